Background: an optimization exercise with open tools, aiming at small area. Do not read the settings as production practice.
The RTL was checked by simulation tests, not by an equivalence proof against the original design.
Order is by start time. A run may have started before the one above it ended, and the first run may already hold edits.
Some runs may be left out. An edit can pass the tests and still lose a function that they never use.
Power is estimated from default activity; no workload was simulated.

==> design/flow/constraint.sdc <==
create_clock -name core_clock -period 20.0 [get_ports {clk}]
set_input_delay 4.0000 -clock core_clock [delete_from_list [all_inputs] [get_ports {clk}]]
set_output_delay 4.0000 -clock core_clock [all_outputs]
set_load 0.01 [all_outputs]
==> design/flow/design.v <==
module riscv_pipeline (
    input clk,
    input rst,
    output [31:0] inst_adr,
    input [31:0] inst,
    output mem_read,
    output mem_write,     
    output [3:0] data_out_mask,   
    input  [31:0] data_in,
    output [31:0] data_adr,
    output [31:0] data_out
);
    wire b,h,w;
    wire pc_en; 
    wire NOP;
    wire [4:0] ID_EX_rd_hu;
    wire mem_read_hu;
    wire [4:0] ID_Src1_hu;
    wire [4:0] ID_Src2_hu;
    wire IF_ID_en;
    wire ID_EX_en;
    wire EX_MEM_en;
    wire MEM_WB_en;
    wire[4:0] ID_EX_rd_fu;
    wire[4:0] EX_MEM_rd_fu;
    wire[4:0] MEM_WB_rd_fu;
    wire ID_EX_reg_write_fu; 
    wire EX_MEM_reg_write_fu; 
    wire MEM_WB_reg_write_fu; 
    wire[1:0] forwardSrc1; 
    wire[1:0] forwardSrc2;
    wire[6:0] opcode; 
    wire[2:0] func3;
    wire[6:0] func7; 
    wire PC_src;
    wire jal_jalr;
    wire alu_src1;
    wire [1:0] alu_src2;
    wire ensh2;
    wire set0;
    wire gt;
    wire lt;
    wire eq;
    wire sgn_unsgn;
    wire [2:0] imm_typ;
    wire [3:0] alu_operation;
    wire wb_src;
    wire reg_write;
    wire mem_read_i; 
    wire mem_write_i;
    wire bhu;
    wire IF_flush;
  datapath DP(
    .clk(clk),
    .rst(rst),
    .pc_en(pc_en), 
    .NOP(NOP),
    .ID_EX_rd_hu(ID_EX_rd_hu),
    .mem_read_hu(mem_read_hu), 
    .ID_Src1_hu(ID_Src1_hu),
    .ID_Src2_hu(ID_Src2_hu),
    .IF_ID_en(IF_ID_en),
    .ID_EX_en(ID_EX_en),
    .EX_MEM_en(ID_EX_en),
    .MEM_WB_en(ID_EX_en), 
    .ID_EX_rd_fu(ID_EX_rd_fu),
    .EX_MEM_rd_fu(EX_MEM_rd_fu),
    .MEM_WB_rd_fu(MEM_WB_rd_fu),
    .ID_EX_reg_write_fu(ID_EX_reg_write_fu), 
    .EX_MEM_reg_write_fu(EX_MEM_reg_write_fu), 
    .MEM_WB_reg_write_fu(MEM_WB_reg_write_fu), 
    .forwardSrc1(forwardSrc1), 
    .forwardSrc2(forwardSrc2),
    .inst_adr(inst_adr),
    .inst(inst),
    .opcode(opcode), 
    .func3(func3),
    .func7(func7), 
    .PC_src(PC_src),
    .jal_jalr(jal_jalr),
    .alu_src1(alu_src1),
    .alu_src2(alu_src2),
    .ensh2(ensh2),
    .set0(set0),
    .gt(gt),
    .lt(lt),
    .eq(eq),
    .sgn_unsgn(sgn_unsgn),
    .imm_typ(imm_typ),
    .alu_operation(alu_operation),
    .wb_src(wb_src),
    .reg_write(reg_write),
    .mem_read_i(mem_read_i), 
    .mem_write_i(mem_write_i),
    .b(b),
    .h(h),
    .w(w),
    .bhu(bhu),
    .IF_flush(IF_flush),
    .mem_read_o(mem_read), 
    .mem_write_o(mem_write),
    .data_out_mask(data_out_mask), 
    .data_adr(data_adr), 
    .data_out(data_out),
    .data_in(data_in)
);
  controller CU( 
    .opcode(opcode), 
    .func3(func3),
    .func7(func7),
    .gt(gt),
    .lt(lt),
    .eq(eq), 
    .PC_src(PC_src),
    .jal_jalr(jal_jalr),
    .alu_src1(alu_src1),
    .alu_src2(alu_src2),
    .ensh2(ensh2),
    .set0(set0),
    .sgn_unsgn(sgn_unsgn),
    .imm_typ(imm_typ),
    .alu_operation(alu_operation),
    .wb_src(wb_src),
    .reg_write(reg_write),
    .mem_read_i(mem_read_i), 
    .mem_write_i(mem_write_i),
    .b(b),
    .h(h),
    .w(w),
    .bhu(bhu),
    .IF_flush(IF_flush)
);
  hazard_unit HU (
    .ID_EX_memread(mem_read_hu),
    .ID_EX_rd(ID_EX_rd_hu), 
    .IF_ID_rs1(ID_Src1_hu), 
    .IF_ID_rs2(ID_Src2_hu),
    .pc_en(pc_en), 
    .IF_ID_en(IF_ID_en), 
    .ID_EX_en(ID_EX_en),
    .EX_MEM_en(ID_EX_en),
    .MEM_WB_en(ID_EX_en), 
    .c_or_nop(NOP)
);
  forwarding_unit FU(
    .ID_EX_reg_write(ID_EX_reg_write_fu), 
    .EX_MEM_reg_write(EX_MEM_reg_write_fu), 
    .MEM_WB_reg_write(MEM_WB_reg_write_fu),
    .IF_ID_rs1(ID_Src1_hu), 
    .IF_ID_rs2(ID_Src2_hu), 
    .ID_EX_rd(ID_EX_rd_fu), 
    .EX_MEM_rd(EX_MEM_rd_fu), 
    .MEM_WB_rd(MEM_WB_rd_fu),
    .forwardSrc1(forwardSrc1),
    .forwardSrc2(forwardSrc2)
);
endmodule
module datapath(
    input clk,
    input rst,
    input pc_en, 
    input NOP,
    output [4:0] ID_EX_rd_hu,
    output mem_read_hu, 
    output [4:0] ID_Src1_hu,
    output [4:0] ID_Src2_hu,
    input IF_ID_en,
    input ID_EX_en,
    input EX_MEM_en,
    input MEM_WB_en, 
    output[4:0] ID_EX_rd_fu,
    output[4:0] EX_MEM_rd_fu,
    output[4:0] MEM_WB_rd_fu,
    output ID_EX_reg_write_fu, 
    output EX_MEM_reg_write_fu, 
    output MEM_WB_reg_write_fu, 
    input[1:0] forwardSrc1, 
    input[1:0] forwardSrc2,
    output[31:0] inst_adr,
    input[31:0] inst,
    output[6:0] opcode, 
    output[2:0] func3,
    output[6:0] func7, 
    input PC_src,
    input jal_jalr,
    input alu_src1,
    input [1:0] alu_src2,
    input ensh2,
    input set0,
    output gt,
    output lt,
    output eq,
    input sgn_unsgn,
    input [2:0] imm_typ,
    input [3:0] alu_operation,
    input wb_src,
    input reg_write,
    input mem_read_i, 
    input mem_write_i,
    input b,
    input h,
    input w,
    input bhu,
    input IF_flush,
    output mem_read_o, 
    output mem_write_o,
    output [3:0] data_out_mask, 
    output[31:0] data_adr, 
    output[31:0] data_out,
    input[31:0] data_in
);
    wire [31:0] IF_PC_Out;  
    wire [31:0] IF_PC_Out_reg;  
    wire [31:0] inst_reg;  
    wire [31:0] jump_address;  
    wire bhu_reg;  
    wire b_reg;  
    wire h_reg;  
    wire w_reg;  
    wire [7:0] control_signals_nop_reg;  
    wire [31:0] ID_PC_reg;   
    wire [31:0] ID_ALU_Src2_L1_reg;  
    wire [4:0] ID_rf_rd_reg;  
    wire [31:0] ID_ALU_Src2_reg;  
    wire [31:0] ID_ALU_Src1_reg;  
    wire [4:0] ID_EX_rd;  
    wire ID_EX_reg_write;  
    wire [31:0] alu_out;  
    wire ID_EX_bhu_reg;  
    wire ID_EX_b_reg;  
    wire ID_EX_h_reg;  
    wire ID_EX_w_reg;  
    wire ID_EX_wb_src_reg;  
    wire ID_EX_reg_write_reg;  
    wire ID_EX_mem_read_i_reg;  
    wire ID_EX_mem_write_i_reg;  
    wire [31:0] EX_PC_reg;  
    wire [31:0] ID_EX_ALU_Src2_L1_reg;  
    wire [31:0] alu_out_reg;  
    wire [4:0] ID_EX_rd_reg;  
    wire[4:0] EX_MEM_rd;  
    wire EX_MEM_reg_write;  
    wire [31:0] EX_MEM_alu_out;  
    wire EX_MEM_mem_read_i;  
    wire EX_MEM_mem_write_i;  
    wire [31:0] data_out_pr;  
    wire [31:0] EX_RF_WR_Data;  
    wire EX_MEM_reg_write_reg;  
    wire [31:0] MEM_PC_reg;  
    wire [31:0] EX_RF_WR_Data_reg;  
    wire [4:0] EX_MEM_rd_reg;  
    wire[4:0] MEM_WB_rd;  
    wire MEM_WB_reg_write;  
    wire [31:0] RF_WR_Data;  
    assign ID_EX_rd_fu = ID_EX_rd;
    assign ID_EX_reg_write_fu = ID_EX_reg_write;
    assign EX_MEM_rd_fu = EX_MEM_rd;
    assign EX_MEM_reg_write_fu = EX_MEM_reg_write;
    assign MEM_WB_rd_fu = MEM_WB_rd;
    assign MEM_WB_reg_write_fu = MEM_WB_reg_write;
    assign mem_read_o = EX_MEM_mem_read_i; 
    assign mem_write_o = EX_MEM_mem_write_i; 
    assign data_out = data_out_pr;
    assign data_adr = {EX_MEM_alu_out[31:2], 2'b00};
    assign inst_adr = IF_PC_Out;
    fetch_stage IF (
        .clk(clk),
        .rst(rst),
        .pc_en(pc_en),  
        .PC_src(PC_src),  
        .IF_flush(IF_flush),  
        .IF_ID_en(IF_ID_en),  
        .inst(inst),  
        .jump_address(jump_address),  
        .IF_PC_Out(IF_PC_Out),  
        .IF_PC_Out_reg(IF_PC_Out_reg),  
        .inst_reg(inst_reg)  
    );
    decode_stage ID (
        .clk(clk),
        .rst(rst),
        .imm_typ(imm_typ),  
        .jal_jalr(jal_jalr),  
        .ensh2(ensh2),  
        .set0(set0),  
        .mem_write_i(mem_write_i),  
        .mem_read_i(mem_read_i),  
        .reg_write(reg_write),  
        .wb_src(wb_src),  
        .alu_operation(alu_operation),  
        .NOP(NOP),  
        .forwardSrc1(forwardSrc1),  
        .forwardSrc2(forwardSrc2),  
        .alu_src1(alu_src1),  
        .alu_src2(alu_src2),  
        .sgn_unsgn(sgn_unsgn),  
        .ID_EX_en(ID_EX_en),  
        .bhu(bhu),  
        .b(b),  
        .h(h),  
        .w(w),  
        .inst_reg(inst_reg),  
        .IF_PC_Out_reg(IF_PC_Out_reg),  
        .EX_RF_WR_Data(EX_RF_WR_Data),  
        .alu_out(alu_out),  
        .MEM_WB_reg_write(MEM_WB_reg_write),  
        .MEM_WB_rd(MEM_WB_rd),  
        .RF_WR_Data(RF_WR_Data),  
        .func3(func3),  
        .func7(func7),  
        .opcode(opcode),  
        .ID_Src1_hu(ID_Src1_hu),  
        .ID_Src2_hu(ID_Src2_hu),  
        .gt(gt),  
        .lt(lt),  
        .eq(eq),  
        .jump_address(jump_address),  
        .bhu_reg(bhu_reg),  
        .b_reg(b_reg),  
        .h_reg(h_reg),  
        .w_reg(w_reg),  
        .control_signals_nop_reg(control_signals_nop_reg),  
        .ID_PC_reg(ID_PC_reg),  
        .ID_ALU_Src2_L1_reg(ID_ALU_Src2_L1_reg),  
        .ID_rf_rd_reg(ID_rf_rd_reg),  
        .ID_ALU_Src2_reg(ID_ALU_Src2_reg),  
        .ID_ALU_Src1_reg(ID_ALU_Src1_reg)  
    );
    execute_stage EX(
        .clk(clk),
        .rst(rst),
        .EX_MEM_en(EX_MEM_en),  
        .bhu_reg(bhu_reg),  
        .b_reg(b_reg),  
        .h_reg(h_reg),  
        .w_reg(w_reg),  
        .control_signals_nop_reg(control_signals_nop_reg),  
        .ID_PC_reg(ID_PC_reg),  
        .ID_ALU_Src2_L1_reg(ID_ALU_Src2_L1_reg),  
        .ID_rf_rd_reg(ID_rf_rd_reg),  
        .ID_ALU_Src2_reg(ID_ALU_Src2_reg),  
        .ID_ALU_Src1_reg(ID_ALU_Src1_reg),  
        .ID_EX_rd_hu(ID_EX_rd_hu),  
        .mem_read_hu(mem_read_hu),  
        .ID_EX_rd(ID_EX_rd),  
        .ID_EX_reg_write(ID_EX_reg_write),  
        .alu_out(alu_out),  
        .ID_EX_bhu_reg(ID_EX_bhu_reg),  
        .ID_EX_b_reg(ID_EX_b_reg),  
        .ID_EX_h_reg(ID_EX_h_reg),  
        .ID_EX_w_reg(ID_EX_w_reg),  
        .ID_EX_wb_src_reg(ID_EX_wb_src_reg),  
        .ID_EX_reg_write_reg(ID_EX_reg_write_reg),  
        .ID_EX_mem_read_i_reg(ID_EX_mem_read_i_reg),  
        .ID_EX_mem_write_i_reg(ID_EX_mem_write_i_reg),  
        .EX_PC_reg(EX_PC_reg),  
        .ID_EX_ALU_Src2_L1_reg(ID_EX_ALU_Src2_L1_reg),  
        .alu_out_reg(alu_out_reg),  
        .ID_EX_rd_reg(ID_EX_rd_reg)  
    );
    mem_stage MEM(
        .clk(clk),
        .rst(rst),
        .data_in(data_in),  
        .data_out_mask(data_out_mask),  
        .MEM_WB_en(MEM_WB_en),  
        .ID_EX_bhu_reg(ID_EX_bhu_reg),  
        .ID_EX_b_reg(ID_EX_b_reg),  
        .ID_EX_h_reg(ID_EX_h_reg),  
        .ID_EX_w_reg(ID_EX_w_reg),  
        .ID_EX_wb_src_reg(ID_EX_wb_src_reg),  
        .ID_EX_reg_write_reg(ID_EX_reg_write_reg),  
        .ID_EX_mem_read_i_reg(ID_EX_mem_read_i_reg),  
        .ID_EX_mem_write_i_reg(ID_EX_mem_write_i_reg),  
        .EX_PC_reg(EX_PC_reg),  
        .ID_EX_ALU_Src2_L1_reg(ID_EX_ALU_Src2_L1_reg),  
        .alu_out_reg(alu_out_reg),  
        .ID_EX_rd_reg(ID_EX_rd_reg),  
        .EX_MEM_rd(EX_MEM_rd),  
        .EX_MEM_reg_write(EX_MEM_reg_write),  
        .EX_MEM_alu_out(EX_MEM_alu_out),  
        .EX_MEM_mem_read_i(EX_MEM_mem_read_i),  
        .EX_MEM_mem_write_i(EX_MEM_mem_write_i),  
        .data_out_pr(data_out_pr),  
        .EX_RF_WR_Data(EX_RF_WR_Data),  
        .EX_MEM_reg_write_reg(EX_MEM_reg_write_reg),  
        .MEM_PC_reg(MEM_PC_reg),  
        .EX_RF_WR_Data_reg(EX_RF_WR_Data_reg),  
        .EX_MEM_rd_reg(EX_MEM_rd_reg)  
    );
    writeback_stage WB(
        .EX_MEM_reg_write_reg(EX_MEM_reg_write_reg),  
        .MEM_PC_reg(MEM_PC_reg),  
        .EX_RF_WR_Data_reg(EX_RF_WR_Data_reg),  
        .EX_MEM_rd_reg(EX_MEM_rd_reg),  
        .MEM_WB_rd(MEM_WB_rd),  
        .MEM_WB_reg_write(MEM_WB_reg_write),  
        .RF_WR_Data(RF_WR_Data)  
    );
endmodule
module fetch_stage (
    input clk,
    input rst,
    input pc_en,  
    input PC_src,  
    input IF_flush,  
    input IF_ID_en,  
    input [31:0] inst,  
    input [31:0] jump_address,  
    output [31:0] IF_PC_Out,  
    output [31:0] IF_PC_Out_reg,  
    output [31:0] inst_reg  
);
    wire [31:0] IF_PC_In;  
    wire [31:0] PCplus4;  
    register #(
        .size(32)
    ) PC (
        .clk(clk),
        .rst(rst),
        .clr(1'b0),
        .ld(pc_en),
        .d_in(IF_PC_In),
        .d_out(IF_PC_Out)
    );
    adder #(
        .size(32)
    ) PCC_ADDER (
        .a(IF_PC_Out),
        .b(32'd4),
        .cin(1'b0),
        .cout(),
        .sum(PCplus4)
    );
    mux2to1 #(
        .size(32)
    ) PC_Input_Src_MUX (
        .i0(PCplus4), 
        .i1(jump_address),
        .sel(PC_src),
        .y(IF_PC_In)
    );
    register #(
        .size(64)
    ) IF_ID_reg (
        .clk(clk),
        .rst(rst),
        .clr(IF_flush & IF_ID_en),
        .ld(IF_ID_en),
        .d_in({IF_PC_Out, inst}),
        .d_out({IF_PC_Out_reg, inst_reg})
    );
endmodule
module decode_stage (
    input clk,
    input rst,
    input [2:0] imm_typ,  
    input jal_jalr,  
    input ensh2,  
    input set0,  
    input mem_write_i,  
    input mem_read_i,  
    input reg_write,  
    input wb_src,  
    input [3:0] alu_operation,  
    input NOP,  
    input [1:0] forwardSrc1,  
    input [1:0] forwardSrc2,  
    input alu_src1,  
    input [1:0] alu_src2,  
    input sgn_unsgn,  
    input ID_EX_en,  
    input bhu,  
    input b,  
    input h,  
    input w,  
    input [31:0] inst_reg,  
    input [31:0] IF_PC_Out_reg,  
    input [31:0] EX_RF_WR_Data,  
    input [31:0] alu_out,  
    input MEM_WB_reg_write,  
    input [4:0] MEM_WB_rd,  
    input [31:0] RF_WR_Data,  
    output [2:0] func3,  
    output [6:0] func7,  
    output [6:0] opcode,  
    output [4:0] ID_Src1_hu,  
    output [4:0] ID_Src2_hu,  
    output gt,  
    output lt,  
    output eq,  
    output [31:0] jump_address,  
    output bhu_reg, 
    output b_reg, 
    output h_reg, 
    output w_reg, 
    output [7:0] control_signals_nop_reg, 
    output [31:0] ID_PC_reg,  
    output [31:0] ID_ALU_Src2_L1_reg, 
    output [4:0] ID_rf_rd_reg, 
    output [31:0] ID_ALU_Src2_reg, 
    output [31:0] ID_ALU_Src1_reg
);
    wire [31:0] ID_PC;  
    wire [4:0] shamt;  
    wire [11:0] imm_itype;  
    wire [19:0] imm_jtype;  
    wire [11:0] imm_stype;  
    wire [11:0] imm_btype;  
    wire [19:0] imm_utype;  
    wire [4:0] ID_rf_src2;  
    wire [4:0] ID_rf_src1;  
    wire [4:0] ID_rf_rd;  
    wire [31:0] RF_src1_data;  
    wire [31:0] RF_src2_data;  
    wire [31:0] sgn_ext_imm;  
    wire [31:0] base_address;  
    wire [31:0] offset_address;  
    wire [31:0] j_address;  
    wire [7:0] control_signals_nop;  
    wire [31:0] ID_ALU_Src1_L1;  
    wire [31:0] ID_ALU_Src1;  
    wire [31:0] ID_ALU_Src2_L1;  
    wire [31:0] ID_ALU_Src2;  
    wire [32:0] diff_sgn, diff_usg;  
    wire gt_sgn, lt_sgn, gt_usg, lt_usg;  
    assign func3 = inst_reg[14:12];
    assign func7 = inst_reg[31:25];
    assign ID_rf_src2 = inst_reg[24:20];
    assign ID_rf_src1 = inst_reg[19:15];
    assign ID_rf_rd = inst_reg[11:7];
    assign opcode = inst_reg[6:0];
    assign imm_itype = inst_reg[31:20];
    assign imm_jtype = {inst_reg[31], inst_reg[20:13], inst_reg[21], inst_reg[30:21]};
    assign imm_stype = {inst_reg[31:25], inst_reg[11:7]};
    assign imm_utype = inst_reg[31:12];
    assign imm_btype = {inst_reg[31], inst_reg[7], inst_reg[30:25], inst_reg[11:8]};
    assign shamt = inst_reg[24:20];
    assign ID_PC = IF_PC_Out_reg;
    assign ID_Src1_hu = ID_rf_src1;
    assign ID_Src2_hu = ID_rf_src2;
    reg_file RF (
        .clk(clk),
        .rst(rst),
        .reg_write(MEM_WB_reg_write),  
        .rd_reg1(ID_rf_src1), 
        .rd_reg2(ID_rf_src2), 
        .wr_reg(MEM_WB_rd),
        .wr_data(RF_WR_Data),
        .rd_data1(RF_src1_data), 
        .rd_data2(RF_src2_data)
    );
    imm_gen IMM_GEN (
        .imm_itype(imm_itype),
        .imm_jtype(imm_jtype),
        .imm_stype(imm_stype),
        .imm_btype(imm_btype),
        .imm_utype(imm_utype),
        .shamt(shamt),
        .typ(imm_typ),
        .d_out(sgn_ext_imm)
    );
    mux2to1 #(
        .size(32)
    ) BASE_JMP_MUX (
        .i0(ID_PC), 
        .i1(RF_src1_data), 
        .sel(jal_jalr),
        .y(base_address)
    );
    assign offset_address = (ensh2) ? {sgn_ext_imm[29:0], 2'b00} : sgn_ext_imm;
    adder #(
        .size(32)
    ) ADDRESS_ADDER (
        .a(base_address),
        .b(offset_address),
        .cin(1'b0),
        .cout(),
        .sum(j_address)
    );
    assign jump_address = (set0) ? {j_address[31:1], 1'b0} : j_address;
    mux2to1 #(
        .size(8)
    ) STALL_MUX (
        .i0({alu_operation, wb_src, reg_write, mem_read_i, mem_write_i}), 
        .i1(8'b0),
        .sel(NOP),
        .y(control_signals_nop)
    );
    mux4to1 #(
        .size(32)
    ) MUX_ALU_Src1_L1 (
        .i0(RF_src1_data), 
        .i1(alu_out),
        .i2(EX_RF_WR_Data),
        .i3(RF_WR_Data),
        .sel(forwardSrc1),
        .y(ID_ALU_Src1_L1)
    );
    mux2to1 #(
        .size(32)
    ) MUX_ALU_Src1 (
        .i0(ID_ALU_Src1_L1), 
        .i1(ID_PC),
        .sel(alu_src1),
        .y(ID_ALU_Src1)
    );
    mux4to1 #(
        .size(32)
    ) MUX_ALU_Src2_L1 (
        .i0(RF_src2_data), 
        .i1(alu_out),
        .i2(EX_RF_WR_Data),
        .i3(RF_WR_Data),
        .sel(forwardSrc2),
        .y(ID_ALU_Src2_L1)
    );
    mux4to1 #(
        .size(32)
    ) MUX_ALU_Src2 (
        .i0(ID_ALU_Src2_L1), 
        .i1(sgn_ext_imm),
        .i2(32'd4),
        .i3(),
        .sel(alu_src2),
        .y(ID_ALU_Src2)
    );
    assign diff_sgn = {ID_ALU_Src1_L1[31], ID_ALU_Src1_L1} - {ID_ALU_Src2_L1[31], ID_ALU_Src2_L1};
    assign gt_sgn = (diff_sgn[32] == 1'b1) ? 1'b0 : 1'b1;
    assign lt_sgn = (diff_sgn[32] == 1'b1) ? 1'b1 : 1'b0;
    assign diff_usg = {1'b0, ID_ALU_Src1_L1} - {1'b0, ID_ALU_Src2_L1};
    assign gt_usg = (diff_usg[32] == 1'b1) ? 1'b0 : 1'b1;
    assign lt_usg = (diff_usg[32] == 1'b1) ? 1'b1 : 1'b0;
    assign gt = (sgn_unsgn == 1'b0) ? gt_sgn :
                gt_usg;
    assign lt = (sgn_unsgn == 1'b0) ? lt_sgn :
                lt_usg;
    assign eq = (ID_ALU_Src1_L1 == ID_ALU_Src2_L1) ? 1'b1 : 1'b0;
    register #(
        .size(145)
    ) ID_EX_reg (
        .clk(clk),
        .rst(rst),
        .clr(1'b0), 
        .ld(ID_EX_en),
        .d_in({bhu, b, h, w, control_signals_nop, ID_PC,  ID_ALU_Src2_L1, ID_rf_rd, ID_ALU_Src2, ID_ALU_Src1}),
        .d_out({bhu_reg, b_reg, h_reg, w_reg, control_signals_nop_reg, ID_PC_reg, ID_ALU_Src2_L1_reg, ID_rf_rd_reg, ID_ALU_Src2_reg, ID_ALU_Src1_reg})
    );
endmodule
module execute_stage (
    input clk,
    input rst,
    input EX_MEM_en,  
    input bhu_reg,  
    input b_reg,  
    input h_reg,  
    input w_reg,  
    input [7:0] control_signals_nop_reg,  
    input [31:0] ID_PC_reg,  
    input [31:0] ID_ALU_Src2_L1_reg,  
    input [4:0] ID_rf_rd_reg,  
    input [31:0] ID_ALU_Src2_reg,  
    input [31:0] ID_ALU_Src1_reg,  
    output [4:0] ID_EX_rd_hu,  
    output mem_read_hu,  
    output [4:0] ID_EX_rd,  
    output ID_EX_reg_write,  
    output [31:0] alu_out,  
    output ID_EX_bhu_reg,  
    output ID_EX_b_reg,  
    output ID_EX_h_reg,  
    output ID_EX_w_reg,  
    output ID_EX_wb_src_reg,  
    output ID_EX_reg_write_reg,  
    output ID_EX_mem_read_i_reg,  
    output ID_EX_mem_write_i_reg,  
    output [31:0] EX_PC_reg,  
    output [31:0] ID_EX_ALU_Src2_L1_reg,  
    output [31:0] alu_out_reg,  
    output [4:0] ID_EX_rd_reg  
);
    wire [31:0] EX_PC;  
    wire [31:0] ALU_OP1;  
    wire [31:0] ALU_OP2;  
    wire [3:0] ID_EX_alu_operation;  
    wire ID_EX_wb_src;  
    wire ID_EX_mem_read_i;  
    wire ID_EX_mem_write_i;  
    wire zero;  
    wire [31:0] ID_EX_ALU_Src2_L1;  
    wire ID_EX_b;  
    wire ID_EX_h;  
    wire ID_EX_w;  
    wire ID_EX_bhu;  
    assign EX_PC = ID_PC_reg;
    assign ID_EX_ALU_Src2_L1 = ID_ALU_Src2_L1_reg;
    assign ID_EX_rd = ID_rf_rd_reg;
    assign ALU_OP1 = ID_ALU_Src1_reg;
    assign ALU_OP2 = ID_ALU_Src2_reg;
    assign {ID_EX_alu_operation, ID_EX_wb_src, ID_EX_reg_write, ID_EX_mem_read_i, ID_EX_mem_write_i} = control_signals_nop_reg;
    assign ID_EX_w = w_reg;
    assign ID_EX_h = h_reg;
    assign ID_EX_b = b_reg;
    assign ID_EX_bhu = bhu_reg;
    assign ID_EX_rd_hu = ID_EX_rd;
    assign mem_read_hu = ID_EX_mem_read_i;
    alu #(
        .size(32)
    ) ALU (
        .a(ALU_OP1), 
        .b(ALU_OP2),
        .ctrl(ID_EX_alu_operation),
        .y(alu_out),
        .zero(zero)
    ); 
    register #(
        .size(109)
    ) EX_MEM_reg (
        .clk(clk),
        .rst(rst),
        .clr(1'b0),
        .ld(EX_MEM_en),
        .d_in({ID_EX_bhu, ID_EX_b, ID_EX_h, ID_EX_w, ID_EX_wb_src, ID_EX_reg_write, ID_EX_mem_read_i, ID_EX_mem_write_i, EX_PC, ID_EX_ALU_Src2_L1, alu_out, ID_EX_rd}),
        .d_out({ID_EX_bhu_reg, ID_EX_b_reg, ID_EX_h_reg, ID_EX_w_reg, ID_EX_wb_src_reg, ID_EX_reg_write_reg, ID_EX_mem_read_i_reg, ID_EX_mem_write_i_reg, EX_PC_reg, ID_EX_ALU_Src2_L1_reg, alu_out_reg, ID_EX_rd_reg})
    );
endmodule
module mem_stage(
    input clk,
    input rst,
    input [31:0] data_in,  
    output [3:0] data_out_mask,  
    input MEM_WB_en,  
    input ID_EX_bhu_reg,  
    input ID_EX_b_reg,  
    input ID_EX_h_reg,  
    input ID_EX_w_reg,  
    input ID_EX_wb_src_reg,  
    input ID_EX_reg_write_reg,  
    input ID_EX_mem_read_i_reg,  
    input ID_EX_mem_write_i_reg,  
    input [31:0] EX_PC_reg,  
    input [31:0] ID_EX_ALU_Src2_L1_reg,  
    input [31:0] alu_out_reg,  
    input [4:0] ID_EX_rd_reg,  
    output [4:0] EX_MEM_rd,  
    output EX_MEM_reg_write,  
    output [31:0] EX_MEM_alu_out,  
    output EX_MEM_mem_read_i,  
    output EX_MEM_mem_write_i,  
    output [31:0] data_out_pr,  
    output [31:0] EX_RF_WR_Data,  
    output EX_MEM_reg_write_reg,  
    output [31:0] MEM_PC_reg,  
    output [31:0] EX_RF_WR_Data_reg,  
    output [4:0] EX_MEM_rd_reg  
);
    wire [31:0] EX_MEM_ALU_Src2_L1;  
    wire [31:0] MEM_PC;  
    wire EX_MEM_wb_src;  
    wire [31:0] data_in_pr;
    wire EX_MEM_b;  
    wire EX_MEM_h;  
    wire EX_MEM_w;  
    wire EX_MEM_bhu;  
    assign EX_MEM_rd = ID_EX_rd_reg;
    assign EX_MEM_alu_out = alu_out_reg;
    assign EX_MEM_ALU_Src2_L1 = ID_EX_ALU_Src2_L1_reg;
    assign MEM_PC = EX_PC_reg;
    assign {EX_MEM_wb_src, EX_MEM_reg_write, EX_MEM_mem_read_i, EX_MEM_mem_write_i} = {ID_EX_wb_src_reg, ID_EX_reg_write_reg, ID_EX_mem_read_i_reg, ID_EX_mem_write_i_reg};
    assign EX_MEM_w = ID_EX_w_reg;
    assign EX_MEM_h = ID_EX_h_reg;
    assign EX_MEM_b = ID_EX_b_reg;
    assign EX_MEM_bhu = ID_EX_bhu_reg;
    assign data_in_pr = (EX_MEM_b && ~EX_MEM_bhu && EX_MEM_alu_out[1:0]==2'b00) ? {{24{data_in[7]}}, data_in[7:0]} :
                        (EX_MEM_b && ~EX_MEM_bhu && EX_MEM_alu_out[1:0]==2'b01) ? {{24{data_in[15]}}, data_in[15:8]} :
                        (EX_MEM_b && ~EX_MEM_bhu && EX_MEM_alu_out[1:0]==2'b10) ? {{24{data_in[23]}}, data_in[23:16]} :
                        (EX_MEM_b && ~EX_MEM_bhu && EX_MEM_alu_out[1:0]==2'b11) ? {{24{data_in[31]}}, data_in[31:24]} :
                        (EX_MEM_h && ~EX_MEM_bhu && EX_MEM_alu_out[1:0]==2'b00) ? {{16{data_in[15]}}, data_in[15:0]} :
                        (EX_MEM_h && ~EX_MEM_bhu && EX_MEM_alu_out[1:0]==2'b10) ? {{16{data_in[31]}}, data_in[31:16]} :
                        (EX_MEM_b && EX_MEM_bhu && EX_MEM_alu_out[1:0]==2'b00) ? {24'd0, data_in[7:0]} :
                        (EX_MEM_b && EX_MEM_bhu && EX_MEM_alu_out[1:0]==2'b01) ? {24'd0, data_in[15:8]} :
                        (EX_MEM_b && EX_MEM_bhu && EX_MEM_alu_out[1:0]==2'b10) ? {24'd0, data_in[23:16]} :
                        (EX_MEM_b && EX_MEM_bhu && EX_MEM_alu_out[1:0]==2'b11) ? {24'd0, data_in[31:24]} :
                        (EX_MEM_h && EX_MEM_bhu && EX_MEM_alu_out[1:0]==2'b00) ? {16'd0, data_in[15:0]} :
                        (EX_MEM_h && EX_MEM_bhu && EX_MEM_alu_out[1:0]==2'b10) ? {16'd0, data_in[31:16]} :
                        (EX_MEM_w) ? data_in :
                        data_in;
    assign data_out_pr = (EX_MEM_b && EX_MEM_alu_out[1:0]==2'b00) ? {24'd0, EX_MEM_ALU_Src2_L1[7:0]} :
                         (EX_MEM_b && EX_MEM_alu_out[1:0]==2'b01) ? {16'd0, EX_MEM_ALU_Src2_L1[7:0], 8'd0} :
                         (EX_MEM_b && EX_MEM_alu_out[1:0]==2'b10) ? {8'd0, EX_MEM_ALU_Src2_L1[7:0], 16'd0} :
                         (EX_MEM_b && EX_MEM_alu_out[1:0]==2'b11) ? {EX_MEM_ALU_Src2_L1[7:0], 24'd0} :
                         (EX_MEM_h && EX_MEM_alu_out[1:0]==2'b00) ? {16'd0, EX_MEM_ALU_Src2_L1[15:0]} :
                         (EX_MEM_h && EX_MEM_alu_out[1:0]==2'b10) ? {EX_MEM_ALU_Src2_L1[15:0], 16'd0} :
                         (EX_MEM_w) ? EX_MEM_ALU_Src2_L1 :
                         EX_MEM_ALU_Src2_L1;
    assign data_out_mask = (EX_MEM_b && EX_MEM_alu_out[1:0]==2'b00) ? {4'b0001} :
                           (EX_MEM_b && EX_MEM_alu_out[1:0]==2'b01) ? {4'b0010} :
                           (EX_MEM_b && EX_MEM_alu_out[1:0]==2'b10) ? {4'b0100} :
                           (EX_MEM_b && EX_MEM_alu_out[1:0]==2'b11) ? {4'b1000} :
                           (EX_MEM_h && EX_MEM_alu_out[1:0]==2'b00) ? {4'b0011} :
                           (EX_MEM_h && EX_MEM_alu_out[1:0]==2'b10) ? {4'b1100} :
                           (EX_MEM_w) ? 4'b1111 :
                           4'b1111;
    mux2to1 #(
        .size(32)
    ) MUX7 (
        .i0(EX_MEM_alu_out), 
        .i1(data_in_pr),
        .sel(EX_MEM_wb_src),
        .y(EX_RF_WR_Data)
    );
    register #(
        .size(70)
    ) MEM_WB_reg (
        .clk(clk),
        .rst(rst),
        .clr(1'b0),
        .ld(MEM_WB_en),
        .d_in({EX_MEM_reg_write, MEM_PC, EX_RF_WR_Data, EX_MEM_rd}),
        .d_out({EX_MEM_reg_write_reg, MEM_PC_reg, EX_RF_WR_Data_reg, EX_MEM_rd_reg})
    );
endmodule
module writeback_stage (
    input EX_MEM_reg_write_reg,  
    input [31:0] MEM_PC_reg,  
    input [31:0] EX_RF_WR_Data_reg,  
    input [4:0] EX_MEM_rd_reg,  
    output [4:0] MEM_WB_rd,  
    output MEM_WB_reg_write,  
    output [31:0] RF_WR_Data  
);
    wire [31:0] WB_PC;  
    assign MEM_WB_rd = EX_MEM_rd_reg;
    assign RF_WR_Data = EX_RF_WR_Data_reg;
    assign WB_PC = MEM_PC_reg;
    assign MEM_WB_reg_write = EX_MEM_reg_write_reg;
endmodule
module reg_file (
    input clk,
    input rst,
    input reg_write,  
    input [4:0] rd_reg1, 
    input [4:0] rd_reg2, 
    input [4:0] wr_reg,
    input [31:0] wr_data,
    output [31:0] rd_data1, 
    output [31:0] rd_data2  
);
    reg [31:0] register_file [0:31];
    integer i;
    assign rd_data1 = register_file[rd_reg1];
    assign rd_data2 = register_file[rd_reg2];    
    always @(negedge clk, posedge rst)begin
        if (rst == 1'b1)
            for (i=0; i<32; i=i+1 )
                register_file[i] <= 32'd0;
        else if (reg_write == 1'b1)
            if(wr_reg != 5'd0)begin
                register_file[wr_reg] <= wr_data;
            end
    end
endmodule
module register #(
    parameter size = 8
) (
    input clk,
    input rst,
    input clr,
    input ld,
    input [size-1:0] d_in,
    output reg [size-1:0] d_out
);
    always @(posedge clk, posedge rst) begin
        if (rst)
            d_out <= {{size}{1'b0}};
        else if (clr==1'b1)
            d_out <= {{size}{1'b0}};
        else if (ld)
            d_out <= d_in;
    end
endmodule
module alu #(
    parameter size=32
) (
    input [size-1:0] a, 
    input [size-1:0] b,
    input [3:0] ctrl,
    output [size-1:0] y,
    output zero
);
    wire [32:0] res;
    wire [32:0] opA;
    wire [32:0] opB;
    wire [63:0] opSRA;
    wire ov;
    assign res = opA + opB;
    assign ov = (opA[32] & opB[32] & (~res[32])) | ((~opA[32]) & (~opB[32]) & res[32]);
    assign y = (ctrl == 4'b0000) ? (32'd0) :
               (ctrl == 4'b0001) ? (res[31:0]) :
               (ctrl == 4'b0010) ? (res[31:0]) :
               (ctrl == 4'b0011) ? b :
               (ctrl == 4'b0100) ? (res[32]) :
               (ctrl == 4'b0101) ? (res[32]) :
               (ctrl == 4'b0110) ? (a ^ b) :
               (ctrl == 4'b0111) ? (a | b) :
               (ctrl == 4'b1000) ? (a & b) :
               (ctrl == 4'b1001) ? a << b[4:0] :
               (ctrl == 4'b1010) ? a >> b[4:0] :
               (ctrl == 4'b1011) ? opSRA[31:0] :
               33'd0;
    assign opA = (ctrl == 4'b0000) ? 33'b0 :
                 (ctrl == 4'b0001) ? {a[31], a} :
                 (ctrl == 4'b0010) ? {a[31], a} :
                 (ctrl == 4'b0011) ? 33'b0 :
                 (ctrl == 4'b0100) ? {a[31], a} :
                 (ctrl == 4'b0101) ? {1'b0, a} :
                 33'd0;
    assign opB = (ctrl == 4'b0000) ? 33'b0 :
                 (ctrl == 4'b0001) ? {b[31], b} :
                 (ctrl == 4'b0010) ? (~{b[31], b} + 1'b1):
                 (ctrl == 4'b0011) ? 33'b0 :
                 (ctrl == 4'b0100) ? (~{b[31], b} + 1'b1):
                 (ctrl == 4'b0101) ? (~{1'b0, b} + 1'b1):
                 33'd0;
    assign opSRA = (ctrl == 4'b1011) ? ({{32{a[31]}},a} >> b[4:0]) : 64'b0;
    assign zero = (y == 32'd0) ? 1'b1 : 1'b0;
endmodule
module adder #(
    parameter size = 8
) (
    input [size-1:0] a,
    input [size-1:0] b,
    input cin,
    output cout,
    output [size-1:0] sum
);
    assign {cout, sum} = a + b + cin;
endmodule
module imm_gen (
    input [11:0] imm_itype,
    input [19:0] imm_jtype,
    input [11:0] imm_stype,
    input [11:0] imm_btype,
    input [19:0] imm_utype,
    input [4:0] shamt,
    input [2:0] typ,
    output [31:0] d_out
);
    assign d_out = (typ == 3'b001) ? {{20{imm_itype[11]}}, imm_itype} :
                   (typ == 3'b010) ? {{20{imm_stype[11]}}, imm_stype} :
                   (typ == 3'b011) ? {{19{imm_btype[11]}}, imm_btype, 1'b0} :
                   (typ == 3'b100) ? {imm_utype, {12'd0}} :
                   (typ == 3'b101) ? {{11{imm_jtype[19]}}, imm_jtype, 1'b0} :
                   (typ == 3'b110) ? {27'd0, shamt} :
                   32'd0;
endmodule
module mux2to1 #(
    parameter size = 8
) (
    input [size-1:0] i0, 
    input [size-1:0] i1,
    input sel,
    output [size-1:0] y
);
    assign y = (sel == 1'b1) ? i1 : i0;
endmodule
module mux4to1 #(
    parameter size = 8
) (
    input [size-1:0] i0, 
    input [size-1:0] i1,
    input [size-1:0] i2,
    input [size-1:0] i3,
    input [1:0] sel,
    output [size-1:0] y
);
    assign y = (sel == 2'b00) ? i0 :
               (sel == 2'b01) ? i1 :
               (sel == 2'b10) ? i2 :
               i3;
endmodule
module controller ( 
    input [6:0] opcode, 
    input [2:0] func3,
    input [6:0] func7,
    input gt,
    input lt,
    input eq, 
    output PC_src,
    output jal_jalr,
    output alu_src1,
    output [1:0] alu_src2,
    output ensh2,
    output set0,
    output sgn_unsgn,
    output [2:0] imm_typ,
    output [3:0] alu_operation,
    output wb_src,
    output reg_write,
    output mem_read_i, 
    output mem_write_i,
    output b,
    output h,
    output w,
    output bhu,
    output IF_flush
);
    assign {IF_flush, PC_src, jal_jalr, alu_src1, alu_src2, ensh2, set0, sgn_unsgn, imm_typ, alu_operation, wb_src, reg_write, mem_read_i, mem_write_i, b, h, w, bhu} =
    (opcode==7'b0110111) ? 24'b0_0_0_0_01_0_0_0_100_0011_0_1_0_0_0_0_0_0 :
    (opcode==7'b0010111) ? 24'b0_0_0_1_01_0_0_0_100_0001_0_1_0_0_0_0_0_0 :
    (opcode==7'b1101111) ? 24'b1_1_0_1_10_0_0_0_101_0001_0_1_0_0_0_0_0_0 :
    (opcode==7'b1100111 && func3==3'b000) ? 24'b1_1_1_1_10_0_1_0_001_0001_0_1_0_0_0_0_0_0 :
    (opcode==7'b1100011 && func3==3'b000) ? {eq, eq, 22'b0_0_00_0_0_0_011_0000_0_0_0_0_0_0_0_0} :
    (opcode==7'b1100011 && func3==3'b001) ? {~eq, ~eq, 22'b0_0_00_0_0_0_011_0000_0_0_0_0_0_0_0_0} :
    (opcode==7'b1100011 && func3==3'b100) ? {lt, lt, 22'b0_0_00_0_0_0_011_0000_0_0_0_0_0_0_0_0} :
    (opcode==7'b1100011 && func3==3'b101) ? {gt, gt, 22'b0_0_00_0_0_0_011_0000_0_0_0_0_0_0_0_0} :
    (opcode==7'b1100011 && func3==3'b110) ? {lt, lt, 22'b0_0_00_0_0_1_011_0000_0_0_0_0_0_0_0_0} :
    (opcode==7'b1100011 && func3==3'b111) ? {gt, gt, 22'b0_0_00_0_0_1_011_0000_0_0_0_0_0_0_0_0} :
    (opcode==7'b0000011 && func3==3'b000) ? 24'b0_0_0_0_01_0_0_0_001_0001_1_1_1_0_1_0_0_0 :
    (opcode==7'b0000011 && func3==3'b001) ? 24'b0_0_0_0_01_0_0_0_001_0001_1_1_1_0_0_1_0_0 :
    (opcode==7'b0000011 && func3==3'b010) ? 24'b0_0_0_0_01_0_0_0_001_0001_1_1_1_0_0_0_1_0 :
    (opcode==7'b0000011 && func3==3'b100) ? 24'b0_0_0_0_01_0_0_0_001_0001_1_1_1_0_1_0_0_1 :
    (opcode==7'b0000011 && func3==3'b101) ? 24'b0_0_0_0_01_0_0_0_001_0001_1_1_1_0_0_1_0_1 :
    (opcode==7'b0100011 && func3==3'b000) ? 24'b0_0_0_0_01_0_0_0_010_0001_0_0_0_1_1_0_0_0 :
    (opcode==7'b0100011 && func3==3'b001) ? 24'b0_0_0_0_01_0_0_0_010_0001_0_0_0_1_0_1_0_0 :
    (opcode==7'b0100011 && func3==3'b010) ? 24'b0_0_0_0_01_0_0_0_010_0001_0_0_0_1_0_0_1_0 :
    (opcode==7'b0010011 && func3==3'b000) ? 24'b0_0_0_0_01_0_0_0_001_0001_0_1_0_0_0_0_0_0 :
    (opcode==7'b0010011 && func3==3'b010) ? 24'b0_0_0_0_01_0_0_0_001_0100_0_1_0_0_0_0_0_0 :
    (opcode==7'b0010011 && func3==3'b011) ? 24'b0_0_0_0_01_0_0_0_001_0101_0_1_0_0_0_0_0_0 :
    (opcode==7'b0010011 && func3==3'b100) ? 24'b0_0_0_0_01_0_0_0_001_0110_0_1_0_0_0_0_0_0 :
    (opcode==7'b0010011 && func3==3'b110) ? 24'b0_0_0_0_01_0_0_0_001_0111_0_1_0_0_0_0_0_0 :
    (opcode==7'b0010011 && func3==3'b111) ? 24'b0_0_0_0_01_0_0_0_001_1000_0_1_0_0_0_0_0_0 :
    (opcode==7'b0010011 && func3==3'b001 && func7==7'b0000000) ? 24'b0_0_0_0_01_0_0_0_110_1001_0_1_0_0_0_0_0_0 :
    (opcode==7'b0010011 && func3==3'b101 && func7==7'b0000000) ? 24'b0_0_0_0_01_0_0_0_110_1010_0_1_0_0_0_0_0_0 :
    (opcode==7'b0010011 && func3==3'b101 && func7==7'b0100000) ? 24'b0_0_0_0_01_0_0_0_110_1011_0_1_0_0_0_0_0_0 :
    (opcode==7'b0110011 && func3==3'b000 && func7==7'b0000000) ? 24'b0_0_0_0_00_0_0_0_000_0001_0_1_0_0_0_0_0_0 :
    (opcode==7'b0110011 && func3==3'b000 && func7==7'b0100000) ? 24'b0_0_0_0_00_0_0_0_000_0010_0_1_0_0_0_0_0_0 :
    (opcode==7'b0110011 && func3==3'b001 && func7==7'b0000000) ? 24'b0_0_0_0_00_0_0_0_000_1001_0_1_0_0_0_0_0_0 :
    (opcode==7'b0110011 && func3==3'b010 && func7==7'b0000000) ? 24'b0_0_0_0_00_0_0_0_000_0100_0_1_0_0_0_0_0_0 :
    (opcode==7'b0110011 && func3==3'b011 && func7==7'b0000000) ? 24'b0_0_0_0_00_0_0_0_000_0101_0_1_0_0_0_0_0_0 :
    (opcode==7'b0110011 && func3==3'b100 && func7==7'b0000000) ? 24'b0_0_0_0_00_0_0_0_000_0110_0_1_0_0_0_0_0_0 :
    (opcode==7'b0110011 && func3==3'b101 && func7==7'b0000000) ? 24'b0_0_0_0_00_0_0_0_000_1010_0_1_0_0_0_0_0_0 :
    (opcode==7'b0110011 && func3==3'b101 && func7==7'b0100000) ? 24'b0_0_0_0_00_0_0_0_000_1011_0_1_0_0_0_0_0_0 :
    (opcode==7'b0110011 && func3==3'b110 && func7==7'b0000000) ? 24'b0_0_0_0_00_0_0_0_000_0111_0_1_0_0_0_0_0_0 :
    (opcode==7'b0110011 && func3==3'b111 && func7==7'b0000000) ? 24'b0_0_0_0_00_0_0_0_000_1000_0_1_0_0_0_0_0_0 :
    24'b0_0_0_0_00_0_0_0_000_0000_0_0_0_0_0_0_0_0;
endmodule
module hazard_unit (
    input ID_EX_memread,
    input[4:0] ID_EX_rd, 
    input[4:0] IF_ID_rs1, 
    input[4:0] IF_ID_rs2,
    output pc_en, 
    output IF_ID_en, 
    output ID_EX_en,
    output EX_MEM_en,
    output MEM_WB_en, 
    output c_or_nop
);
    assign {pc_en, IF_ID_en, ID_EX_en, EX_MEM_en, MEM_WB_en, c_or_nop} = (ID_EX_memread == 1 && (ID_EX_rd == IF_ID_rs1 || ID_EX_rd == IF_ID_rs2)) ? 6'b001111 : 6'b111110;
endmodule
module forwarding_unit (
    input ID_EX_reg_write, 
    input EX_MEM_reg_write, 
    input MEM_WB_reg_write,
    input[4:0] IF_ID_rs1, 
    input[4:0] IF_ID_rs2, 
    input[4:0] ID_EX_rd, 
    input[4:0] EX_MEM_rd, 
    input[4:0] MEM_WB_rd,
    output [1:0] forwardSrc1,
    output [1:0] forwardSrc2
);
    assign forwardSrc1 = (ID_EX_reg_write == 1'b1 && IF_ID_rs1 == ID_EX_rd && ID_EX_rd != 5'b0)    ? 2'b01 :
                      (EX_MEM_reg_write == 1'b1 && IF_ID_rs1 == EX_MEM_rd && EX_MEM_rd != 5'b0) ? 2'b10 :
                      (MEM_WB_reg_write == 1'b1 && IF_ID_rs1 == MEM_WB_rd && MEM_WB_rd != 5'b0) ? 2'b11 : 
                      2'b00;
    assign forwardSrc2 = (ID_EX_reg_write == 1'b1 && IF_ID_rs2 == ID_EX_rd && ID_EX_rd != 5'b0)    ? 2'b01 :
                      (EX_MEM_reg_write == 1'b1 && IF_ID_rs2 == EX_MEM_rd && EX_MEM_rd != 5'b0) ? 2'b10 :
                      (MEM_WB_reg_write == 1'b1 && IF_ID_rs2 == MEM_WB_rd && MEM_WB_rd != 5'b0) ? 2'b11 : 
                      2'b00;
endmodule
==> design/flow/config.mk <==
export PLATFORM = sky130hd
export DESIGN_NAME = riscv_pipeline
export DESIGN_NICKNAME = riscv_pipeline
export VERILOG_FILES = /design/flow/design.v
export SDC_FILE = /design/flow/constraint.sdc
export NUM_CORES = 4
export LEC_CHECK = 0
export CAP_MARGIN = 20
export CORE_MARGIN = 2
export CORE_UTILIZATION = 40
export SLEW_MARGIN = 20
==> design/flow/run.sh <==
#!/bin/bash
# synth_recipe.tcl (not shown) runs the flow's synth.tcl, then flattens the netlist and writes it again
# the make line also repeats each setting of config.mk as NAME=value (left out here)
make -C /OpenROAD-flow-scripts/flow DESIGN_CONFIG=/design/flow/config.mk WORK_HOME=/design/flow/orfs CLKGATE_MAP_FILE= SYNTH_SCRIPT=/design/flow/synth_recipe.tcl finish
==> summary.txt, run 1 <==
Synth top area share 32.6%; Resized cells post-CTS 0; via count 74973; Distinct cells, synth 92; pre-CTS setup slack 3640 ps; post-synthesis sequential area ratio 42.7%; max cap viols 0; vias per std cell 7.12; total CTS buffers 151; Final Skew 122 ps; RePlAce Congestion 1.02; die area 0.200 mm2; Worst-Margin Slew 1400 ps; dpl hpwl 251000 um; core area 0.195 mm2; average wire per standard cell 38.3 um; leakage power 41.1 nW; Setup WS post-layout 3380 ps; vias in the first global route 70426; Area growth, synth to finish 12.4%; Slew headroom 5.69%; Final setup viols 0; critical path type register to register; IR drop worst, VDD 0.0000831 V; outcome timing/DRC/antenna clean; CTS H-Tree Depth 4; hold_buf cts 0; Nets 7991; Synth Cell Area 0.0787 mm2; initial antenna violation count 31; top cells by area, synth dfrtn_1 (33%), mux2_2 (15%), dfrtp_1 (10%), a22oi_1 (8.0%), nand2_1 (3.8%); Final Hold Fails 0; post-place instance area 0.0831 mm2; Power Total 6.42 mW; Reg clk slew, reported paths 60 ps; largest net degree at the start of global routing 165; post-synth top area cell dfrtn_1; initial core utilization 40.3%; crit-path cells and3_1 -> a2111oi_0 -> nand3_1 -> or4_1 -> o22ai_1 -> o211ai_1 -> o211a_1 -> a21o_1 -> ha_1 -> nand4_1 -> nor3_1 -> and4_1 -> o31a_1 -> nor4_1 -> a211oi_1 -> a31o_2 -> nor2_1 -> a221o_1; Die Span X 448 um; WP buf/inv 0; CP max-delay cell o22ai_1; Final Max Slew Viols 0; post-synthesis register bit count 1344; Top Family by Delay on Critical Path compound AO/OA/AOI/OAI gates; Synth Instances 7952; Port Buffer Count 165; Die Ht 448 um; number of synthesized flops with an enable pin 0; Std-Cell Rows 162; Critical Path RT 20720 ps; RSZ-0062 raised after global routing false; post-route DRC violation count 0; placed insts 10228; hold_ws 338 ps; DRT Pass-1 Iters 10; Commonest cells post-synth mux2_2 (1058), dfrtn_1 (1024), a22oi_1 (840), nand2_1 (796), clkbuf_1 (508); CTS tree built; CP Capture Type register; Startpoint Class register; final std cells w/o fill 10529; clock tree buffer depth 3; setup TNS 0 ps; total global routing overflow 0; Tightest Hold Check Type register to register; Slowest Stage Delay on Critical Path 1010 ps; Top FF cell, synth dfrtn_1; Post CTS Setup Buffer Count 0; top-count cell post-synth mux2_2; first-pass GRT wire length 553000 um; final wirelength 403000 um; Final ANT Viol Nets 0; synthesized area per cell 9.90 um2; root buffer cell clkbuf_16; fin util 45.3%; maximum net fanout on the critical path 37; Worst EP arrival 17340 ps; power per cell area 72.5 mW/mm2; final instance area 0.0885 mm2; Global Route Usage Sum 39.1%; asr flop ratio synth 100%; synth warn 40; layout cell share with drive strength beyond 1 22.5%; clk latency of the worst-skew pair 850 ps; I/O Pins 168; clk sinks 1344; initial drt markers 13299
[worst register-to-register path: cells and delay by family (launching register included)]
family	cells	cell delay (ps)
fa+ha+maj	1	300
flops	1	350
simple gates	8	1820
compound gates	9	4130
[path summary, 6_finish.rpt]
path / from / to / slack, ps / depth (start not counted)
min reg2reg: DP.ID.RF.register_file[0][2] / DP.ID.RF.register_file[0][2] / 340 / 0
max in group asynchronous: rst / DP.ID.RF.register_file[8][21] / 4490 / 4
max reg2reg: DP.ID.RF.register_file[2][28] / DP.IF.PC.d_out[30] / 3380 / 18
min in group asynchronous: rst / DP.MEM.MEM_WB_reg.d_out[32] / 4340 / 3
min: DP.ID.RF.register_file[0][2] / DP.ID.RF.register_file[0][2] / 340 / 0
max: DP.ID.RF.register_file[2][28] / DP.IF.PC.d_out[30] / 3380 / 18
[state kept, by name, indices dropped and copies added (netlist names)]
name and cells:
DP.EX.EX_MEM_reg.d_out 75, DP.ID.ID_EX_reg.d_out 111, DP.ID.RF.register_file 1024, DP.IF.IF_ID_reg.d_out 64, DP.IF.PC.d_out 32, DP.MEM.MEM_WB_reg.d_out 38
[area by class of cell]
class	instances	area [um2]
Tap cell	2624	3280
Sequential cell	1344	33700
Clock buffer	203	4270
Fill cell	18312	107000
Antenna cell	30	75.1
Multi-Input combinational cell	5685	42000
Clock inverter	64	917
Timing Repair Buffer	412	3640
Inverter	167	631
[power by group]
part	switching (mW)	internal, mW
Sequential	0.108	2.78
Clock	1.25	1.69
Combinational	0.406	0.185
[placed cells by master, fill, tap and decap left out, types with 73 or more instances in the layout]
cell | Yosys | layout
nor4_1 | 78 | 73
ha_1 | 162 | 162
dfrtp_1 | 320 | 301
buf_4 | 40 | 235
o21ai_0 | 346 | 345
inv_1 | 164 | 162
clkbuf_16 | 0 | 153
nand4_1 | 109 | 109
nor3_1 | 113 | 106
dfrtn_1 | 1024 | 1024
nor2_1 | 395 | 336
nand2_1 | 796 | 786
clkdlybuf4s50_1 | 0 | 165
and3_1 | 98 | 96
nand3_1 | 247 | 246
xnor2_1 | 73 | 73
a22oi_1 | 840 | 840
mux2_2 | 1058 | 1058
a21oi_1 | 315 | 314
[routing by layer]
layer / global-route usage, % / part of all wire, % / vias to the layer above
met5: 0.684 / 0.064 / -
met2: 53.2 / 39 / 6781
met4: 25.9 / 8.5 / 36
met1: 49.6 / 37 / 37049
li1: - / - / 29182
met3: 17.2 / 15 / 1925
[cells by family after synthesis]
group / count (synthesis) / synth area share [%]
AOI/OAI and AO/OA: 2148 / 18.9
xor gates and xnor gates: 95 / 1.06
adders and majority gates: 164 / 2.63
buffers and inverters: 924 / 4.83
DFF: 1344 / 42.7
muxes: 1174 / 17.3
other: 1 / 0.00476
and+or+nand+nor: 2102 / 12.6
==> run 2: changes to the inputs <==
==> design/flow/design.v (replaced) <==
module riscv_pipeline (
    input clk,
    input rst,
    output [31:0] inst_adr,
    input [31:0] inst,
    output mem_read,
    output mem_write,
    output [3:0] data_out_mask,
    input  [31:0] data_in,
    output [31:0] data_adr,
    output [31:0] data_out
);
    integer k;
    reg  [31:0] pc;
    reg  [31:0] d_pc;           
    reg  [31:1] d_ir;
    reg         d_ir0;          
    reg  [31:0] e_a, e_b, e_sd;  
    reg  [4:0]  e_rd;
    reg  [2:0]  e_fn;
    reg         e_alt;
    reg         e_regw, e_memr, e_memw;
    reg  [31:0] m_y, m_sd;      
    reg  [4:0]  m_rd;
    reg  [2:0]  m_f3;
    reg         m_regw, m_memr, m_memw;
    reg  [31:1] rf_v;           
    wire [1023:32] rf_q;       
    wire [31:0] ir = {d_ir, d_ir0};
    wire [6:0] opc = ir[6:0];
    wire [2:0] f3  = ir[14:12];
    wire [6:0] f7  = ir[31:25];
    wire [4:0] rs1 = ir[19:15];
    wire [4:0] rs2 = ir[24:20];
    wire [4:0] rd  = ir[11:7];
    wire op_lui   = opc == 7'b0110111;
    wire op_auipc = opc == 7'b0010111;
    wire op_jal   = opc == 7'b1101111;
    wire op_jalr  = opc == 7'b1100111 && f3 == 3'b000;
    wire op_br    = opc == 7'b1100011 && f3[2:1] != 2'b01;
    wire op_load  = opc == 7'b0000011 && f3 != 3'b011 && f3[2:1] != 2'b11;
    wire op_store = opc == 7'b0100011 && (f3 == 3'b000 || f3 == 3'b001 || f3 == 3'b010);
    wire op_imm   = opc == 7'b0010011 &&
                    (f3 == 3'b001 ? f7 == 7'b0000000 :
                     f3 == 3'b101 ? (f7 == 7'b0000000 || f7 == 7'b0100000) : 1'b1);
    wire op_reg   = opc == 7'b0110011 &&
                    (f7 == 7'b0000000 || (f7 == 7'b0100000 && (f3 == 3'b000 || f3 == 3'b101)));
    wire regw = op_lui | op_auipc | op_jal | op_jalr | op_load | op_imm | op_reg;
    reg [31:0] rf1, rf2;
    always @* begin
        rf1 = 32'd0;
        rf2 = 32'd0;
        for (k = 1; k < 32; k = k + 1) begin
            rf1 = rf1 | ({32{rs1 == k && rf_v[k]}} & rf_q[k*32 +: 32]);
            rf2 = rf2 | ({32{rs2 == k && rf_v[k]}} & rf_q[k*32 +: 32]);
        end
    end
    wire [1:0] off = m_y[1:0];
    wire m_byte = m_f3[1:0] == 2'b00;
    wire m_half = m_f3[1:0] == 2'b01;
    wire m_hx   = m_half & ~off[0];
    wire [7:0]  ld_b = off == 2'b00 ? data_in[7:0] : off == 2'b01 ? data_in[15:8] :
                       off == 2'b10 ? data_in[23:16] : data_in[31:24];
    wire [15:0] ld_h = off[1] ? data_in[31:16] : data_in[15:0];
    wire        ld_s = ~m_f3[2] & (m_byte ? ld_b[7] : ld_h[15]);
    wire [31:0] ld   = m_byte ? {{24{ld_s}}, ld_b} :
                       m_hx   ? {{16{ld_s}}, ld_h} : data_in;
    wire [31:0] wb   = m_memr ? ld : m_y;
    assign mem_read  = m_memr;
    assign mem_write = m_memw;
    assign data_adr  = {m_y[31:2], 2'b00};
    assign data_out_mask = m_byte ? (4'b0001 << off) :
                           m_hx   ? (off[1] ? 4'b1100 : 4'b0011) : 4'b1111;
    assign data_out = {m_byte ? m_sd[7:0] : m_hx ? m_sd[15:8] : m_sd[31:24],
                       (m_byte | m_hx) ? m_sd[7:0] : m_sd[23:16],
                       m_byte ? m_sd[7:0] : m_sd[15:8],
                       m_sd[7:0]};
    wire [2:0] fn = (e_memr | e_memw) ? 3'b000 : e_fn;
    wire sub = (fn == 3'b000 & e_alt) | fn == 3'b010 | fn == 3'b011;
    wire [32:0] sum = {1'b0, e_a} + {1'b0, e_b ^ {32{sub}}} + {32'd0, sub};
    wire slt  = (e_a[31] ^ e_b[31]) ? e_a[31] : sum[31];
    wire sltu = ~sum[32];
    wire [31:0] sh_in;
    genvar gi;
    generate
        for (gi = 0; gi < 32; gi = gi + 1) begin : g_rev
            assign sh_in[gi] = fn[2] ? e_a[gi] : e_a[31-gi];
        end
    endgenerate
    wire sh_fill = fn[2] & e_alt & e_a[31];
    wire [31:0] sh_1 = e_b[0] ? {sh_fill, sh_in[31:1]} : sh_in;
    wire [31:0] sh_2 = e_b[1] ? {{2{sh_fill}}, sh_1[31:2]} : sh_1;
    wire [31:0] sh_4 = e_b[2] ? {{4{sh_fill}}, sh_2[31:4]} : sh_2;
    wire [31:0] sh_8 = e_b[3] ? {{8{sh_fill}}, sh_4[31:8]} : sh_4;
    wire [31:0] sh_r = e_b[4] ? {{16{sh_fill}}, sh_8[31:16]} : sh_8;
    wire [31:0] sh_l;
    generate
        for (gi = 0; gi < 32; gi = gi + 1) begin : g_rev2
            assign sh_l[gi] = sh_r[31-gi];
        end
    endgenerate
    reg [31:0] y;
    always @* begin
        case (fn)
            3'b000: y = sum[31:0];
            3'b001: y = sh_l;
            3'b010: y = {31'd0, slt};
            3'b011: y = {31'd0, sltu};
            3'b100: y = e_a ^ e_b;
            3'b101: y = sh_r[31:0];
            3'b110: y = e_a | e_b;
            default: y = e_a & e_b;
        endcase
    end
    wire stall = e_memr & (e_rd == rs1 | e_rd == rs2);
    wire [31:0] fwd1 = (e_regw && e_rd == rs1) ? y : (m_regw && m_rd == rs1) ? wb : rf1;
    wire [31:0] fwd2 = (e_regw && e_rd == rs2) ? y : (m_regw && m_rd == rs2) ? wb : rf2;
    wire uns = f3[1];
    wire eq = fwd1 == fwd2;
    wire lt_r = {fwd1[31] ^ ~uns, fwd1[30:0]} < {fwd2[31] ^ ~uns, fwd2[30:0]};
    wire cond = f3[2] ? (lt_r ^ f3[0]) : (eq ^ f3[0]);
    wire take = op_jal | op_jalr | (op_br & cond);
    wire [31:0] imm_i = {{20{ir[31]}}, ir[31:20]};
    wire [31:0] imm_s = {{20{ir[31]}}, ir[31:25], ir[11:7]};
    wire [31:0] imm_b = {{20{ir[31]}}, ir[7], ir[30:25], ir[11:8], 1'b0};
    wire [31:0] imm_u = {ir[31:12], 12'd0};
    wire [31:0] imm_j = {{12{ir[31]}}, ir[20:13], ir[21], ir[30:21], 1'b0};
    wire is_jalr = ~ir[3] & ir[2];
    wire [31:0] j_base = is_jalr ? rf1 : d_pc;
    wire [31:0] j_off  = ir[2] ? (ir[3] ? imm_j : imm_i) : imm_b;
    wire [31:0] j_sum  = j_base + j_off;
    wire [31:0] j_tgt  = {j_sum[31:1], j_sum[0] & ~is_jalr};
    wire [31:0] a_val = (op_auipc | op_jal | op_jalr) ? d_pc : op_lui ? 32'd0 : fwd1;
    wire [31:0] b_val = (op_jal | op_jalr) ? 32'd4 :
                        (op_lui | op_auipc) ? imm_u :
                        op_store ? imm_s :
                        (op_load | op_imm) ? imm_i : fwd2;
    assign inst_adr = pc;
    always @(posedge clk or posedge rst) begin
        if (rst) begin
            pc <= 32'd0;
            d_ir0 <= 1'b0;
        end else if (!stall) begin
            pc <= take ? j_tgt : {pc[31:2] + 30'd1, pc[1:0]};
            d_ir0 <= inst[0] & ~take;
        end
    end
    always @(posedge clk) begin
        if (!stall) begin
            d_pc <= pc;
            d_ir <= inst[31:1];
        end
    end
    always @(posedge clk or posedge rst) begin
        if (rst) begin
            e_regw <= 1'b0;
            e_memr <= 1'b0;
            e_memw <= 1'b0;
            m_regw <= 1'b0;
            m_memr <= 1'b0;
            m_memw <= 1'b0;
        end else begin
            e_regw <= regw & (rd != 5'd0) & ~stall;
            e_memr <= op_load & ~stall;
            e_memw <= op_store & ~stall;
            m_regw <= e_regw;
            m_memr <= e_memr;
            m_memw <= e_memw;
        end
    end
    always @(posedge clk) begin
        e_a   <= a_val;
        e_b   <= b_val;
        e_sd  <= fwd2;
        e_rd  <= rd;
        e_fn  <= (op_reg | op_imm | op_load | op_store) ? f3 : 3'b000;
        e_alt <= f7[5] & (op_reg | (op_imm & f3 == 3'b101));
        m_y   <= y;
        m_sd  <= e_sd;
        m_rd  <= e_rd;
        m_f3  <= e_fn;
    end
    always @(posedge clk or posedge rst) begin
        if (rst)
            rf_v <= 31'd0;
        else if (m_regw)
            rf_v[m_rd] <= 1'b1;
    end
    generate
        for (gi = 1; gi < 32; gi = gi + 1) begin : g_rf
            reg [31:0] r;
            always @(posedge clk)
                if (m_regw && m_rd == gi)
                    r <= wb;
            assign rf_q[gi*32 +: 32] = r;
        end
    endgenerate
endmodule
==> run 2 against run 1 <==
Still clean. First-iteration DRC count down 8.2%. Routed wire length fell by 21%. Register-to-register slack improved by 7000 ps. Synthesized cell count down 34%. Combinational power grew 43%. Critical path type unchanged. Critical endpoint is now pc[22]. Largest power group is now sequential cells. Highest routed layer unchanged.
==> summary.txt, run 2 <==
Global Route met3 Usage 18.7% (was 17.2%); die area 0.163 mm2 (was 0.200 mm2); Final Max Slew Viols 0 (unchanged); Final setup viols 0 (unchanged); power per cell area 91.1 mW/mm2 (was 72.5 mW/mm2); Final ANT Viol Nets 0 (unchanged); WP buf/inv 2 (was 0); Nets 5543 (was 7991); Setup WS post-layout 10420 ps (was 3380 ps); leakage power 25.6 nW (was 41.1 nW); number of synthesized flops with an enable pin 1055 (was 0); synthesized area per cell 12.2 um2 (was 9.90 um2); Global Route Usage Sum 37.7% (was 39.1%); Post CTS Setup Buffer Count 0 (unchanged); setup TNS 0 ps (unchanged); Die Span X 404 um (was 448 um); Reg clk slew, reported paths 70 ps (was 60 ps); CTS tree built (unchanged); Tightest Hold Check Type register to register (unchanged); Critical Path RT 20660 ps (was 20720 ps); asr flop ratio synth 5.38% (was 100%); largest reg by FF count g_rf.r (was DP.ID.RF.register_file); I/O Pins 168 (unchanged); Slowest Stage Delay on Critical Path 660 ps (was 1010 ps); outcome timing/DRC/antenna clean (unchanged); Distinct cells, synth 95 (was 92); Std-Cell Rows 146 (was 162); largest net degree at the start of global routing 74 (was 165); CP Capture Type register (unchanged); total CTS buffers 135 (was 151); Top FF cell, synth edfxtp_1 (was dfrtn_1); DRT Pass-1 Iters 11 (was 10); worst reg-to-reg path cell count 29 (was 18); total global routing overflow 0 (unchanged); CTS H-Tree Depth 4 (unchanged); top cells by area, synth edfxtp_1 (50%), dfxtp_1 (5.5%), a22oi_1 (3.9%), a22o_1 (3.4%), ha_1 (3.4%) (was dfrtn_1 (33%), mux2_2 (15%), dfrtp_1 (10%), a22oi_1 (8.0%), nand2_1 (3.8%)); initial drt markers 12202 (was 13299); first-pass GRT wire length 426000 um (was 553000 um); layout cell share with drive strength beyond 1 12.6% (was 22.5%); fill count 14250 (was 18312); CP most frequent cell o21ai_0; Worst-Margin Slew 1190 ps (was 1400 ps); clock tree buffer depth 3 (unchanged); busiest layer in global routing met2 (unchanged); post-synthesis sequential area ratio 57.8% (was 42.7%); RSZ-0062 raised after global routing false (unchanged); post-place instance area 0.0683 mm2 (was 0.0831 mm2); Area growth, synth to finish 13.8% (was 12.4%); final wirelength 318000 um (was 403000 um); critical path type register to register (unchanged); IR drop worst, VDD 0.0000652 V (was 0.0000831 V); commonest cells after routing, fill and taps aside edfxtp_1 (1055), a22oi_1 (329), nand2_1 (247), a22o_1 (247), nor2_1 (245) (was mux2_2 (1058), dfrtn_1 (1024), a22oi_1 (840)); Resized cells post-CTS 0 (unchanged); register-to-register setup slack 10420 ps (was 3380 ps); Slew headroom 20.7% (was 5.69%); max FFs per register 992 (was 1024); root buffer cell clkbuf_16 (unchanged); Commonest cells post-synth edfxtp_1 (1055), clkbuf_1 (339), a22oi_1 (329), nor2_1 (280), nand2_1 (249) (was mux2_2 (1058), dfrtn_1 (1024), a22oi_1 (840), nand2_1 (796), clkbuf_1 (508)); vias in the first global route 51350 (was 70426); average wire per standard cell 42.4 um (was 38.3 um); Port Buffer Count 165 (unchanged); Levels on crit path 29 (was 18); top-count cell post-synth edfxtp_1 (was mux2_2); max cap viols 0 (unchanged); clk sinks 1302 (was 1344); period utilization 47.9%; initial core utilization 40.3% (about the same); Synth Instances 5251 (was 7952); vias per std cell 7.49 (was 7.12); RePlAce Congestion 1.09 (was 1.02); hold_ws 326 ps (was 338 ps); post-synthesis register bit count 1302 (was 1344); final instance area 0.0728 mm2 (was 0.0885 mm2); hold_buf cts 0 (unchanged); Synth Cell Area 0.0639 mm2 (was 0.0787 mm2); multi-input logic area 0.0249 mm2 (was 0.0420 mm2); CP max-delay cell nand2_2 (was o22ai_1); Period minus WS final 9580 ps; clk latency of the worst-skew pair 810 ps (was 850 ps); Synth top area share 49.6% (was 32.6%); initial antenna violation count 25 (was 31); Final Skew 40.2 ps (was 122 ps); Die Ht 404 um (was 448 um); maximum net fanout on the critical path 49 (was 37); post-route DRC violation count 0 (unchanged); fmax 104 MHz; Final Hold Fails 0 (unchanged); Top Family by Delay on Critical Path compound AO/OA/AOI/OAI gates (unchanged); core area 0.159 mm2 (was 0.195 mm2); commonest non-fill, non-tap cell in the layout edfxtp_1 (was mux2_2); via count 56187 (was 74973); met1 Usage GRT 47.4% (was 49.6%); pre-CTS setup slack 9770 ps (was 3640 ps); WHS Path Cells 0 (unchanged); dpl hpwl 193000 um (was 251000 um); Worst EP arrival 10250 ps (was 17340 ps); synth warn 1 (was 40); M2 GR Usage 50.8% (was 53.2%); Power Total 6.63 mW (was 6.42 mW); Startpoint Class register (unchanged); storage element area 0.0370 mm2 (was 0.0337 mm2); post-synth top area cell edfxtp_1 (was dfrtn_1)
## run 2: cell types whose count changed after synthesis, sizes merged, moves of 162 or more
cell    delta
dfxtp    +177
dfrtn   -1024
nand2    -546
a22o     +204
a22oi    -512
dfrtp    -250
a221oi   +183
o21ai    -162
edfxtp  +1055
clkbuf   -169
mux2     -982
## run 2: worst paths after layout
check                      startpoint  endpoint
max                            e_memr    pc[22]
min                          e_sd[12]  m_sd[12]
max reg2reg                    e_memr    pc[22]
min reg2reg                  e_sd[12]  m_sd[12]
max in group asynchronous         rst  rf_v[15]
min in group asynchronous         rst     d_ir0
## run 2: kinds of logic after synthesis
logic type | after synthesis | synth area share, %
AOI/OAI and AO/OA | 1746 | 20.6
xor gates and xnor gates | 117 | 1.60
adders and majority gates | 174 | 3.43
buffers and inverters | 626 | 4.03
DFF | 1302 | 57.8
muxes | 210 | 4.21
other | 1 | 0.00587
and+or+nand+nor | 1075 | 8.32
## run 2: worst reg2reg max path, delay by kind of cell, from the launching register on
kind / cells / cell delay [ps]
adder cells (fa/ha/maj): 2 / 720
buffers and inverters: 2 / 140
AND/OR/NAND/NOR: 10 / 3500
flip-flops: 1 / 540
XOR/XNOR: 2 / 710
AO/OA/AOI/OAI: 13 / 3830
## run 2: layer usage
| metal | vias up | part of all wire [%] |
|---|---|---|
| li1 | 21216 | - |
| met1 | 27202 | 34 |
| met2 | 6124 | 39 |
| met3 | 1607 | 19 |
| met4 | 38 | 8.4 |
| met5 | - | 0.15 |
## run 2: where the power goes
group / internal (mW) / total [mW] / switching, mW / leakage, nW
sequential: 3.07 / 3.22 / 0.150 / 12.2
combinational: 0.320 / 0.842 / 0.522 / 11.3
clock: 1.45 / 2.57 / 1.12 / 2.15
total: 4.83 / 6.63 / 1.80 / 25.6
## run 2: final cells by class
type	count	area share (%)
diodes	17	0.0585
repair buffers	360	4.31
inverters	180	0.932
multi-input cells	3324	34.2
clock buffers	177	5.03
well taps	2072	3.56
clock inverters	67	1.04
flip-flops and latches	1302	50.8
## run 2: stage by stage
stage                     instances  utilization (%)
after floorplan                5252                -
after global placement         7237             43.0
after detailed placement       7237             43.0
after CTS                      7481             45.8
after global routing           7487             45.9
final                          7499             45.9
==> run 3: changes to the inputs <==
--- a/design/flow/design.v
+++ b/design/flow/design.v
@@ -11,21 +11,20 @@
     output [31:0] data_out
 );
     integer k;
+    genvar gi;
     reg  [31:0] pc;
-    reg  [31:0] d_pc;           
     reg  [31:1] d_ir;
     reg         d_ir0;          
-    reg  [31:0] e_a, e_b, e_sd;  
+    reg  [31:0] e_y, e_sd;      
     reg  [4:0]  e_rd;
-    reg  [2:0]  e_fn;
-    reg         e_alt;
+    reg  [2:0]  e_f3;
     reg         e_regw, e_memr, e_memw;
     reg  [31:0] m_y, m_sd;      
     reg  [4:0]  m_rd;
     reg  [2:0]  m_f3;
     reg         m_regw, m_memr, m_memw;
     reg  [31:1] rf_v;           
-    wire [1023:32] rf_q;       
+    wire [1023:32] rf_q;        
     wire [31:0] ir = {d_ir, d_ir0};
     wire [6:0] opc = ir[6:0];
     wire [2:0] f3  = ir[14:12];
@@ -46,6 +45,16 @@
     wire op_reg   = opc == 7'b0110011 &&
                     (f7 == 7'b0000000 || (f7 == 7'b0100000 && (f3 == 3'b000 || f3 == 3'b101)));
     wire regw = op_lui | op_auipc | op_jal | op_jalr | op_load | op_imm | op_reg;
+    wire [31:0] d_pc;
+    wire [32:2] dec_b;          
+    assign dec_b[2] = 1'b1;
+    assign d_pc[1:0] = pc[1:0];
+    generate
+        for (gi = 2; gi < 32; gi = gi + 1) begin : g_dec
+            assign d_pc[gi] = pc[gi] ^ dec_b[gi];
+            assign dec_b[gi+1] = dec_b[gi] & ~pc[gi];
+        end
+    endgenerate
     reg [31:0] rf1, rf2;
     always @* begin
         rf1 = 32'd0;
@@ -75,24 +84,46 @@
                        (m_byte | m_hx) ? m_sd[7:0] : m_sd[23:16],
                        m_byte ? m_sd[7:0] : m_sd[15:8],
                        m_sd[7:0]};
-    wire [2:0] fn = (e_memr | e_memw) ? 3'b000 : e_fn;
-    wire sub = (fn == 3'b000 & e_alt) | fn == 3'b010 | fn == 3'b011;
-    wire [32:0] sum = {1'b0, e_a} + {1'b0, e_b ^ {32{sub}}} + {32'd0, sub};
-    wire slt  = (e_a[31] ^ e_b[31]) ? e_a[31] : sum[31];
-    wire sltu = ~sum[32];
+    wire stall = e_memr & (e_rd == rs1 | e_rd == rs2);
+    wire [31:0] fwd1 = (e_regw && e_rd == rs1) ? e_y : (m_regw && m_rd == rs1) ? wb : rf1;
+    wire [31:0] fwd2 = (e_regw && e_rd == rs2) ? e_y : (m_regw && m_rd == rs2) ? wb : rf2;
+    wire [31:0] imm_i = {{20{ir[31]}}, ir[31:20]};
+    wire [31:0] imm_s = {{20{ir[31]}}, ir[31:25], ir[11:7]};
+    wire [31:0] imm_b = {{20{ir[31]}}, ir[7], ir[30:25], ir[11:8], 1'b0};
+    wire [31:0] imm_u = {ir[31:12], 12'd0};
+    wire [31:0] imm_j = {{12{ir[31]}}, ir[20:13], ir[21], ir[30:21], 1'b0};
+    wire c_u    = opc[2] & ~opc[6];             
+    wire c_lui  = c_u & opc[5];
+    wire c_jump = opc[2] & opc[6];              
+    wire c_br   = opc[6] & ~opc[2];
+    wire c_st   = opc[5] & ~opc[4] & ~opc[6] & ~opc[2];
+    wire c_ldi  = ~opc[5] & ~opc[6] & ~opc[2];  
+    wire c_alu  = opc[4] & ~opc[2];             
+    wire c_reg  = c_alu & opc[5];
+    wire [31:0] a = ((c_u & ~opc[5]) | c_jump) ? d_pc : c_lui ? 32'd0 : fwd1;
+    wire [31:0] b = c_jump ? 32'd4 :
+                    c_u ? imm_u :
+                    c_st ? imm_s :
+                    c_ldi ? imm_i : fwd2;
+    wire [2:0] fn = c_alu ? f3 : 3'b000;
+    wire alt = f7[5];
+    wire sub = c_br | (c_alu & f3[2:1] == 2'b01) | (c_reg & f3 == 3'b000 & f7[5]);
+    wire [32:0] sum = {1'b0, a} + {1'b0, b ^ {32{sub}}} + {32'd0, sub};
+    wire lts = (a[31] ^ b[31]) ? a[31] : sum[31];
+    wire ltu = ~sum[32];
+    wire [31:0] x = a ^ b;
     wire [31:0] sh_in;
-    genvar gi;
     generate
         for (gi = 0; gi < 32; gi = gi + 1) begin : g_rev
-            assign sh_in[gi] = fn[2] ? e_a[gi] : e_a[31-gi];
-        end
-    endgenerate
-    wire sh_fill = fn[2] & e_alt & e_a[31];
-    wire [31:0] sh_1 = e_b[0] ? {sh_fill, sh_in[31:1]} : sh_in;
-    wire [31:0] sh_2 = e_b[1] ? {{2{sh_fill}}, sh_1[31:2]} : sh_1;
-    wire [31:0] sh_4 = e_b[2] ? {{4{sh_fill}}, sh_2[31:4]} : sh_2;
-    wire [31:0] sh_8 = e_b[3] ? {{8{sh_fill}}, sh_4[31:8]} : sh_4;
-    wire [31:0] sh_r = e_b[4] ? {{16{sh_fill}}, sh_8[31:16]} : sh_8;
+            assign sh_in[gi] = fn[2] ? a[gi] : a[31-gi];
+        end
+    endgenerate
+    wire sh_fill = fn[2] & alt & a[31];
+    wire [31:0] sh_1 = b[0] ? {sh_fill, sh_in[31:1]} : sh_in;
+    wire [31:0] sh_2 = b[1] ? {{2{sh_fill}}, sh_1[31:2]} : sh_1;
+    wire [31:0] sh_4 = b[2] ? {{4{sh_fill}}, sh_2[31:4]} : sh_2;
+    wire [31:0] sh_8 = b[3] ? {{8{sh_fill}}, sh_4[31:8]} : sh_4;
+    wire [31:0] sh_r = b[4] ? {{16{sh_fill}}, sh_8[31:16]} : sh_8;
     wire [31:0] sh_l;
     generate
         for (gi = 0; gi < 32; gi = gi + 1) begin : g_rev2
@@ -104,37 +135,31 @@
         case (fn)
             3'b000: y = sum[31:0];
             3'b001: y = sh_l;
-            3'b010: y = {31'd0, slt};
-            3'b011: y = {31'd0, sltu};
-            3'b100: y = e_a ^ e_b;
-            3'b101: y = sh_r[31:0];
-            3'b110: y = e_a | e_b;
-            default: y = e_a & e_b;
+            3'b010: y = {31'd0, lts};
+            3'b011: y = {31'd0, ltu};
+            3'b100: y = x;
+            3'b101: y = sh_r;
+            3'b110: y = a | b;
+            default: y = a & b;
         endcase
     end
-    wire stall = e_memr & (e_rd == rs1 | e_rd == rs2);
-    wire [31:0] fwd1 = (e_regw && e_rd == rs1) ? y : (m_regw && m_rd == rs1) ? wb : rf1;
-    wire [31:0] fwd2 = (e_regw && e_rd == rs2) ? y : (m_regw && m_rd == rs2) ? wb : rf2;
-    wire uns = f3[1];
-    wire eq = fwd1 == fwd2;
-    wire lt_r = {fwd1[31] ^ ~uns, fwd1[30:0]} < {fwd2[31] ^ ~uns, fwd2[30:0]};
-    wire cond = f3[2] ? (lt_r ^ f3[0]) : (eq ^ f3[0]);
+    wire eq = ~|x;
+    wire lt = f3[1] ? ltu : lts;
+    wire cond = f3[2] ? (lt ^ f3[0]) : (eq ^ f3[0]);
     wire take = op_jal | op_jalr | (op_br & cond);
-    wire [31:0] imm_i = {{20{ir[31]}}, ir[31:20]};
-    wire [31:0] imm_s = {{20{ir[31]}}, ir[31:25], ir[11:7]};
-    wire [31:0] imm_b = {{20{ir[31]}}, ir[7], ir[30:25], ir[11:8], 1'b0};
-    wire [31:0] imm_u = {ir[31:12], 12'd0};
-    wire [31:0] imm_j = {{12{ir[31]}}, ir[20:13], ir[21], ir[30:21], 1'b0};
     wire is_jalr = ~ir[3] & ir[2];
     wire [31:0] j_base = is_jalr ? rf1 : d_pc;
     wire [31:0] j_off  = ir[2] ? (ir[3] ? imm_j : imm_i) : imm_b;
-    wire [31:0] j_sum  = j_base + j_off;
-    wire [31:0] j_tgt  = {j_sum[31:1], j_sum[0] & ~is_jalr};
-    wire [31:0] a_val = (op_auipc | op_jal | op_jalr) ? d_pc : op_lui ? 32'd0 : fwd1;
-    wire [31:0] b_val = (op_jal | op_jalr) ? 32'd4 :
-                        (op_lui | op_auipc) ? imm_u :
-                        op_store ? imm_s :
-                        (op_load | op_imm) ? imm_i : fwd2;
+    wire [31:0] j_sum;
+    wire [32:0] j_c;
+    assign j_c[0] = 1'b0;
+    generate
+        for (gi = 0; gi < 32; gi = gi + 1) begin : g_jadd
+            assign j_sum[gi] = j_base[gi] ^ j_off[gi] ^ j_c[gi];
+            assign j_c[gi+1] = (j_base[gi] & j_off[gi]) | (j_c[gi] & (j_base[gi] ^ j_off[gi]));
+        end
+    endgenerate
+    wire [31:0] j_tgt = {j_sum[31:1], j_sum[0] & ~is_jalr};
     assign inst_adr = pc;
     always @(posedge clk or posedge rst) begin
         if (rst) begin
@@ -146,10 +171,8 @@
         end
     end
     always @(posedge clk) begin
-        if (!stall) begin
-            d_pc <= pc;
+        if (!stall)
             d_ir <= inst[31:1];
-        end
     end
     always @(posedge clk or posedge rst) begin
         if (rst) begin
@@ -169,16 +192,14 @@
         end
     end
     always @(posedge clk) begin
-        e_a   <= a_val;
-        e_b   <= b_val;
+        e_y   <= y;
         e_sd  <= fwd2;
         e_rd  <= rd;
-        e_fn  <= (op_reg | op_imm | op_load | op_store) ? f3 : 3'b000;
-        e_alt <= f7[5] & (op_reg | (op_imm & f3 == 3'b101));
-        m_y   <= y;
+        e_f3  <= f3;
+        m_y   <= e_y;
         m_sd  <= e_sd;
         m_rd  <= e_rd;
-        m_f3  <= e_fn;
+        m_f3  <= e_f3;
     end
     always @(posedge clk or posedge rst) begin
         if (rst)
==> design/flow/flow/run.sh (new file) <==
#!/bin/bash
# Own layout flow: the standard ORFS flow (standard.sh) with three changes.
#  - Synthesis: the same ORFS/yosys script, but ABC maps the combinational
#    logic with flow/abc_area.script (area-oriented: fraig, dc2, syn2 and
#    six rounds of dch + nf) in place of ORFS's delay-oriented script.
#    Flip-flops are mapped by yosys before ABC runs, so the registers, their
#    names and cell types are those of the standard synthesis.
#  - Port buffers: every input and output port still gets its buffer, but a
#    sky130_fd_sc_hd__buf_1 instead of the larger cell buffer_ports picks.
#  - Clock tree: clkbuf_8 buffers, sink clusters of up to 14 flip-flops within
#    45 um, no dummy loads.
# Each tool's full output is in ORFS's own logs under orfs/logs; the make
# output of the whole run is in flow_make.log.
set -euo pipefail
here=$(pwd)
rm -rf "$here/scripts"
cp -r "$FLOW_HOME/scripts" "$here/scripts"
cp "$here/flow/abc_area.script" "$here/scripts/abc_speed.script"
export SCRIPTS_DIR="$here/scripts"
export BUFFER_PORTS_ARGS="-buffer_cell sky130_fd_sc_hd__buf_1"
export CTS_ARGS="-sink_clustering_enable -repair_clock_nets -dont_use_dummy_load -sink_clustering_size 14 -sink_clustering_max_diameter 45 -buf_list sky130_fd_sc_hd__clkbuf_8"
bash standard.sh finish > "$here/flow_make.log" 2>&1
==> design/flow/flow/abc_area.script (new file) <==
strash
&get -n
&fraig -x
&put
scorr
dc2
strash
&get -n
&syn2
&dch -f
&nf -R 1000
&put
strash
&get -n
&dch -f
&nf -R 1000
&put
strash
&get -n
&dch -f
&nf -R 1000
&put
strash
&get -n
&dch -f
&nf -R 1000
&put
strash
&get -n
&dch -f
&nf -R 1000
&put
strash
&get -n
&dch -f
&nf -R 1000
&put
topo
dnsize -c
==> design/flow/standard.sh (new file) <==
#!/bin/bash
# synth_recipe.tcl (not shown) runs the flow's synth.tcl, then flattens the netlist and writes it again
# the make line also repeats each setting of config.mk as NAME=value (left out here)
make -C /OpenROAD-flow-scripts/flow DESIGN_CONFIG=/design/flow/config.mk WORK_HOME=/design/flow/orfs CLKGATE_MAP_FILE= SYNTH_SCRIPT=/design/flow/synth_recipe.tcl "${@:-finish}"
removed: design/flow/run.sh
==> run 3 against run 2 <==
Clock-buffer cell count decreased by 29. Global-route usage increased by 3.4 points. Routed wire length decreased by 3.2%. Setup slack got worse by 7200 ps. Clock skew increased by 68 ps. Non-clock buffer count increased by 35. First-iteration DRC count increased by 14%. Highest routed layer unchanged.
==> summary.txt, run 3 <==
initial drt markers 13890 (was 12202); Post CTS Setup Buffer Count 0 (unchanged); vias per std cell 7.69 (was 7.49); initial antenna violation count 29 (was 25); Top FF cell, synth edfxtp_1 (unchanged); Synth top area share 54.2% (was 49.6%); CP most frequent cell o21ai_0 (unchanged); Setup WS post-layout 3230 ps (was 10420 ps); leakage power 22.1 nW (was 25.6 nW); placed insts 6627 (was 7237); asr flop ratio synth 5.66% (was 5.38%); period utilization 83.8% (was 47.9%); number of synthesized flops with an enable pin 1023 (was 1055); fill count 12940 (was 14250); Tightest Hold Check Type register to register (unchanged); WP buf/inv 7 (was 2); largest net degree at the start of global routing 71 (was 74); Synth Cell Area 0.0567 mm2 (was 0.0639 mm2); Area growth, synth to finish 12.6% (was 13.8%); Worst-Margin Slew 1450 ps (was 1190 ps); largest reg by FF count g_rf.r (unchanged); outcome timing/DRC/antenna clean (unchanged); Logic pwr share 20.0% (was 12.7%); Die Span X 381 um (was 404 um); fmax 59.6 MHz (was 104 MHz); RSZ-0062 raised after global routing false (unchanged); IR drop worst, VDD 0.0000790 V (was 0.0000652 V); post-synthesis sequential area ratio 62.3% (was 57.8%); maximum net fanout on the critical path 32 (was 49); RePlAce Congestion 1.03 (was 1.09); Top Family by Delay on Critical Path compound AO/OA/AOI/OAI gates (unchanged); Final setup viols 0 (unchanged); Std-Cell Rows 138 (was 146); clk latency of the worst-skew pair 970 ps (was 810 ps); total global routing overflow 0 (unchanged); commonest non-fill, non-tap cell in the layout edfxtp_1 (unchanged); Final ANT Viol Nets 0 (unchanged); Period minus WS final 16770 ps (was 9580 ps); CP Capture Type register (unchanged); dpl hpwl 190000 um (was 193000 um); vias in the first global route 48479 (was 51350); Resized cells post-CTS 0 (unchanged); setup TNS 0 ps (unchanged); post-synthesis register bit count 1237 (was 1302); Net Switching 1.94 mW (was 1.80 mW); average wire per standard cell 45.3 um (was 42.4 um); commonest cells after routing, fill and taps aside edfxtp_1 (1023), a222oi_1 (452), nand2_1 (360) (was edfxtp_1 (1055), a22oi_1 (329), nand2_1 (247), a22o_1 (247), nor2_1 (245)); Seq pwr share 54.3% (was 48.5%); pre-CTS setup slack 3060 ps (was 9770 ps); Slowest Stage Delay on Critical Path 960 ps (was 660 ps); clk sinks 1237 (was 1302); Final Hold Fails 0 (unchanged); hold_buf cts 0 (unchanged); clock tree buffer depth 3 (unchanged); Reg clk slew, reported paths 80 ps (was 70 ps); max cap viols 0 (unchanged); DRT Pass-1 Iters 17 (was 11); top-count cell post-synth edfxtp_1 (unchanged); first-pass GRT wire length 409000 um (was 426000 um); I/O Pins 168 (unchanged); Synth Instances 4383 (was 5251); CTS H-Tree Depth 4 (unchanged); root buffer cell clkbuf_8 (was clkbuf_16); Startpoint Class primary input (was register); Final Skew 108 ps (was 40.2 ps); Distinct cells, synth 61 (was 95); post-route DRC violation count 0 (unchanged); Nets 5125 (was 5543); synthesized area per cell 12.9 um2 (was 12.2 um2); Power Total 6.02 mW (was 6.63 mW); fin util 45.2% (was 45.9%); final wirelength 308000 um (was 318000 um); Slew headroom 3.54% (was 20.7%); initial core utilization 40.2% (was 40.3%); Global Route Usage Sum 41.0% (was 37.7%); total CTS buffers 148 (was 135); via count 52290 (was 56187); Commonest cells post-synth edfxtp_1 (1023), a222oi_1 (452), nand2_1 (363), nor2_1 (270), a21oi_1 (260) (was edfxtp_1 (1055), clkbuf_1 (339), a22oi_1 (329), nor2_1 (280), nand2_1 (249)); P_int 4.07 mW (was 4.83 mW); Final Max Slew Viols 0 (unchanged); top cells by area, synth edfxtp_1 (54%), a222oi_1 (8.0%), dfxtp_1 (5.1%), dfrtp_1 (3.1%), ha_1 (3.1%) (was edfxtp_1 (50%), dfxtp_1 (5.5%), a22oi_1 (3.9%), a22o_1 (3.4%), ha_1 (3.4%)); synth warn 1 (unchanged); critical path type primary input to register (was register to register); post-synth top area cell edfxtp_1 (unchanged); layout cell share with drive strength beyond 1 10.7% (was 12.6%); Port Buffer Count 165 (unchanged); Worst EP arrival 17590 ps (was 10250 ps); Die Ht 381 um (was 404 um); max FFs per register 992 (unchanged); die area 0.145 mm2 (was 0.163 mm2); clock share of power 25.7% (was 38.8%); core area 0.141 mm2 (was 0.159 mm2); CTS tree built (unchanged); final std cells w/o fill 6798 (was 7499); Sw Ratio 32.3% (was 27.1%); CP max-delay cell mux2i_1 (was nand2_2); power per cell area 94.2 mW/mm2 (was 91.1 mW/mm2); Critical Path RT 20820 ps (was 20660 ps)
[run 3: cell types whose count changed after synthesis, moves of 52 or more]
cell and delta:
a222oi_1 +299, a22oi_1 -112, nand3_1 +52, a22o_1 -228, nand2_1 +114, nand4_1 -62
clkbuf_1 -339, inv_1 -179, clkinv_1 +146, a221oi_1 -137, mux2_2 -76
[run 3: final cells by class]
type,instances,area (um2),share of cell area (%)
multi-input combinational,2961,21200,33.1
antenna,21,52.6,0.0823
sequential,1237,35400,55.3
tap,1890,2360,3.70
inverter,146,549,0.860
clock buffer,148,2040,3.19
timing repair buffer,395,2360,3.69
[run 3: worst paths after layout]
path / from / endpoint / slack [ps] / depth (start not counted)
setup reg to reg: d_ir[15] / pc[31] / 4730 / 53
hold / removal: e_sd[10] / m_sd[10] / 290 / 0
setup / recovery: data_in[26] / pc[26] / 3230 / 64
hold reg to reg: e_sd[10] / m_sd[10] / 290 / 0
max in group asynchronous: rst / m_regw / 15940 / 3
min in group asynchronous: rst / e_memw / 3350 / 3
[run 3: through the flow]
| stage | area (um2) | hold slack, ps |
|---|---|---|
| finish | 63900 | 285 |
| global route | 63800 | 331 |
| CTS | 63800 | 309 |
| detailed placement | 61700 | 312 |
| global placement | 61700 | 311 |
| floorplan | 56700 | 310 |
[run 3: power groups by stage]
stage	registers, mW	logic [mW]	clock network (mW)
CTS	3.26	1.15	1.53
global placement	3.31	1.15	0
detailed placement	3.31	1.14	0
floorplan	3.24	0.613	0
global route	3.27	1.26	1.63
finish	3.27	1.20	1.55
[run 3: cells by family after synthesis]
kind of cell,count (synthesis),synth area share (%)
adder cells (fa/ha/maj),170,4.16
buffers and inverters,186,1.50
other,1,0.00661
AND/OR/NAND/NOR,1129,9.23
multiplexers,71,1.28
XOR/XNOR,73,1.13
AO/OA/AOI/OAI,1516,20.4
flip-flops,1237,62.3
[run 3: layer usage]
metal  GRT usage, %  up-vias  part of all wire (%)  wire length, um
li1               -    19410                     -                -
met1           47.9    25092                    32            99800
met2           57.1     5864                    40           123000
met3           21.1     1904                    17            53500
met4           30.7       20                    10            31600
met5          0.694        -                 0.075              232

==> afterwards: timing with drivers on the ports <==
The flow's constraints put no driver on any port. The routed layouts listed below were extracted and timed again, unchanged, in two steps.
Step 1 sets driving cells, clkbuf_16 on the clock port and buf_2 on the other inputs (assumed; they add their load-dependent delay and slew).
Step 2, shift: input delay + t, output delay - t, t = (earliest + latest rising clock arrival at the registers) / 2. This alone moves slack from input paths to output paths.
Slacks: ideal / step 1 / step 2; pairs: ideal / step 1.
run | t (ns) | setup WS [ns] | slew at the worst register clock pin (ns)
run 2 | 0.869 | 10.415 / 10.415 / 9.771 | 0.07 / 0.07
run 3 | 0.987 | 3.232 / 3.287 / 2.300 | 0.10 / 0.10
After both steps every run listed still meets setup and hold. The setup slack of run 3, which loses most, moves by +0.055 ns with the drivers and by -0.932 ns with both steps.
